Background: an optimization exercise with open tools, aiming at small area and a short achievable clock period. Do not read the settings as production practice. At most, simulation tests tie the RTL to the original design; equivalence was not proved. The runs stand in the order in which they began. Some may have run side by side, so a run need not build on the results above it, and the first need not be the original design. Some runs may be left out. An edit can pass the tests and still lose a function that they never use. Only the layout flow was run in run 3; the RTL was not checked for function there. No activity file was given, so power comes from the tool's default toggle rates.

$ cat flow/design.v
module ExtensorSinal(input [15:0] A, output [31:0]Y);
		assign Y = (A[15]==1'b1) ? {16'hFFFF,A} : {16'h0000,A}; 
endmodule
module Mux2x1_32bits(input [31:0] A, input [31:0] B, input S, output [31:0] Y);
   assign Y = (S==0) ? A:B;
endmodule
module Mux2x1_5bits(input [4:0]A,input [4:0] B,input S, output [4:0]Y);
   assign Y = (S==0) ? A:B;
endmodule
module PC_Soma4(
    input wire [31:0] A,  
    output wire [31:0] Y  
);
	assign Y = A+1;
endmodule
module PC_SomaDesvio (
  input [31:0] pcAtual,      
  input [31:0] valorDesvio,  
  output wire [31:0] novoPC   
);
   assign novoPC = pcAtual + valorDesvio;
endmodule
module RegistradorPC(
    input wire [31:0] A,  
    input wire Clk,       
    input wire Rst,       
    output wire [31:0] Y  
);
    reg [31:0] pc_reg;
    always @(posedge Clk or posedge Rst) begin
        if (Rst)
            pc_reg <= 32'd0;
        else
            pc_reg <= A;
    end
    assign Y = pc_reg;
endmodule
module ULA (
  input [3:0] codigo_controle,  
  input [31:0] operando_A,      
  input [31:0] operando_B,      
  output reg [31:0] resultado,  
  output reg zero_flag          
);
  always @(*) begin
	zero_flag = 0;
	resultado = 32'd0;
    case (codigo_controle)
      4'b0000:begin
		 resultado = operando_A + operando_B;    
	      	end
      4'b0001:begin
		 resultado = operando_A - operando_B;    
		end
      4'b0010:begin
		 resultado = operando_A & operando_B;    
		end
      4'b0011:begin
		 resultado = operando_A | operando_B;    
		end
      4'b0100:begin
		resultado = (operando_A[31] == 1 && operando_B[31] == 0) ? 1 :		 
           	(operando_A[31] == 0 && operando_B[31] == 1) ? 0 :
           	(operando_A < operando_B) ? 1 : 0;
		end
      4'b0101:begin
		 resultado = operando_A ^ operando_B;    
		end
      4'b0110:begin
		 resultado = ~(operando_A | operando_B);  
		end
      4'b0111:begin
		 resultado = operando_A << operando_B;   
		end
      4'b1000:begin
		 resultado = operando_A >> operando_B;   
		end
      4'b1001:begin
		 resultado = $signed(operando_A) >>> operando_B;  
		end
      4'b1010:begin
		 resultado = (operando_A < operando_B) ? 1'b1 : 1'b0;  
		end
      4'b1011:begin
		 zero_flag = 1'b1;                
		end
      4'b1100:begin
		 resultado = 0;
		zero_flag = (operando_A == operando_B) ? 1'b1: 1'b0;  
		end
      4'b1101:begin
		 zero_flag = 1'b1;                
    		end
       4'b1110:begin
		 zero_flag = (operando_A != operando_B) ? 1'b1 : 1'b0;	 
		end
      4'b1111:begin
		 resultado = {operando_B[15:0], 16'b0}; 
		end
      default:begin
		 resultado = 32'd0;
		end
    endcase
  end
endmodule
module alu_decoder(i_opcode, i_funct, o_alu_control);
input [5:0] i_opcode;		
input [5:0] i_funct;		
output reg [3:0] o_alu_control;	
always @(*) begin 
	o_alu_control = 4'b1011;	
	casez(i_opcode)
		6'b000000:	 
			begin
				casez(i_funct)
					6'b100000:	
						begin	
							o_alu_control = 4'b0000;  
						end 
					6'b100010:	
						begin	
							o_alu_control = 4'b0001;  
						end
					6'b100100:	
						begin
							o_alu_control = 4'b0010;  
						end
					6'b100101:	
						begin	
							o_alu_control = 4'b0011;  
						end
					6'b101010:	
						begin	
							o_alu_control = 4'b0100;  
						end
					6'b100110:	
						begin	
							o_alu_control = 4'b0101;  
						end
					6'b100111:	
						begin	
							o_alu_control = 4'b0110;  
						end
					6'b000000:						
						begin
							o_alu_control = 4'b0111;  
						end
					6'b000010:
						begin
							o_alu_control = 4'b1000;  
						end
					6'b000011:	
						begin
							o_alu_control = 4'b1001;  
						end
					6'b000100:	
						begin
							o_alu_control = 4'b0111;  
						end
					6'b000110:	
						begin
							o_alu_control = 4'b1000;  
						end
					6'b000111:	
						begin
							o_alu_control = 4'b1001;  
						end
					6'b101011:	
						begin
							o_alu_control = 4'b1010;  
						end
					6'b001000:	
						begin
							o_alu_control = 4'b1011;  
						end			
					default: 	
						begin
							o_alu_control = 4'b1011;  
						end
				endcase	
			end
		6'b100011:	 
			begin
				o_alu_control = 4'b0000;	 
			end
		6'b101011:	 
			begin
				o_alu_control = 4'b0000;	 
			end
		6'b000100:	 
			begin
				o_alu_control = 4'b1100;	
			end
		6'b000101:	 
			begin
				o_alu_control = 4'b1110;	
			end
		6'b001000:	 
			begin
				o_alu_control = 4'b0000;	 
			end
		6'b001010:	 
			begin
				o_alu_control = 4'b0100;	 
			end
		6'b001100:	 
			begin
				o_alu_control = 4'b0010;	 
			end
		6'b001101:	 
			begin
				o_alu_control = 4'b0011;	 
			end
		6'b001110:	 
			begin
				o_alu_control = 4'b0101;	 
			end
		6'b001011:	 
			begin
				o_alu_control = 4'b1010;	 
			end
		6'b001111:	 
			begin
				o_alu_control = 4'b1111;	
			end
		6'b000010:	 
			begin
				o_alu_control = 4'b1011;	
			end
		6'b000011:	 
			begin
				o_alu_control = 4'b1101;	
			end
		default:	 
			begin
				o_alu_control = 4'b1011;	
			end
	endcase
end
endmodule
module control(i_opcode, i_funct, o_memto_reg, o_mem_write, o_mem_read, o_branch_beq, o_branch_bne, o_jump, o_jal, o_jr, o_alu_src, o_reg_dst, o_reg_write);  
input [5:0] i_opcode;
input [5:0] i_funct;
output reg o_memto_reg;
output reg o_mem_write;
output reg o_mem_read;
output reg o_branch_beq;
output reg o_branch_bne;
output reg o_jump;
output reg o_jal;
output reg o_jr;
output reg o_alu_src;
output reg o_reg_dst;
output reg o_reg_write;
reg r_valid;
always @(*) begin
	case (i_funct)
		6'b100000, 6'b100010, 6'b100100, 6'b100101, 6'b101010, 6'b100110, 6'b100111,
		6'b000000, 6'b000010, 6'b000011, 6'b000100, 6'b000110, 6'b000111, 6'b101011:
			r_valid = 1'b1;
		default:
			r_valid = 1'b0;
	endcase
end
always @(*) begin
	o_reg_write = 1'b0;
	o_reg_dst = 1'b0;
	o_alu_src = 1'b0;
	o_branch_beq = 1'b0;
	o_branch_bne = 1'b0;
	o_mem_write = 1'b0;
	o_mem_read = 1'b0;
	o_memto_reg = 1'b0;
	o_jump = 1'b0;
	o_jal = 1'b0;
	o_jr = 1'b0;
	case(i_opcode)
		6'b000000:	 
			begin
				o_reg_write = r_valid;
				o_reg_dst = 1'b1;
				o_jump = (i_funct == 6'b001000);
				o_jr = (i_funct == 6'b001000);
			end
		6'b100011:				 
			begin
				o_reg_write = 1'b1;
				o_alu_src = 1'b1;
				o_mem_read = 1'b1;
				o_memto_reg = 1'b1;
			end
		6'b101011:				 
			begin
				o_alu_src = 1'b1;
				o_mem_write = 1'b1;
			end
		6'b000100:				 
			begin
				o_branch_beq = 1'b1;
			end
		6'b000101:				 
			begin
				o_branch_bne = 1'b1;
			end
		6'b001000,				 
		6'b001010,				 
		6'b001100,				 
		6'b001101,				 
		6'b001110,				 
		6'b001011,				 
		6'b001111:				 
			begin
				o_reg_write = 1'b1;
				o_alu_src = 1'b1;
			end
		6'b000010:				 
			begin
				o_jump = 1'b1;
			end
		6'b000011:				 
			begin
				o_reg_write = 1'b1;
				o_jump = 1'b1;
				o_jal = 1'b1;
			end
		default:
			begin
			end
	endcase
end
endmodule
module data_mem #(
parameter mem_size = 32
)
(
  input wire clk,
  input wire [31:0] address,
  input wire [31:0] data_in,
  input wire write_enable,
  input wire read_enable,
  output reg [31:0] data_out
);
  reg [31:0] memory [0:mem_size - 1];
  always @(posedge clk) begin
    if (write_enable) begin
      memory[address[4:0]] <= data_in;
    end
  end
  always @(*) begin
    if (read_enable)
      data_out = memory[address[4:0]];
    else
      data_out = 32'd0;
  end
endmodule
module regfile(
input wire [4:0] ReadAddr1,
input wire [4:0] ReadAddr2,
output reg [31:0] ReadData1,
output reg [31:0] ReadData2,
input wire clk,
input wire [4:0] WriteAddr,
input wire [31:0] WriteData,
input wire RegWrite,
input wire Reset
);
reg [1023:0] regMem;
integer i;
always @(posedge clk or posedge Reset)
	begin
	if(Reset == 1)
		begin
			regMem <= 1024'd0;
		end
	else if(RegWrite == 1 && WriteAddr != 0) begin
		regMem[32*WriteAddr +: 32] <= WriteData;
		end
	end
always @(*) begin
	ReadData1 = regMem[32*ReadAddr1 +: 32];
	ReadData2 = regMem[32*ReadAddr2 +: 32];
	end
endmodule
module Top_Level(
    input wire Clk,               
    input wire Rst,               
    input wire [31:0] instr,      
    output wire [31:0] Y,         
    output wire [31:0] resultado,  
    output wire [31:0] data_out   
);
	wire [31:0] Soma4_Y;
	wire [31:0] i_out;
	wire o_memto_reg;
	wire o_mem_read;
	wire o_mem_write;
	wire o_branch_beq;
	wire o_branch_bne;
	wire o_jump;
	wire o_jal;
	wire o_jr;
	wire o_alu_src;
	wire o_reg_dst;
	wire o_reg_write;
	wire [4:0] Mux_5bits_Y;
	wire [4:0] WriteAddr;
	wire [31:0] ReadData1;
	wire [31:0] ReadData2;
	wire [3:0] o_alu_control;
	wire [31:0] Y_Ext;
	wire zero_flag;
	wire [31:0] Mux_32bits_Y_ULA;
	wire [31:0] pc_desvio;
	wire [31:0] Mux2x1_32bits_Y_memOrUla;
	wire [31:0] WriteData;
	wire [31:0] MuxPC32_Y;
	wire [31:0] MuxPC32_J;
	wire [31:0] pc_jump;
	assign i_out = instr;
	PC_Soma4 pc_soma4(
    .A(Y),
    .Y(Soma4_Y)
   );
	RegistradorPC pc_register(
    .A(MuxPC32_J),
    .Clk(Clk),
    .Rst(Rst),
    .Y(Y)
   );
	control ctrl(
	.i_opcode(i_out[31:26]),
	.i_funct(i_out[5:0]),
	.o_memto_reg(o_memto_reg),
	.o_mem_write(o_mem_write),
	.o_mem_read(o_mem_read),
	.o_branch_beq(o_branch_beq),
	.o_branch_bne(o_branch_bne),
	.o_jump(o_jump),
	.o_jal(o_jal),
	.o_jr(o_jr),
	.o_alu_src(o_alu_src),
	.o_reg_dst(o_reg_dst),
	.o_reg_write(o_reg_write)
	);
	Mux2x1_5bits Mux5Bits_para_regfile(
	.A(i_out[20:16]),
	.B(i_out[15:11]),
	.S(o_reg_dst),
	.Y(Mux_5bits_Y)
	);
	assign WriteAddr = o_jal ? 5'd31 : Mux_5bits_Y;
	assign WriteData = o_jal ? Soma4_Y : Mux2x1_32bits_Y_memOrUla;
	regfile rf(
	.ReadAddr1(i_out[25:21]),
	.ReadAddr2(i_out[20:16]),
	.ReadData1(ReadData1),
	.ReadData2(ReadData2),
	.clk(Clk),
	.WriteAddr(WriteAddr),
	.WriteData(WriteData),
	.RegWrite(o_reg_write),
	.Reset(Rst)
	);
	alu_decoder alu_dec(
	.i_opcode(i_out[31:26]),
	.i_funct(i_out[5:0]),
	.o_alu_control(o_alu_control)
	);
	ExtensorSinal sext(
	.A(i_out[15:0]),
	.Y(Y_Ext)
	);
	Mux2x1_32bits Mux32Bits_para_ULA(
	.A(ReadData2),
	.B(Y_Ext),
	.S(o_alu_src),
	.Y(Mux_32bits_Y_ULA)
	);
	ULA ula(
	.codigo_controle(o_alu_control),
	.operando_A(ReadData1),
	.operando_B(Mux_32bits_Y_ULA),
	.resultado(resultado),
	.zero_flag(zero_flag)
	);
	data_mem dmem(
	.clk(Clk),
	.address(resultado),
	.data_in(ReadData2),
	.write_enable(o_mem_write & ~Rst),  
	.read_enable(o_mem_read),
	.data_out(data_out)
	);
	PC_SomaDesvio pc_soma_desvio(
	.pcAtual(Soma4_Y),
	.valorDesvio(Y_Ext),
	.novoPC(pc_desvio)
	);
	Mux2x1_32bits MuxPC(
	.A(Soma4_Y),
	.B(pc_desvio),
	.S((o_branch_beq | o_branch_bne) & zero_flag),
	.Y(MuxPC32_Y)
	);
	assign pc_jump = o_jr ? ReadData1 : {Soma4_Y[31:26], i_out[25:0]};
	Mux2x1_32bits MuxJump(
	.A(MuxPC32_Y),
	.B(pc_jump),
	.S(o_jump),
	.Y(MuxPC32_J)
	);
	Mux2x1_32bits mem_or_ula(
	.A(resultado),
	.B(data_out),
	.S(o_memto_reg),
	.Y(Mux2x1_32bits_Y_memOrUla)
	);
endmodule
$ cat flow/run.sh
#!/bin/bash
# synth_recipe.tcl (not shown) runs the flow's synth.tcl, then flattens the netlist and writes it again
# the make line also repeats each setting of config.mk as NAME=value (left out here)
make -C /OpenROAD-flow-scripts/flow DESIGN_CONFIG=/design/flow/config.mk WORK_HOME=/design/flow/orfs CLKGATE_MAP_FILE= SYNTH_SCRIPT=/design/flow/synth_recipe.tcl finish
$ cat flow/config.mk
export PLATFORM = sky130hd
export DESIGN_NAME = Top_Level
export DESIGN_NICKNAME = Top_Level
export VERILOG_FILES = /design/flow/design.v
export SDC_FILE = /design/flow/constraint.sdc
export NUM_CORES = 4
export LEC_CHECK = 0
export CAP_MARGIN = 20
export CORE_MARGIN = 2
export CORE_UTILIZATION = 30
export SLEW_MARGIN = 20
$ cat flow/constraint.sdc
create_clock -name core_clock -period 17.0 [get_ports {Clk}]
set_input_delay 3.4000 -clock core_clock [delete_from_list [all_inputs] [get_ports {Clk}]]
set_output_delay 3.4000 -clock core_clock [all_outputs]
set_load 0.01 [all_outputs]
==> results.txt, run 1 <==
status=complete, no violations; DR WL/cell=30.7 um; core area=roughly 0.37 sq mm; Sw Pwr=5100 uW; min cycle time layout=16.23 ns; reg2reg setup slack=7.74 ns; top-count cell post-synth=nor2_1; Die Y-Extent=612 um; Final Hold Vio Count=0; total of max-cap violations=0; initial antenna violation count=28; WP data required=~14 ns; global-route wire length before repair=633,000 um; Seq/Total Area, Yosys=51.6%; Worst Clk Skew=0.112 ns; Pint=10,100 uW; drt initial violations=13.0k; clock latency on the worst-skew pair=0.94 ns; largest cells by area after synthesis=edfxtp_1 28%, dfrtp_1 24%, mux2i_1 7.6%, mux4_2 6.9%, a21oi_1 4.1%; routed wire length=452,000 um; Max Freq=0.0616 GHz; vias in the first global route=82.1k; Post-synth ARST share=between 50 and 60%; Worst Setup End Kind=primary output; GRT Residual Overflow=0; Reg clk slew, reported paths=0.06 ns; Fillers=36.4k; Clk pwr share=31.5%; synth warn=6; gp weighted congestion=roughly 1.0; worst stage delay on the critical path=0.88 ns; Seq pwr share=42.2%; Buf/Inv on CP=7; top cell type's share of synthesized area=27.7%; number of nets with antenna violations after routing=0; Mapped Avg Cell Area=11.2 sq um; Mapped Area=0.111 sq mm; # clock sinks=roughly 2.1k; most frequent cells after synthesis=1,073 x nor2_1, 1,056 x dfrtp_1, 1,024 x edfxtp_1; DRC violation count after routing=0; crit path cell chain=clkdlybuf4s50_1 > and2_4 > buf_4 > a22oi_1 > nand3_1 > nand4_1 > ha_1 > inv_1 > o21bai_1 > a21oi_1 > o21bai_1 > o311ai_0 > nor3b_1 > o31ai_1 > a21oi_1 > a211oi_4 > a21o_4 > clkinv_8 > buf_12 > mux2i_1 > o221ai_1 > nor4b_4 > buf_4 > clkdlybuf4s50_1; ys flop type=dfrtp_1; Initial Util=30.1%; Syn-to-layout area delta=13.2%; Clock Path Buffers=4; Root Driver=clkbuf_16; switching fraction of total power=33.5%; biggest area consumer among synthesized cells=edfxtp_1; hold buffer count at CTS=0; final slew viol count=0; Setup violations, final=0; Max FO, Critical Path=79; worst-margin pin slew=1.20 ns; DR vias/cell=5.94; number of synthesized flops with an enable pin=1,024; Logic pwr share=a little over a quarter; Leak=0.0479 uW; post-synthesis cell count=9,889; htree depth=4; clock buffer count from CTS=217; die width=612 um; Post-CTS Setup Repair Bufs=0; CTS tree=done; WP data arrival=12.83 ns; Detail Placement HPWL=approximately 290,000 um; routed via count=87.6k; Max VDD drop=96.0 uV; Post-DP Area=0.119 sq mm; FP Rows=223; buffers added on ports=between 100 and 150; share of layout cells above drive strength 1=between 10% and 20%; Max-Slew Margin vs Limit=19.0%; Cell variety after synth=109; #FFs+latches synth=roughly 2.1k; first-pass detailed-route iteration total=7; pwr/cell area=121 mW/mm^2; nets=9,898; RSZ-0062 raised after global routing=false; Top delay family on crit path=buffers and inverters; pre-CTS WS=0.964 ns; largest net degree at the start of global routing=~180; Setup crit start kind=input port; IO Count=130; die footprint=0.374 sq mm; worst hold path type=reg -> reg; final period utilization=a little over nine tenths; Setup CP Type=in -> out; post-cts sizing count=0; critical path's slowest cell=clkdlybuf4s50_1; post-route cell area=between 0.1 and 0.15 sq mm; GRT Overall Usage=23.3%; Final WS setup=0.775 ns
worst register-to-register path, delay by kind of cell (launching register included):
family | cells | cell delay (ns)
AOI/OAI and AO/OA | 12 | 4.94
and+or+nand+nor | 4 | 1.43
muxes | 3 | 1.12
buffers and inverters | 3 | 0.96
DFF | 1 | 0.39
adders and majority gates | 1 | 0.31
layer usage:
layer  vias up  global-route usage (%)  share of wire (%)
li1      36800                       -                  -
met1     44100                    31.0                 39
met5         -                       0              0.022
met3      1225                    6.20                 11
met4        14                    12.4                6.2
met2      5423                    34.6                 43
area by class of cell:
type | instances | area [sq um] | share of cell area, %
repair buffers | 526 | 4710 | 3.75
inverters | 332 | 1280 | 1.02
multi-input cells | 6569 | 49300 | 39.3
flip-flops and latches | 2080 | 57200 | 45.5
clock buffers | 291 | 6080 | 4.85
diodes | 10 | 25.0 | 0.0199
clock inverters | 88 | 888 | 0.708
well taps | 4837 | 6050 | 4.82
per-stage QoR:
| stage | setup TNS (ns) | instances | hold slack [ns] | util, % | total power, uW |
|---|---|---|---|---|---|
| 6_report | 0 | 14700 | 0.399 | 34.1 | 15200 |
| 5_1_grt | 0 | 14700 | 0.413 | 34.1 | 15800 |
| 4_1_cts | 0 | 14700 | 0.403 | 34.1 | 15100 |
| 3_5_place_dp | 0 | 14300 | 0.390 | 32.2 | 10400 |
| 3_3_place_gp | 0 | 14300 | 0.383 | 32.2 | 10300 |
| 2_1_floorplan | -1015.38 | 9889 | 0.445 | - | 8890 |
path summary, 6_finish.rpt:
kind	endpoint	from	depth (start not counted)
max reg2reg	rf.regMem[891]	rf.regMem[963]	23
min	rf.regMem[20]	rf.regMem[20]	0
min in group asynchronous	pc_register.pc_reg[13]	Rst	2
max in group asynchronous	rf.regMem[281]	Rst	5
max	data_out[25]	instr[24]	24
min reg2reg	rf.regMem[20]	rf.regMem[20]	0
layout by cell type, fill, tap and decap left out, types with 46 or more instances in the layout:
cell type / n
nand3_1: 238
o21ai_1: 121
buf_4: 362
ha_1: 135
a211oi_1: 449
clkdlybuf4s50_1: 121
clkbuf_16: 220
nor2_1: 1011
mux4_2: 340
a31oi_1: 56
xnor2_1: 62
o211ai_1: 101
nor3_1: 109
inv_1: 316
o21ai_0: 219
a22oi_1: 315
nand4_1: 56
a311oi_1: 46
nand2_1: 564
edfxtp_1: 1024
a21oi_1: 914
o22ai_1: 60
dfrtp_1: 1056
nor2_4: 58
mux2_2: 132
mux2i_1: 837
power by group through the flow:
stage / logic, uW / clock network, uW / registers, uW
2_1_floorplan: 2540 / 0 / 6350
3_3_place_gp: 3850 / 0 / 6480
3_5_place_dp: 3890 / 0 / 6500
4_1_cts: 3900 / 4830 / 6400
5_1_grt: 4240 / 5030 / 6480
6_report: 4010 / 4800 / 6430
kinds of logic after synthesis:
group	after synthesis	share of synthesized area, %
AO/OA/AOI/OAI	2693	15.9
AND/OR/NAND/NOR	2334	9.32
flip-flops	2080	51.6
multiplexers	1315	15.9
buffers and inverters	1240	5.02
adder cells (fa/ha/maj)	138	1.58
XOR/XNOR	89	0.703
==> inputs of run 2 (changes only) <==
==> flow/design.v (replaced) <==
module Top_Level(
    input wire Clk,               
    input wire Rst,               
    input wire [31:0] instr,      
    output wire [31:0] Y,         
    output wire [31:0] resultado,  
    output wire [31:0] data_out   
);
	genvar i, b;
	wire [5:0] op = instr[31:26];
	wire [5:0] fn = instr[5:0];
	wire [4:0] rs = instr[25:21];
	wire [4:0] rt = instr[20:16];
	wire [4:0] rd = instr[15:11];
	wire [15:0] imm = instr[15:0];
	wire [31:0] simm = {{16{imm[15]}}, imm};
	wire rtype = (op == 6'b000000);
	wire f_add  = rtype & (fn == 6'b100000);
	wire f_sub  = rtype & (fn == 6'b100010);
	wire f_and  = rtype & (fn == 6'b100100);
	wire f_or   = rtype & (fn == 6'b100101);
	wire f_xor  = rtype & (fn == 6'b100110);
	wire f_nor  = rtype & (fn == 6'b100111);
	wire f_slt  = rtype & (fn == 6'b101010);
	wire f_sltu = rtype & (fn == 6'b101011);
	wire f_sll  = rtype & (fn == 6'b000000 | fn == 6'b000100);
	wire f_srl  = rtype & (fn == 6'b000010 | fn == 6'b000110);
	wire f_sra  = rtype & (fn == 6'b000011 | fn == 6'b000111);
	wire f_jr   = rtype & (fn == 6'b001000);
	wire o_lw    = (op == 6'b100011);
	wire o_sw    = (op == 6'b101011);
	wire o_beq   = (op == 6'b000100);
	wire o_bne   = (op == 6'b000101);
	wire o_addi  = (op == 6'b001000);
	wire o_slti  = (op == 6'b001010);
	wire o_sltiu = (op == 6'b001011);
	wire o_andi  = (op == 6'b001100);
	wire o_ori   = (op == 6'b001101);
	wire o_xori  = (op == 6'b001110);
	wire o_lui   = (op == 6'b001111);
	wire o_j     = (op == 6'b000010);
	wire o_jal   = (op == 6'b000011);
	wire use_imm = o_lw | o_sw | o_addi | o_slti | o_sltiu | o_andi | o_ori | o_xori;
	wire do_add  = f_add | o_lw | o_sw | o_addi;
	wire do_sub  = f_sub;
	wire do_slt  = f_slt | o_slti;
	wire do_sltu = f_sltu | o_sltiu;
	wire do_and  = f_and | o_andi;
	wire do_or   = f_or | o_ori;
	wire do_xor  = f_xor | o_xori;
	wire do_nor  = f_nor;
	wire inv_b   = do_sub | do_slt | do_sltu;
	wire r_write = f_add | f_sub | f_and | f_or | f_xor | f_nor | f_slt | f_sltu |
	               f_sll | f_srl | f_sra;
	wire reg_write = r_write | o_lw | o_addi | o_slti | o_sltiu | o_andi | o_ori |
	                 o_xori | o_lui | o_jal;
	wire [4:0] waddr = o_jal ? 5'd31 : (rtype ? rd : rt);
	wire [1023:0] rf;
	wire [31:0] rv;
	wire [31:0] wdata;
	assign rf[31:0] = 32'd0;
	assign rv[0] = 1'b0;
	generate
		for (i = 1; i < 32; i = i + 1) begin : g_rf
			reg [31:0] r;
			reg v;
			wire we = reg_write & (waddr == i);
			always @(posedge Clk)
				if (we) r <= wdata;
			always @(posedge Clk or posedge Rst)
				if (Rst) v <= 1'b0;
				else if (we) v <= 1'b1;
			assign rf[32*i +: 32] = r;
			assign rv[i] = v;
		end
	endgenerate
	wire [31:0] selA = (32'd1 << rs) & rv;
	wire [31:0] selB = (32'd1 << rt) & rv;
	wire [31:0] A, B;
	rdmux rdA(.sel(selA), .d(rf), .y(A));
	rdmux rdB(.sel(selB), .d(rf), .y(B));
	wire [31:0] Bop = use_imm ? simm : B;
	wire [31:0] Bx = Bop ^ {32{inv_b}};
	wire [32:0] sum = {1'b0, A} + {1'b0, Bx} + {32'd0, inv_b};
	wire lt_u = ~sum[32];
	wire lt_s = (A[31] ^ Bop[31]) ? A[31] : sum[31];
	wire [31:0] A_rev;
	generate
		for (b = 0; b < 32; b = b + 1) begin : g_rev
			assign A_rev[b] = A[31-b];
		end
	endgenerate
	wire [31:0] sh_in = f_sll ? A_rev : A;
	wire fill = f_sra & A[31];
	wire big = |B[31:5];
	wire [63:0] sh_full = {{32{fill}}, sh_in} >> B[4:0];
	wire [31:0] sh_r = big ? {32{fill}} : sh_full[31:0];
	wire [31:0] sh_rev;
	generate
		for (b = 0; b < 32; b = b + 1) begin : g_rev2
			assign sh_rev[b] = sh_r[31-b];
		end
	endgenerate
	assign resultado =
		({32{do_add | do_sub}} & sum[31:0]) |
		({32{do_and}} & (A & Bop)) |
		({32{do_or}}  & (A | Bop)) |
		({32{do_xor}} & (A ^ Bop)) |
		({32{do_nor}} & ~(A | Bop)) |
		{31'd0, (do_slt & lt_s) | (do_sltu & lt_u)} |
		({32{f_srl | f_sra}} & sh_r) |
		({32{f_sll}} & sh_rev) |
		({32{o_lui}} & {imm, 16'd0});
	wire [4:0] maddr = A[4:0] + imm[4:0];
	wire [31:0] mdec = 32'd1 << maddr;
	wire [31:0] msel = mdec & {32{o_lw}};
	wire [31:0] mwe = mdec & {32{o_sw & ~Rst}};
	wire [1023:0] mem;
	generate
		for (i = 0; i < 32; i = i + 1) begin : g_mem
			reg [31:0] m;
			always @(posedge Clk)
				if (mwe[i]) m <= B;
			assign mem[32*i +: 32] = m;
		end
	endgenerate
	rdmux rdM(.sel(msel), .d(mem), .y(data_out));
	reg [31:0] pc;
	wire [31:0] pc1 = pc + 32'd1;
	assign wdata = o_jal ? pc1 : (o_lw ? data_out : resultado);
	wire eq = (A == B);
	wire taken = (o_beq & eq) | (o_bne & ~eq);
	wire [31:0] pc_br = pc1 + simm;
	wire [31:0] pc_next =
		f_jr ? A :
		(o_j | o_jal) ? {pc1[31:26], instr[25:0]} :
		taken ? pc_br : pc1;
	always @(posedge Clk or posedge Rst)
		if (Rst) pc <= 32'd0;
		else pc <= pc_next;
	assign Y = pc;
endmodule
module rdmux(
    input wire [31:0] sel,
    input wire [1023:0] d,
    output wire [31:0] y
);
	genvar b, i;
	generate
		for (b = 0; b < 32; b = b + 1) begin : g_bit
			wire [31:0] col;
			for (i = 0; i < 32; i = i + 1) begin : g_col
				assign col[i] = d[32*i + b];
			end
			assign y[b] = |(col & sel);
		end
	endgenerate
endmodule
--- a/flow/config.mk
+++ b/flow/config.mk
@@ -8,4 +8,6 @@
 export CAP_MARGIN = 20
 export CORE_MARGIN = 2
 export CORE_UTILIZATION = 30
+export SETUP_SLACK_MARGIN = 5
 export SLEW_MARGIN = 20
+export SYNTH_HIERARCHICAL = 1
==> results.txt, run 2 <==
total of max-cap violations=0; reg2reg setup slack=10.07 ns; most frequent cells in the layout=2,016 x edfxtp_1, 1,493 x a22oi_1, 441 x buf_4, 402 x nand4_1, 210 x clkbuf_16; post-synthesis cell count=6,457; worst hold path type=reg -> reg; Worst Setup End Kind=primary output; IO Count=130; number of synthesized flops with an enable pin=2,016; most frequent cells after synthesis=2,016 x edfxtp_1, 1,550 x a22oi_1, 402 x nand4_1; Setup crit start kind=input port; share of layout cells above drive strength 1=21.5%; largest net degree at the start of global routing=68; max reg flops=1,024; buffers added on ports=129; Final WS setup=4.82 ns; top-count cell post-synth=edfxtp_1; routed via count=69.8k; Mapped Area=0.0919 sq mm; # clock sinks=2,079; WP data arrival=slightly below 9 ns; first-pass detailed-route iteration total=9; CP dominant cell by count=buf_4; pwr/cell area=107 mW/mm^2; Post-synth ARST share=3.03%; final period utilization=71.7%; Detail Placement HPWL=251,000 um; Top delay family on crit path=simple AND/OR/NAND/NOR gates; number of nets with antenna violations after routing=0; Die Y-Extent=~560 um; vias in the first global route=65.7k; worst stage delay on the critical path=0.67 ns; gp weighted congestion=1.04; Leak=approximately 0.037 uW; clock buffer count from CTS=203; final slew viol count=0; die footprint=approximately 0.31 sq mm; initial antenna violation count=45; critical path's slowest cell=or4_4; Cell variety after synth=88; Root Driver=clkbuf_16; nets=7,233; register area=0.0621 sq mm; synth warn=7; Post-Layout Cell Count=11.3k; Fillers=28.8k; DR vias/cell=6.16; Buf/Inv on CP=9; #FFs+latches synth=2,079; biggest area consumer among synthesized cells=edfxtp_1; Setup violations, final=0; placed cells=about 11k; GRT Residual Overflow=0; WP data required=between 10 and 15 ns; Post-DP Area=about 0.1 sq mm; FP Rows=slightly above 200; Final Power=~12,000 uW; Critical Path Start=instr[19]; Largest Register=g_mem.m; Mapped Avg Cell Area=14.2 sq um; hold buffer count at CTS=0; routed wire length=393,000 um; Reg clk slew, reported paths=0.06 ns; Sum Neg Setup Slack=0 ns; Max FO, Critical Path=7; min cycle time layout=12.18 ns; status=complete, no violations; Setup CP Type=in -> out; Worst Clk Skew=0.0936 ns; Max VDD drop=84.7 uV; commonest non-fill, non-tap cell in the layout=edfxtp_1; Final Hold Vio Count=0; Max-Slew Margin vs Limit=16.0%; clock latency on the worst-skew pair=0.89 ns; pre-CTS WS=2.15 ns; global-route wire length before repair=532,000 um; ys flop type=edfxtp_1; largest cells by area after synthesis=edfxtp_1 66%, a22oi_1 13%, nand4_1 2.7%, ha_1 1.9%, dfrtp_1 1.7%; CTS tree=done; worst-margin pin slew=about 1.2 ns; Seq/Total Area, Yosys=about 68%; Initial Util=a little under a third; htree depth=4; top cell type's share of synthesized area=65.8%; die width=558 um; DR WL/cell=34.7 um; Max Freq=0.0821 GHz; drt initial violations=11.2k; multi-input logic area=0.0310 sq mm; Clock Path Buffers=4; Hold Startpoint=g_rf[8].v; post-route cell area=0.112 sq mm; Syn-to-layout area delta=22.1%; DRC violation count after routing=0; core area=0.305 sq mm; worst r2r src=g_rf[5].v; RSZ-0062 raised after global routing=true; GRT Overall Usage=24.2%
-- run 2: changes by cell type after synthesis, sizes merged, moves of 225 or more --
cell,previous run,this run
a211oi,454,26
a21oi,936,140
a22oi,315,1550
buf,395,159
clkbuf,513,251
dfrtp,1056,63
edfxtp,1024,2016
inv,329,104
mux2i,843,62
mux4,340,42
nand2,572,210
nand4,57,402
nor2,1074,283
o21ai,344,115
-- run 2: worst paths after layout --
path,to,cells past startpoint
worst max-delay path,resultado[30],25
worst min-delay path,g_rf[8].v,1
worst min register to register,g_rf[8].v,1
worst max register to register,g_rf[11].r[30],20
min in group asynchronous,pc[11],2
max in group asynchronous,g_rf[28].v,3
-- run 2: logic make-up after synthesis --
family,count (synthesis),synth area share [%]
buf+inv,514,2.57
flops,2079,67.6
fa+ha+maj,142,1.96
mux,112,1.81
compound gates,2108,16.7
other cells,1,0.00408
xor+xnor,153,1.46
simple gates,1348,7.98
-- run 2: metal layers --
metal | global-route usage (%) | vias to the layer above | wire [um] | share of wire [%]
met5 | 0 | - | 148 | 0.038
met4 | 12.7 | 24 | 26100 | 6.6
met3 | 6.05 | 1083 | 47500 | 12
met2 | 38.4 | 5262 | 179000 | 45
met1 | 30.5 | 35400 | 141000 | 36
li1 | - | 28000 | - | -
-- run 2: worst register-to-register path, stage by stage, from the launching register on --
cell	delay [ns]
dfrtp_1	0.39
and3_4	0.25
buf_4	0.21
a22oi_1	0.21
nand4_1	0.34
or4_4	0.70
fa_2	0.48
a21o_1	0.20
a21oi_4	0.23
xor2_2	0.15
nand2_4	0.16
buf_12	0.14
buf_4	0.14
nor2_4	0.04
buf_6	0.20
a22oi_1	0.24
nand4_1	0.29
or4_4	0.62
buf_4	0.16
nor2_1	0.83
o21ai_4	0.48
-- run 2: final cells by class --
class	instances	area share, %
timing repair buffer	727	6.48
tap	4100	4.57
inverter	104	0.371
clock buffer	263	4.83
antenna	18	0.0401
sequential	2079	55.3
clock inverter	92	0.711
multi-input combinational	3942	27.7
-- run 2: Yosys stat by module, one instance, submodules excluded --
module / area [sq um] / cells / flip-flops and latches
rdmux: 5380 / 768 / 0
Top_Level: 75800 / 4153 / 2079
-- run 2: timing repair --
item / in CTS / in global routing
pin swaps: 214 / 110
cloned: 19 / 4
gates resized for setup: 770 / 194
buffers inserted: 185 / 61
endpoints found under the setup margin: 64 / 63
-- run 2: power breakdown --
part	internal [uW]	switching [uW]	leakage, uW
clock network	2420	1940	0.00306
registers	5770	90.2	0.0196
logic	642	1190	0.0143
-- run 2: through the flow --
| step | util, % | hold WS [ns] |
|---|---|---|
| floorplan | - | 0.446 |
| global placement | 32.8 | 0.459 |
| detailed placement | 32.8 | 0.468 |
| CTS | 36.3 | 0.491 |
| global route | 36.7 | 0.512 |
| finish | 36.8 | 0.496 |
==> inputs of run 3 (changes only) <==
--- a/flow/design.v
+++ b/flow/design.v
@@ -81,40 +81,27 @@
 	rdmux rdB(.sel(selB), .d(rf), .y(B));
 	wire [31:0] Bop = use_imm ? simm : B;
 	wire [31:0] Bx = Bop ^ {32{inv_b}};
-	wire [32:0] sum = {1'b0, A} + {1'b0, Bx} + {32'd0, inv_b};
-	wire lt_u = ~sum[32];
-	wire lt_s = (A[31] ^ Bop[31]) ? A[31] : sum[31];
-	wire [31:0] A_rev;
-	generate
-		for (b = 0; b < 32; b = b + 1) begin : g_rev
-			assign A_rev[b] = A[31-b];
-		end
-	endgenerate
-	wire [31:0] sh_in = f_sll ? A_rev : A;
-	wire fill = f_sra & A[31];
-	wire big = |B[31:5];
-	wire [63:0] sh_full = {{32{fill}}, sh_in} >> B[4:0];
-	wire [31:0] sh_r = big ? {32{fill}} : sh_full[31:0];
-	wire [31:0] sh_rev;
-	generate
-		for (b = 0; b < 32; b = b + 1) begin : g_rev2
-			assign sh_rev[b] = sh_r[31-b];
-		end
-	endgenerate
-	assign resultado =
-		({32{do_add | do_sub}} & sum[31:0]) |
+	wire [31:0] sum;
+	wire lt_s, lt_u;
+	ks_add add(.a(A), .b(Bx), .cin(inv_b), .s(sum), .lt_s(lt_s), .lt_u(lt_u));
+	wire [31:0] sh_r, sh_rev;
+	shifter ush(.A(A), .B(B), .f_sll(f_sll), .f_sra(f_sra), .sh_r(sh_r), .sh_rev(sh_rev));
+	wire [31:0] rest_n = ~(
 		({32{do_and}} & (A & Bop)) |
 		({32{do_or}}  & (A | Bop)) |
 		({32{do_xor}} & (A ^ Bop)) |
 		({32{do_nor}} & ~(A | Bop)) |
-		{31'd0, (do_slt & lt_s) | (do_sltu & lt_u)} |
 		({32{f_srl | f_sra}} & sh_r) |
 		({32{f_sll}} & sh_rev) |
-		({32{o_lui}} & {imm, 16'd0});
-	wire [4:0] maddr = A[4:0] + imm[4:0];
-	wire [31:0] mdec = 32'd1 << maddr;
-	wire [31:0] msel = mdec & {32{o_lw}};
-	wire [31:0] mwe = mdec & {32{o_sw & ~Rst}};
+		({32{o_lui}} & {imm, 16'd0}));
+	wire [31:0] sum_n;
+	nand2v #(32) u_sum_n(.a(sum), .b({32{do_add | do_sub}}), .y(sum_n));
+	wire lt_n;
+	ltsel u_lt(.lt_s(lt_s), .lt_u(lt_u), .do_slt(do_slt), .do_sltu(do_sltu), .y_n(lt_n));
+	wire [31:0] res_n0 = {rest_n[31:1], rest_n[0] & lt_n};
+	nand2v #(32) u_res(.a(sum_n), .b(res_n0), .y(resultado));
+	wire [31:0] msel, mwe;
+	mdecode u_md(.a(A[4:0]), .imm(imm[4:0]), .rd_en(o_lw), .wr_en(o_sw & ~Rst), .rsel(msel), .wsel(mwe));
 	wire [1023:0] mem;
 	generate
 		for (i = 0; i < 32; i = i + 1) begin : g_mem
@@ -145,14 +132,151 @@
     input wire [1023:0] d,
     output wire [31:0] y
 );
+	wire [31:0] q0, q1, q2, q3, n01, n23;
+	rd8 u0(.sel(sel[7:0]),   .d(d[255:0]),    .y(q0));
+	rd8 u1(.sel(sel[15:8]),  .d(d[511:256]),  .y(q1));
+	rd8 u2(.sel(sel[23:16]), .d(d[767:512]),  .y(q2));
+	rd8 u3(.sel(sel[31:24]), .d(d[1023:768]), .y(q3));
+	nor2v #(32) u4(.a(q0), .b(q1), .y(n01));
+	nor2v #(32) u5(.a(q2), .b(q3), .y(n23));
+	nand2v #(32) u6(.a(n01), .b(n23), .y(y));
+endmodule
+module rd8(
+    input wire [7:0] sel,
+    input wire [255:0] d,
+    output wire [31:0] y
+);
 	genvar b, i;
 	generate
 		for (b = 0; b < 32; b = b + 1) begin : g_bit
-			wire [31:0] col;
-			for (i = 0; i < 32; i = i + 1) begin : g_col
+			wire [7:0] col;
+			for (i = 0; i < 8; i = i + 1) begin : g_col
 				assign col[i] = d[32*i + b];
 			end
 			assign y[b] = |(col & sel);
 		end
 	endgenerate
 endmodule
+module nor2v #(parameter W = 32) (input wire [W-1:0] a, input wire [W-1:0] b, output wire [W-1:0] y);
+	assign y = ~(a | b);
+endmodule
+module nand2v #(parameter W = 32) (input wire [W-1:0] a, input wire [W-1:0] b, output wire [W-1:0] y);
+	assign y = ~(a & b);
+endmodule
+module ltsel(input wire lt_s, input wire lt_u, input wire do_slt, input wire do_sltu, output wire y_n);
+	assign y_n = ~((lt_s & do_slt) | (lt_u & do_sltu));
+endmodule
+module mdecode(
+    input wire [4:0] a,
+    input wire [4:0] imm,
+    input wire rd_en,
+    input wire wr_en,
+    output wire [31:0] rsel,
+    output wire [31:0] wsel
+);
+	wire [3:0] la = 4'd1 << a[1:0];
+	wire [3:0] li = 4'd1 << imm[1:0];
+	wire [7:0] ha = 8'd1 << a[4:2];
+	wire [7:0] hi = 8'd1 << imm[4:2];
+	wire [3:0] lo;
+	wire [7:0] h0, h1;
+	genvar j, k;
+	generate
+		for (j = 0; j < 4; j = j + 1) begin : g_lo
+			wire [3:0] t;
+			for (k = 0; k < 4; k = k + 1) begin : g_t
+				assign t[k] = la[k] & li[(j - k + 4) % 4];
+			end
+			assign lo[j] = |t;
+		end
+		for (j = 0; j < 8; j = j + 1) begin : g_hi
+			wire [7:0] t;
+			for (k = 0; k < 8; k = k + 1) begin : g_t
+				assign t[k] = ha[k] & hi[(j - k + 8) % 8];
+			end
+			assign h0[j] = |t;
+		end
+	endgenerate
+	wire c2 = (a[1] & imm[1]) | ((a[1] | imm[1]) & a[0] & imm[0]);
+	assign h1 = {h0[6:0], h0[7]};
+	wire [7:0] hd = c2 ? h1 : h0;
+	wire [7:0] hr = hd & {8{rd_en}};
+	wire [7:0] hw = hd & {8{wr_en}};
+	generate
+		for (k = 0; k < 32; k = k + 1) begin : g_k
+			assign rsel[k] = lo[k % 4] & hr[k / 4];
+			assign wsel[k] = lo[k % 4] & hw[k / 4];
+		end
+	endgenerate
+endmodule
+module xor2v #(parameter W = 32) (input wire [W-1:0] a, input wire [W-1:0] b, output wire [W-1:0] y);
+	assign y = a ^ b;
+endmodule
+module and2v #(parameter W = 32) (input wire [W-1:0] a, input wire [W-1:0] b, output wire [W-1:0] y);
+	assign y = a & b;
+endmodule
+module ks_add(
+    input wire [31:0] a,
+    input wire [31:0] b,
+    input wire cin,
+    output wire [31:0] s,
+    output wire lt_s,
+    output wire lt_u
+);
+	wire [31:0] p, g;
+	wire [32:0] c;
+	xor2v #(32) u_p(.a(a), .b(b), .y(p));
+	and2v #(32) u_g(.a(a), .b(b), .y(g));
+	ks_tree u_t(.g(g), .p(p), .cin(cin), .c(c));
+	xor2v #(32) u_s(.a(p), .b(c[31:0]), .y(s));
+	ltcalc u_lt(.p31(p[31]), .c31(c[31]), .a31(a[31]), .c32(c[32]), .lt_s(lt_s), .lt_u(lt_u));
+endmodule
+module ltcalc(input wire p31, input wire c31, input wire a31, input wire c32, output wire lt_s, output wire lt_u);
+	assign lt_u = ~c32;
+	assign lt_s = p31 ? ~c31 : a31;
+endmodule
+module ks_tree(
+    input wire [31:0] g,
+    input wire [31:0] p,
+    input wire cin,
+    output wire [32:0] c
+);
+	wire [31:0] G [0:5];
+	wire [31:0] P [0:5];
+	assign G[0] = {g[31:1], g[0] | (p[0] & cin)};
+	assign P[0] = p;
+	genvar l, i;
+	generate
+		for (l = 0; l < 5; l = l + 1) begin : g_lvl
+			for (i = 0; i < 32; i = i + 1) begin : g_bit
+				if (i >= (1 << l)) begin : g_op
+					assign G[l+1][i] = G[l][i] | (P[l][i] & G[l][i - (1 << l)]);
+					assign P[l+1][i] = P[l][i] & P[l][i - (1 << l)];
+				end else begin : g_pass
+					assign G[l+1][i] = G[l][i];
+					assign P[l+1][i] = P[l][i];
+				end
+			end
+		end
+	endgenerate
+	assign c = {G[5], cin};
+endmodule
+module shifter(input [31:0] A, input [31:0] B, input f_sll, input f_sra, output [31:0] sh_r, output [31:0] sh_rev);
+	genvar b;
+	wire [31:0] A_rev;
+	generate
+		for (b = 0; b < 32; b = b + 1) begin : g_rev
+			assign A_rev[b] = A[31-b];
+		end
+	endgenerate
+	wire [31:0] sh_in = f_sll ? A_rev : A;
+	wire fill = f_sra & A[31];
+	wire big = |B[31:5];
+	wire [63:0] sh_full = {{32{fill}}, sh_in} >> B[4:0];
+	assign sh_r = big ? {32{fill}} : sh_full[31:0];
+	generate
+		for (b = 0; b < 32; b = b + 1) begin : g_rev2
+			assign sh_rev[b] = sh_r[31-b];
+		end
+	endgenerate
+endmodule
==> flow/flow/run.sh (new file) <==
#!/bin/bash
# The standard layout, with a tighter target for the setup repair and a
# clock tree built from larger sink clusters without dummy balancing loads.
export SETUP_SLACK_MARGIN=6
export CTS_ARGS="-sink_clustering_enable -repair_clock_nets -dont_use_dummy_load -sink_clustering_size 30 -sink_clustering_max_diameter 80"
bash standard.sh > standard.log 2>&1
==> flow/standard.sh (new file) <==
#!/bin/bash
# synth_recipe.tcl (not shown) runs the flow's synth.tcl, then flattens the netlist and writes it again
# the make line also repeats each setting of config.mk as NAME=value (left out here)
make -C /OpenROAD-flow-scripts/flow DESIGN_CONFIG=/design/flow/config.mk WORK_HOME=/design/flow/orfs CLKGATE_MAP_FILE= SYNTH_SCRIPT=/design/flow/synth_recipe.tcl "${@:-finish}"
--- a/flow/config.mk
+++ b/flow/config.mk
@@ -7,7 +7,6 @@
 export LEC_CHECK = 0
 export CAP_MARGIN = 20
 export CORE_MARGIN = 2
-export CORE_UTILIZATION = 30
-export SETUP_SLACK_MARGIN = 5
+export CORE_UTILIZATION = 40
 export SLEW_MARGIN = 20
 export SYNTH_HIERARCHICAL = 1
removed: flow/run.sh
==> results.txt, run 3 <==
CP dominant cell by count=nor2_1; Worst Clk Skew=about 0.17 ns; DR vias/cell=6.89; Cell variety after synth=94; largest cells by area after synthesis=edfxtp_1 65%, a22oi_1 13%, nand4_1 2.7%, dfrtp_1 1.7%, nand2_1 1.5%; ys flop type=edfxtp_1; WP data arrival=8.35 ns; critical path's slowest cell=nand4_1; Sum Neg Setup Slack=0 ns; GRT Overall Usage=between 30% and 40%; most frequent cells after synthesis=2,016 x edfxtp_1, 1,574 x a22oi_1, 403 x nand4_1; final slew viol count=0; nets=between 7k and 8k; routed wire length=404,000 um; Max Freq=0.0851 GHz; Setup violations, final=0; Setup crit start kind=input port; multi-input logic area=between 0.03 and 0.04 sq mm; Clock Path Buffers=3; die width=486 um; placed cells=between 9k and 10k; XOR/XNOR Fraction of Synth Area=1.85%; Mapped Avg Cell Area=13.9 sq um; Initial Util=40.1%; pwr/cell area=92.4 mW/mm^2; post-synthesis compound-gate area fraction=about 16%; Post-DP Area=between 0.09 and 0.1 sq mm; commonest non-fill, non-tap cell in the layout=edfxtp_1; gp weighted congestion=0.987; clock latency on the worst-skew pair=0.84 ns; clock buffer count from CTS=98; Top delay family on crit path=simple AND/OR/NAND/NOR gates; Max FO, Critical Path=16; largest family of logic cells by synthesized area=compound AO/OA/AOI/OAI gates; Leak=0.0378 uW; WP data required=13.60 ns; post-synthesis cell count=6,689; worst-margin pin slew=1.18 ns; Post-synth ARST share=approximately 3%; worst hold path type=reg -> reg; CTS tree=done; core area=0.232 sq mm; biggest area consumer among synthesized cells=edfxtp_1; IO Count=130; Hold WS=0.481 ns; Root Driver=clkbuf_16; min cycle time layout=~12 ns; first-pass detailed-route iteration total=8; GRT Residual Overflow=0; final period utilization=69.1%; htree depth=3; top cell type's share of synthesized area=about two thirds; FP Rows=177; worst stage delay on the critical path=0.51 ns; post-route cell area=0.115 sq mm; largest net degree at the start of global routing=between 60 and 70; Synth Area in Adders=1.31%; number of nets with antenna violations after routing=0; Max VDD drop=87.9 uV; Buf/Inv on CP=5; initial antenna violation count=25; DR WL/cell=38.5 um; Setup CP Type=in -> out; Seq/Total Area, Yosys=66.7%; share of layout cells above drive strength 1=27.5%; mux share of post-synthesis cell area=2.15%; synth warn=8; buffers added on ports=129; total of max-cap violations=0; Fillers=19.3k; drt initial violations=about 12k; register area=just over 0.06 sq mm; Final Hold Vio Count=0; Detail Placement HPWL=~230,000 um; vias in the first global route=66.5k; area share of and/or/nand/nor cells after synthesis=under 10%; most frequent cells in the layout=2,016 x edfxtp_1, 1,422 x a22oi_1, 559 x buf_4, 403 x nand4_1, 244 x nand2_1; # clock sinks=2,079; DRC violation count after routing=0; #FFs+latches synth=approximately 2.1k; Largest Register=g_mem.m; Die Y-Extent=~490 um; Syn-to-layout area delta=23.3%; hold buffer count at CTS=0; Reg clk slew, reported paths=around 0.070 ns; status=complete, no violations; max reg flops=1,024; Post-Layout Cell Count=between 10k and 15k; final core occ=49.4%; Max-Slew Margin vs Limit=19.1%; Worst Setup End Kind=primary output; number of synthesized flops with an enable pin=2,016; Mapped Area=0.0931 sq mm; top-count cell post-synth=edfxtp_1; global-route wire length before repair=about 540,000 um; routed via count=72.3k; die footprint=~0.24 sq mm; RSZ-0062 raised after global routing=true
-- run 3: final timing paths --
check | start | to | slack [ns] | cells past startpoint
min in group asynchronous | Rst | pc[1] | 2.95 | 2
setup reg to reg | g_rf[22].v | g_rf[26].r[31] | 9.90 | 27
max in group asynchronous | Rst | g_rf[3].v | 12.83 | 3
hold / removal | g_rf[13].v | g_rf[13].v | 0.48 | 1
hold reg to reg | g_rf[13].v | g_rf[13].v | 0.48 | 1
setup / recovery | instr[16] | resultado[0] | 5.25 | 25
-- run 3: layout make-up --
class                      instances  share of cell area, %
inverter                         101                  0.346
sequential                      2079                   54.1
antenna                           12                 0.0262
timing repair inverter             1                0.00654
tap                             3043                   3.32
clock buffer                      98                   2.14
multi-input combinational       4156                   30.2
timing repair buffer             993                   9.89
-- run 3: cells by family (layout without fill, tap and decap cells) --
family | count (synthesis) | in the layout
buffers and inverters | 536 | 1193
AOI/OAI and AO/OA | 2107 | 2109
other | 1 | 86
DFF | 2079 | 2079
xor gates and xnor gates | 195 | 195
and+or+nand+nor | 1527 | 1534
muxes | 147 | 147
adders and majority gates | 97 | 97
-- run 3: routing by layer --
metal | GRT usage [%] | routed length [um]
met1 | 41.5 | 139000
met5 | 0 | 189
met3 | 12.1 | 62600
met4 | 20.3 | 32500
met2 | 47.0 | 169000
-- run 3: repair_timing --
action / CTS / global route
endpoints found under the hold margin: 0 / 0
setup buffers: 377 / 152
gates resized for setup: 1719 / 298
pin swaps: 506 / 289
endpoints found under the setup margin: 399 / 64
cloned: 56 / 8
-- run 3: metrics by stage --
stage          total power [uW]  setup WS [ns]
2_1_floorplan              6800           6.00
3_3_place_gp               7600           2.28
3_5_place_dp               7600           2.34
4_1_cts                   10400           5.64
5_1_grt                   10800           5.31
6_report                  10600           5.25
-- run 3: Yosys stat by module, one instance, submodules excluded, excerpt --
| module | area [sq um] | copies in the design | flip-flops and latches | cells inside |
|---|---|---|---|---|
| ltcalc | 12.5 | 1 | 0 | 3 |
| ks_tree | 825 | 1 | 0 | 139 |
| Top_Level | 70200 | 1 | 2079 | 3347 |
| shifter | 3290 | 1 | 0 | 409 |
| mdecode | 823 | 1 | 0 | 134 |
| ltsel | 12.5 | 1 | 0 | 1 |
| rd8 | 1320 | 12 | 0 | 184 |
-- run 3: power by group --
group	switching, uW	internal, uW	leakage (uW)
clock	1550	1030	0.00121
sequential	120	5790	0.0192
combinational	1390	730	0.0174
total	3050	7550	0.0378
==> inputs of run 4 (changes only) <==
--- a/flow/design.v
+++ b/flow/design.v
@@ -49,7 +49,6 @@
 	wire do_or   = f_or | o_ori;
 	wire do_xor  = f_xor | o_xori;
 	wire do_nor  = f_nor;
-	wire inv_b   = do_sub | do_slt | do_sltu;
 	wire r_write = f_add | f_sub | f_and | f_or | f_xor | f_nor | f_slt | f_sltu |
 	               f_sll | f_srl | f_sra;
 	wire reg_write = r_write | o_lw | o_addi | o_slti | o_sltiu | o_andi | o_ori |
@@ -80,10 +79,13 @@
 	rdmux rdA(.sel(selA), .d(rf), .y(A));
 	rdmux rdB(.sel(selB), .d(rf), .y(B));
 	wire [31:0] Bop = use_imm ? simm : B;
-	wire [31:0] Bx = Bop ^ {32{inv_b}};
+	wire inv_i = o_slti | o_sltiu;
+	wire inv_r = (fn == 6'b100010) | (fn == 6'b101010) | (fn == 6'b101011);
+	wire sa = use_imm ? inv_i : inv_r;
 	wire [31:0] sum;
 	wire lt_s, lt_u;
-	ks_add add(.a(A), .b(Bx), .cin(inv_b), .s(sum), .lt_s(lt_s), .lt_u(lt_u));
+	ks_add add(.a(A), .inv_a(sa), .b(B), .imm(simm), .use_imm(use_imm),
+	           .s(sum), .lt_s(lt_s), .lt_u(lt_u));
 	wire [31:0] sh_r, sh_rev;
 	shifter ush(.A(A), .B(B), .f_sll(f_sll), .f_sra(f_sra), .sh_r(sh_r), .sh_rev(sh_rev));
 	wire [31:0] rest_n = ~(
@@ -98,8 +100,8 @@
 	nand2v #(32) u_sum_n(.a(sum), .b({32{do_add | do_sub}}), .y(sum_n));
 	wire lt_n;
 	ltsel u_lt(.lt_s(lt_s), .lt_u(lt_u), .do_slt(do_slt), .do_sltu(do_sltu), .y_n(lt_n));
-	wire [31:0] res_n0 = {rest_n[31:1], rest_n[0] & lt_n};
-	nand2v #(32) u_res(.a(sum_n), .b(res_n0), .y(resultado));
+	nand2v #(31) u_res(.a(sum_n[31:1]), .b(rest_n[31:1]), .y(resultado[31:1]));
+	nand3v #(1) u_res0(.a(sum_n[0]), .b(rest_n[0]), .c(lt_n), .y(resultado[0]));
 	wire [31:0] msel, mwe;
 	mdecode u_md(.a(A[4:0]), .imm(imm[4:0]), .rd_en(o_lw), .wr_en(o_sw & ~Rst), .rsel(msel), .wsel(mwe));
 	wire [1023:0] mem;
@@ -209,6 +211,12 @@
 		end
 	endgenerate
 endmodule
+module nand3v #(parameter W = 32) (input wire [W-1:0] a, input wire [W-1:0] b, input wire [W-1:0] c, output wire [W-1:0] y);
+	assign y = ~(a & b & c);
+endmodule
+module mux2v #(parameter W = 32) (input wire [W-1:0] s, input wire [W-1:0] a, input wire [W-1:0] b, output wire [W-1:0] y);
+	assign y = (s & b) | (~s & a);
+endmodule
 module xor2v #(parameter W = 32) (input wire [W-1:0] a, input wire [W-1:0] b, output wire [W-1:0] y);
 	assign y = a ^ b;
 endmodule
@@ -217,33 +225,37 @@
 endmodule
 module ks_add(
     input wire [31:0] a,
+    input wire inv_a,
     input wire [31:0] b,
-    input wire cin,
+    input wire [31:0] imm,
+    input wire use_imm,
     output wire [31:0] s,
     output wire lt_s,
     output wire lt_u
 );
-	wire [31:0] p, g;
+	wire [31:0] ax, bx, p, g, pq;
 	wire [32:0] c;
-	xor2v #(32) u_p(.a(a), .b(b), .y(p));
-	and2v #(32) u_g(.a(a), .b(b), .y(g));
-	ks_tree u_t(.g(g), .p(p), .cin(cin), .c(c));
-	xor2v #(32) u_s(.a(p), .b(c[31:0]), .y(s));
+	xor2v #(32) u_ax(.a(a), .b({32{inv_a}}), .y(ax));
+	mux2v #(32) u_bx(.s({32{use_imm}}), .a(b), .b(imm), .y(bx));
+	xor2v #(32) u_p(.a(ax), .b(bx), .y(p));
+	and2v #(32) u_g(.a(ax), .b(bx), .y(g));
+	ks_tree u_t(.g(g), .p(p), .c(c));
+	xor2v #(32) u_pq(.a(p), .b({32{inv_a}}), .y(pq));
+	xor2v #(32) u_s(.a(pq), .b(c[31:0]), .y(s));
 	ltcalc u_lt(.p31(p[31]), .c31(c[31]), .a31(a[31]), .c32(c[32]), .lt_s(lt_s), .lt_u(lt_u));
 endmodule
 module ltcalc(input wire p31, input wire c31, input wire a31, input wire c32, output wire lt_s, output wire lt_u);
-	assign lt_u = ~c32;
-	assign lt_s = p31 ? ~c31 : a31;
+	assign lt_u = c32;
+	assign lt_s = p31 ? c31 : a31;
 endmodule
 module ks_tree(
     input wire [31:0] g,
     input wire [31:0] p,
-    input wire cin,
     output wire [32:0] c
 );
 	wire [31:0] G [0:5];
 	wire [31:0] P [0:5];
-	assign G[0] = {g[31:1], g[0] | (p[0] & cin)};
+	assign G[0] = g;
 	assign P[0] = p;
 	genvar l, i;
 	generate
@@ -259,24 +271,13 @@
 			end
 		end
 	endgenerate
-	assign c = {G[5], cin};
+	assign c = {G[5], 1'b0};
 endmodule
 module shifter(input [31:0] A, input [31:0] B, input f_sll, input f_sra, output [31:0] sh_r, output [31:0] sh_rev);
-	genvar b;
-	wire [31:0] A_rev;
-	generate
-		for (b = 0; b < 32; b = b + 1) begin : g_rev
-			assign A_rev[b] = A[31-b];
-		end
-	endgenerate
-	wire [31:0] sh_in = f_sll ? A_rev : A;
 	wire fill = f_sra & A[31];
 	wire big = |B[31:5];
-	wire [63:0] sh_full = {{32{fill}}, sh_in} >> B[4:0];
+	wire [63:0] sh_full = {{32{fill}}, A} >> B[4:0];
 	assign sh_r = big ? {32{fill}} : sh_full[31:0];
-	generate
-		for (b = 0; b < 32; b = b + 1) begin : g_rev2
-			assign sh_rev[b] = sh_r[31-b];
-		end
-	endgenerate
-endmodule
+	wire [31:0] shl = A << B[4:0];
+	assign sh_rev = big ? 32'd0 : shl;
+endmodule
==> flow/flow/run.sh (replaced) <==
#!/bin/bash
# The standard layout with: a setup repair target of 5 ns slack, a clock
# tree built from larger sink clusters without dummy balancing loads, and
# plain buffers on the ports.
export CTS_ARGS="-sink_clustering_enable -repair_clock_nets -dont_use_dummy_load -sink_clustering_size 20 -sink_clustering_max_diameter 60"
export BUFFER_PORTS_ARGS="-buffer_cell sky130_fd_sc_hd__buf_4"
bash standard.sh SETUP_SLACK_MARGIN=5 finish > standard.log 2>&1
==> results.txt, run 4 <==
status=complete, no violations; Setup violations, final=0; Max-Slew Margin vs Limit=15.5%; DR WL/cell=35.5 um; synth warn=8; Detail Placement HPWL=226,000 um; DR vias/cell=6.70; ys flop type=edfxtp_1; WP data arrival=8.68 ns; reg2reg end=g_rf[4].r[27]; Setup crit start kind=input port; switching fraction of total power=approximately 27%; top cell type's share of synthesized area=between 60 and 70%; min cycle time layout=12.08 ns; final period utilization=71.1%; buffers added on ports=between 100 and 150; Syn-to-layout area delta=12.1%; Logic pwr share=16.8%; GRT Overall Usage=approximately 29%; max reg flops=1,024; Root Driver=clkbuf_16; die width=~490 um; number of nets with antenna violations after routing=0; post-synthesis cell count=6,718; Max VDD drop=95.0 uV; most frequent cells in the layout=2,016 x edfxtp_1, 1,539 x a22oi_1, 396 x nand4_1, 365 x buf_4, 289 x nor2_1; Mapped Avg Cell Area=14.0 sq um; Mapped Area=0.0943 sq mm; number of synthesized flops with an enable pin=2,016; Final Hold Vio Count=0; #FFs+latches synth=2,079; Critical Path Sink=resultado[14]; Leak=around 0.035 uW; Worst R2R Path Depth=18; reg2reg setup slack=10.07 ns; CP dominant cell by count=buf_4; share of layout cells above drive strength 1=15.6%; Initial Util=40.2%; clock latency on the worst-skew pair=0.85 ns; # clock sinks=2,079; IO Count=130; Worst Clk Skew=about 0.11 ns; WP data required=13.60 ns; Clk pwr share=29.2%; Critical Path Stages=19; GRT Residual Overflow=0; drt initial violations=roughly 10k; Cell variety after synth=98; FP Rows=178; critical path's slowest cell=mux4_2; Buf/Inv on CP=4; hold buffer count at CTS=0; Critical Path Start=instr[23]; final core occ=45.0%; worst hold path type=reg -> reg; routed wire length=around 360,000 um; gp weighted congestion=0.977; clock buffer count from CTS=~150; commonest non-fill, non-tap cell in the layout=edfxtp_1; Top delay family on crit path=simple AND/OR/NAND/NOR gates; Worst Setup End Kind=primary output; Post-Layout Cell Count=approximately 10k; initial antenna violation count=35; final slew viol count=0; first-pass detailed-route iteration total=8; Largest Register=g_mem.m; RSZ-0062 raised after global routing=true; Sum Neg Setup Slack=0 ns; placed cells=9,935; routed via count=68.0k; Setup CP Type=in -> out; total of max-cap violations=0; crit path cell chain=buf_4 > and2_1 > and3_1 > buf_4 > a22oi_1 > nand4_1 > nor2_1 > nand2_1 > buf_4 > mux4_2 > nor2_1 > nor2_1 > o21ai_0 > o221ai_1 > a222oi_1 > o211ai_1 > a21oi_1 > nand2_1 > buf_4; Fillers=20.9k; core area=0.235 sq mm; largest net degree at the start of global routing=between 50 and 60; worst stage delay on the critical path=about 0.51 ns; Seq/Total Area, Yosys=65.9%; Pint=around 7800 uW; pwr/cell area=102 mW/mm^2; most frequent cells after synthesis=2,016 x edfxtp_1, 1,539 x a22oi_1, 400 x nor2_1; nets=7,114; htree depth=4; CTS tree=done; top-count cell post-synth=edfxtp_1; Seq pwr share=54.0%; DRC violation count after routing=0; vias in the first global route=63.6k; worst-margin pin slew=1.26 ns; die footprint=0.240 sq mm; Hold WS=a little under 0.5 ns; Max FO, Critical Path=32; Sw Pwr=roughly 3000 uW; global-route wire length before repair=496,000 um; Reg clk slew, reported paths=0.05 ns; Max Freq=about 0.083 GHz; largest cells by area after synthesis=edfxtp_1 64%, a22oi_1 12%, nand4_1 2.6%, dfrtp_1 1.7%, xor2_1 1.7%; Post-synth ARST share=3.03%; Clock Path Buffers=3; worst r2r src=g_rf[8].v; biggest area consumer among synthesized cells=edfxtp_1; Die Y-Extent=489 um
## run 4: cell families (layout without fill, tap and decap cells)
family	Yosys count	after routing	synth area share, %
compound gates	2126	2128	16.5
xor+xnor	219	219	2.05
fa+ha+maj	97	97	1.30
buf+inv	531	713	3.14
flops	2079	2079	65.9
mux	223	223	3.39
other cells	2	100	0.00797
simple gates	1441	1447	7.71
## run 4: power groups by stage
stage	registers, uW	logic [uW]	clock network (uW)
detailed placement	5920	1660	0
finish	5810	1810	3140
global route	5810	1890	3340
floorplan	5900	976	0
CTS	5800	1720	3180
global placement	5920	1640	0
## run 4: how the worst min path moves through the flow
stage                     startpoint         end  slack [ns]  cells past startpoint
after floorplan           g_rf[10].v  g_rf[10].v        0.44                      1
after global placement    g_rf[17].v  g_rf[17].v        0.47                      1
after detailed placement  g_rf[16].v  g_rf[16].v        0.47                      1
after CTS                 g_rf[18].v  g_rf[18].v        0.48                      1
after global routing      g_rf[18].v  g_rf[18].v        0.50                      1
final                     g_rf[22].v  g_rf[22].v        0.48                      1
## run 4: modules after synthesis (local to each module, per instance), excerpt
module | copies in the design | cells inside
ltcalc | 1 | 2
ks_tree | 1 | 150
shifter | 1 | 430
ltsel | 1 | 1
mdecode | 1 | 134
Top_Level | 1 | 3249
rd8 | 12 | 184
## run 4: final cells by class
cell class	count	area, sq um	area share [%]
inverter	115	432	0.409
multi-input combinational	4189	31500	29.8
tap	3150	3940	3.73
clock buffer	146	3650	3.46
antenna	25	62.6	0.0592
sequential	2079	62100	58.8
timing repair buffer	452	3920	3.71
## run 4: repair_timing
action / 4_1_cts / 5_1_grt
cloned: 5 / 3
gates resized for setup: 209 / 138
pin swaps: 20 / 16
endpoints found under the setup margin: 64 / 57
buffers inserted: 31 / 10
## run 4: per-layer routing
metal	track usage, %	up-vias	share of wire (%)
met5	0	-	0.022
met3	6.61	935	11
met4	16.6	14	6.7
met2	45.4	4535	45
li1	-	27800	-
met1	37.6	34800	37
## run 4: stage by stage
step	power [uW]	setup slack [ns]	instance area, sq um
final	10800	4.92	106000
after global routing	11000	4.93	106000
after CTS	10700	4.92	105000
after detailed placement	7580	3.66	100000
after global placement	7560	3.76	100000
after floorplan	6880	5.35	94500
==> inputs of run 5 (changes only) <==
==> flow/flow/run.sh (replaced) <==
#!/bin/bash
# The standard layout with: gate sizing not held to the cell footprint, a
# setup repair target of 5 ns slack, a clock tree built from larger sink
# clusters without dummy balancing loads, and plain buffers on the ports.
export CTS_ARGS="-sink_clustering_enable -repair_clock_nets -dont_use_dummy_load -sink_clustering_size 20 -sink_clustering_max_diameter 60"
export BUFFER_PORTS_ARGS="-buffer_cell sky130_fd_sc_hd__buf_4"
bash standard.sh MATCH_CELL_FOOTPRINT=0 SETUP_SLACK_MARGIN=5 finish > standard.log 2>&1
==> results.txt, run 5 <==
DR WL/cell=35.6 um; final period utilization=71.3%; Final Hold Vio Count=0; worst hold path type=reg -> reg; Post-Layout Cell Count=10.1k; Max VDD drop=95.1 uV; Seq/Total Area, Yosys=65.9%; nets=7,111; die footprint=0.240 sq mm; crit path cell chain=buf_4 > and2_1 > and3_1 > buf_4 > a22oi_1 > nand4_1 > nor2_1 > nand2_1 > buf_4 > mux4_2 > nor2_1 > nor2_1 > o21ai_0 > o221ai_1 > a222oi_1 > o211ai_1 > a21oi_1 > nand2_1 > buf_4; final slew viol count=0; Cell variety after synth=98; routed wire length=around 360,000 um; Root Driver=clkbuf_16; Die Y-Extent=489 um; GRT Residual Overflow=0; worst-margin pin slew=1.27 ns; most frequent cells in the layout=2,016 x edfxtp_1, 1,539 x a22oi_1, 396 x nand4_1, 362 x buf_4, 282 x nor2_1; IO Count=130; Leak=~0.035 uW; top cell type's share of synthesized area=64.2%; gp weighted congestion=0.977; number of synthesized flops with an enable pin=a little over 2k; CP dominant cell by count=buf_4; global-route wire length before repair=497,000 um; largest net degree at the start of global routing=58; status=complete, no violations; DR vias/cell=~6.7; Initial Util=between 40% and 50%; drt initial violations=10.2k; WP data required=13.60 ns; largest cells by area after synthesis=edfxtp_1 64%, a22oi_1 12%, nand4_1 2.6%, dfrtp_1 1.7%, xor2_1 1.7%; Hold WS=0.481 ns; buffers added on ports=129; Worst Setup End Kind=primary output; clock buffer count from CTS=146; WP data arrival=8.73 ns; final core occ=between 40 and 50%; GRT Overall Usage=29.2%; #FFs+latches synth=2,079; Mapped Avg Cell Area=14.0 sq um; critical path's slowest cell=mux4_2; share of layout cells above drive strength 1=between 10% and 20%; vias in the first global route=~64k; worst stage delay on the critical path=0.52 ns; biggest area consumer among synthesized cells=edfxtp_1; Reg clk slew, reported paths=0.05 ns; Max Freq=0.0825 GHz; number of nets with antenna violations after routing=0; Max FO, Critical Path=32; max reg flops=1,024; pwr/cell area=approximately 100 mW/mm^2; Worst Clk Skew=0.101 ns; die width=489 um; Syn-to-layout area delta=12.0%; CTS tree=done; Setup CP Type=in -> out; Final WS setup=4.87 ns; RSZ-0062 raised after global routing=false; post-synthesis cell count=6,718; commonest non-fill, non-tap cell in the layout=edfxtp_1; htree depth=4; Post-synth ARST share=3.03%; most frequent cells after synthesis=2,016 x edfxtp_1, 1,539 x a22oi_1, 400 x nor2_1; Largest Register=g_mem.m; Sum Neg Setup Slack=0 ns; min cycle time layout=12.13 ns; synth warn=8; Clock Path Buffers=3; initial antenna violation count=31; pre-CTS WS=3.66 ns; Mapped Area=approximately 0.094 sq mm; routed via count=68.0k; total of max-cap violations=0; Setup crit start kind=input port; Detail Placement HPWL=226,000 um; Max-Slew Margin vs Limit=14.8%; first-pass detailed-route iteration total=9; placed cells=between 9k and 10k; core area=~0.23 sq mm; ys flop type=edfxtp_1; # clock sinks=2,079; DRC violation count after routing=0; clock latency on the worst-skew pair=0.85 ns; Setup violations, final=0; FP Rows=roughly 180; top-count cell post-synth=edfxtp_1
## run 5: changes by cell type in the layout (fill, tap and decap cells not counted), moves of 3 or more
cell	delta
nor2_2	+9
diode_2	-10
nand2_4	+3
buf_4	-3
buf_12	-3
nor2_1	-7
## run 5: layout make-up
class                   count  area [sq um]
well taps                3150          3940
inverters                 115           432
fillers                 20900        129000
flip-flops and latches   2079         62100
repair buffers            449          3890
clock buffers             146          3650
diodes                     15          37.5
multi-input cells        4189         31500
## run 5: worst max-delay path, delay by kind of cell
family / cells / cell delay [ns]
simple gates: 8 / 1.85
compound gates: 6 / 1.83
buf+inv: 4 / 1.01
mux: 1 / 0.52
## run 5: cells by family (layout without fill, tap and decap cells)
logic type / after synthesis / after routing / synth area share (%)
AO/OA/AOI/OAI: 2126 / 2128 / 16.5
flip-flops: 2079 / 2079 / 65.9
AND/OR/NAND/NOR: 1441 / 1447 / 7.71
buffers and inverters: 531 / 710 / 3.14
multiplexers: 223 / 223 / 3.39
XOR/XNOR: 219 / 219 / 2.05
adder cells (fa/ha/maj): 97 / 97 / 1.30
other: 2 / 90 / 0.00797
## run 5: final timing paths
check	endpoint	cells after the start	start	slack, ns
max	resultado[14]	19	instr[22]	4.87
min	g_rf[22].v	1	g_rf[22].v	0.48
max reg2reg	g_rf[12].r[27]	18	g_rf[8].v	10.24
min reg2reg	g_rf[22].v	1	g_rf[22].v	0.48
max in group asynchronous	g_rf[24].v	3	Rst	13.35
min in group asynchronous	pc[1]	2	Rst	2.50
## run 5: modules after synthesis (local to each module, per instance), a selection
module,cells,flip-flops and latches,area (sq um)
mdecode,134,0,823
Top_Level,3249,2079,69800
ltsel,1,0,12.5
rd8,184,0,1320
ks_tree,150,0,947
shifter,430,0,3660
ltcalc,2,0,22.5
## run 5: what timing repair did
action / CTS / global route
gates resized for setup: 213 / 152
buffers inserted: 31 / 7
setup endpoints to repair: 64 / 56
hold buffers: 0 / 0
cloned: 5 / 3
pin swaps: 21 / 16
## run 5: power by group
part	total [uW]	switching (uW)	internal, uW
logic	1810	1220	582
clock network	3150	1630	1510
registers	5810	76.2	5730
## run 5: stage by stage
step	total power (uW)	instance area [sq um]
floorplan	6880	94500
global placement	7560	100000
detailed placement	7580	100000
CTS	10700	105000
global route	11000	106000
finish	10800	106000
## run 5: per-layer routing
| metal | track usage, % | share of wire (%) |
|---|---|---|
| met3 | 6.60 | 11 |
| met4 | 16.8 | 6.7 |
| met1 | 37.6 | 37 |
| met2 | 45.4 | 46 |
| met5 | 0 | 0.018 |
==> inputs of run 6 (changes only) <==
--- a/flow/config.mk
+++ b/flow/config.mk
@@ -5,8 +5,8 @@
 export SDC_FILE = /design/flow/constraint.sdc
 export NUM_CORES = 4
 export LEC_CHECK = 0
-export CAP_MARGIN = 20
+export CAP_MARGIN = 10
 export CORE_MARGIN = 2
 export CORE_UTILIZATION = 40
-export SLEW_MARGIN = 20
+export SLEW_MARGIN = 10
 export SYNTH_HIERARCHICAL = 1
==> results.txt, run 6 <==
Max VDD drop=slightly above 90 uV; most frequent cells after synthesis=2,016 x edfxtp_1, 1,539 x a22oi_1, 400 x nor2_1; initial antenna violation count=30; Leak=0.0349 uW; FP Rows=178; #FFs+latches synth=2,079; GRT Overall Usage=29.3%; largest net degree at the start of global routing=58; die footprint=~0.24 sq mm; Detail Placement HPWL=225,000 um; # clock sinks=just over 2k; IO Count=130; Worst Clk Skew=around 0.09 ns; Clock Path Buffers=3; share of layout cells above drive strength 1=15.3%; WP data arrival=8.72 ns; biggest area consumer among synthesized cells=edfxtp_1; final slew viol count=0; gp weighted congestion=0.977; Top delay family on crit path=compound AO/OA/AOI/OAI gates; Worst R2R Path Depth=18; commonest non-fill, non-tap cell in the layout=edfxtp_1; critical path's slowest cell=nor2_1; clock buffer count from CTS=146; die width=a little under 500 um; worst stage delay on the critical path=0.53 ns; worst hold path type=reg -> reg; crit path cell chain=buf_4 > and2_1 > and3_1 > buf_6 > a22oi_1 > nand4_1 > nor2_1 > nand2_1 > buf_4 > mux4_2 > mux2i_1 > o22ai_1 > a22o_1 > a222oi_1 > o21ai_0 > a221o_1 > a21oi_1 > nand2_2 > buf_4; max reg flops=1,024; DR WL/cell=35.5 um; Max-Slew Margin vs Limit=9.19%; Setup violations, final=0; total of max-cap violations=0; CP dominant cell by count=buf_4; Mapped Avg Cell Area=14.0 sq um; min cycle time layout=12.12 ns; DRC violation count after routing=0; Initial Util=40.2%; Setup CP Type=in -> out; Setup crit start kind=input port; Max Freq=0.0825 GHz; Critical Path Start=instr[22]; Reg clk slew, reported paths=0.06 ns; GRT Residual Overflow=0; Largest Register=g_mem.m; global route hottest layer=met2; first-pass detailed-route iteration total=9; status=complete, no violations; top-count cell post-synth=edfxtp_1; Post-synth ARST share=3.03%; number of synthesized flops with an enable pin=roughly 2k; Sum Neg Setup Slack=0 ns; Fillers=20.9k; Critical Path Sink=resultado[26]; routed wire length=360,000 um; Max FO, Critical Path=32; WP data required=13.60 ns; Buf/Inv on CP=4; worst-margin pin slew=about 1.4 ns; Mapped Area=0.0943 sq mm; global-route wire length before repair=497,000 um; RSZ-0062 raised after global routing=true; Die Y-Extent=489 um; Worst Setup End Kind=primary output; worst r2r src=g_rf[4].v; ys flop type=edfxtp_1; synth warn=8; core area=0.235 sq mm; vias in the first global route=63.7k; hold buffer count at CTS=0; reg2reg setup slack=10.04 ns; buffers added on ports=about 130; clock latency on the worst-skew pair=0.86 ns; Global Route met2 Usage=45.7%; drt initial violations=10.3k; Final Power=10,800 uW; DR vias/cell=roughly 6.7; Seq/Total Area, Yosys=65.9%; top cell type's share of synthesized area=approximately 64%; M1 GR Usage=38.0%; routed via count=68.0k; Final Hold Vio Count=0; Critical Path Stages=19; htree depth=4; pwr/cell area=between 100 and 150 mW/mm^2; number of nets with antenna violations after routing=0; nets=7,107; largest cells by area after synthesis=edfxtp_1 64%, a22oi_1 12%, nand4_1 2.6%, dfrtp_1 1.7%, xor2_1 1.7%; CTS tree=done; final period utilization=a little under three quarters; reg2reg end=g_rf[4].r[27]; most frequent cells in the layout=2,016 x edfxtp_1, 1,539 x a22oi_1, 396 x nand4_1, 349 x buf_4, 303 x nor2_1; post-synthesis cell count=6,718; Syn-to-layout area delta=11.9%; Root Driver=clkbuf_16; GR Layer Usage met3=6.05%; Cell variety after synth=98
[run 6: cell counts after synthesis]
No cell type changed its count.
[run 6: modules after synthesis (local to each module, per instance), a selection]
module     flip-flops and latches  area, sq um  copies in the design  cells inside
Top_Level                    2079        69800                     1          3249
ks_tree                         0          947                     1           150
ltcalc                          0         22.5                     1             2
ltsel                           0         12.5                     1             1
mdecode                         0          823                     1           134
rd8                             0         1320                    12           184
shifter                         0         3660                     1           430
[run 6: area by class of cell]
class                           instances  area [sq um]  area share [%]
Antenna cell                           14          35.0          0.0332
Clock buffer                          146          3650            3.47
Inverter                              115           432           0.409
Multi-Input combinational cell       4191         31400            29.8
Sequential cell                      2079         62100            58.9
Tap cell                             3150          3940            3.74
Timing Repair Buffer                  443          3830            3.63
[run 6: worst min-delay path by stage]
stage / end / slack, ns / start / cells after the start
final: g_rf[18].v / 0.48 / g_rf[18].v / 1
after global routing: g_rf[18].v / 0.50 / g_rf[18].v / 1
after CTS: g_rf[18].v / 0.48 / g_rf[18].v / 1
after detailed placement: g_rf[18].v / 0.46 / g_rf[18].v / 1
after global placement: g_rf[17].v / 0.47 / g_rf[17].v / 1
after floorplan: g_rf[10].v / 0.44 / g_rf[10].v / 1
[run 6: cell families (layout without fill, tap and decap cells)]
kind of cell | Yosys count | after routing | synth area share, %
AOI/OAI and AO/OA | 2126 | 2130 | 16.5
DFF | 2079 | 2079 | 65.9
and+or+nand+nor | 1441 | 1447 | 7.71
buffers and inverters | 531 | 704 | 3.14
muxes | 223 | 223 | 3.39
xor gates and xnor gates | 219 | 219 | 2.05
adders and majority gates | 97 | 97 | 1.30
other | 2 | 89 | 0.00797
[run 6: report_power, final]
part	switching, uW	leakage, uW	internal (uW)
sequential	76.9	0.0194	5730
clock	1640	0.00180	1520
combinational	1220	0.0137	579
[run 6: routing by layer]
metal | vias up | share of wire [%]
met5 | - | 0.026
met2 | 4774 | 46
met3 | 945 | 11
met1 | 34500 | 37
met4 | 14 | 6.5
li1 | 27700 | -
[run 6: repair_timing]
item | CTS | global route
endpoints found under the setup margin | 64 | 51
pin swaps | 20 | 17
buffers inserted | 28 | 7
gates resized for setup | 231 | 103
gates cloned | 8 | 2
[run 6: metrics by stage]
step / setup slack [ns] / util (%) / cells / instance area [sq um] / hold WS, ns
after global routing: 4.93 / 44.9 / 10100 / 105000 / 0.496
final: 4.88 / 44.9 / 10100 / 105000 / 0.480
after CTS: 4.94 / 44.7 / 10100 / 105000 / 0.479
after global placement: 3.76 / 42.6 / 9932 / 100000 / 0.468
after floorplan: 5.35 / - / 6791 / 94500 / 0.439
after detailed placement: 3.69 / 42.6 / 9932 / 100000 / 0.463
==> inputs of run 7 (changes only) <==
--- a/flow/design.v
+++ b/flow/design.v
@@ -86,22 +86,27 @@
 	wire lt_s, lt_u;
 	ks_add add(.a(A), .inv_a(sa), .b(B), .imm(simm), .use_imm(use_imm),
 	           .s(sum), .lt_s(lt_s), .lt_u(lt_u));
-	wire [31:0] sh_r, sh_rev;
-	shifter ush(.A(A), .B(B), .f_sll(f_sll), .f_sra(f_sra), .sh_r(sh_r), .sh_rev(sh_rev));
-	wire [31:0] rest_n = ~(
+	wire [31:0] sh_r, sh_l;
+	shifter ush(.A(A), .sh(B[4:0]), .f_sra(f_sra), .sh_r(sh_r), .sh_l(sh_l));
+	wire big = |B[31:5];
+	wire en_r = (f_srl | f_sra) & ~big;
+	wire en_l = f_sll & ~big;
+	wire fill_big = f_sra & big & A[31];
+	wire [31:0] shift_n;
+	aoi221v #(32) u_shn(.a1({32{en_r}}), .a2(sh_r), .b1({32{en_l}}), .b2(sh_l),
+	                    .c({32{fill_big}}), .y(shift_n));
+	wire [31:0] logic_n = ~(
 		({32{do_and}} & (A & Bop)) |
 		({32{do_or}}  & (A | Bop)) |
 		({32{do_xor}} & (A ^ Bop)) |
 		({32{do_nor}} & ~(A | Bop)) |
-		({32{f_srl | f_sra}} & sh_r) |
-		({32{f_sll}} & sh_rev) |
 		({32{o_lui}} & {imm, 16'd0}));
 	wire [31:0] sum_n;
 	nand2v #(32) u_sum_n(.a(sum), .b({32{do_add | do_sub}}), .y(sum_n));
 	wire lt_n;
 	ltsel u_lt(.lt_s(lt_s), .lt_u(lt_u), .do_slt(do_slt), .do_sltu(do_sltu), .y_n(lt_n));
-	nand2v #(31) u_res(.a(sum_n[31:1]), .b(rest_n[31:1]), .y(resultado[31:1]));
-	nand3v #(1) u_res0(.a(sum_n[0]), .b(rest_n[0]), .c(lt_n), .y(resultado[0]));
+	nand3v #(31) u_res(.a(sum_n[31:1]), .b(logic_n[31:1]), .c(shift_n[31:1]), .y(resultado[31:1]));
+	nand4v #(1) u_res0(.a(sum_n[0]), .b(logic_n[0]), .c(shift_n[0]), .d(lt_n), .y(resultado[0]));
 	wire [31:0] msel, mwe;
 	mdecode u_md(.a(A[4:0]), .imm(imm[4:0]), .rd_en(o_lw), .wr_en(o_sw & ~Rst), .rsel(msel), .wsel(mwe));
 	wire [1023:0] mem;
@@ -217,6 +222,12 @@
 module mux2v #(parameter W = 32) (input wire [W-1:0] s, input wire [W-1:0] a, input wire [W-1:0] b, output wire [W-1:0] y);
 	assign y = (s & b) | (~s & a);
 endmodule
+module nand4v #(parameter W = 32) (input wire [W-1:0] a, input wire [W-1:0] b, input wire [W-1:0] c, input wire [W-1:0] d, output wire [W-1:0] y);
+	assign y = ~(a & b & c & d);
+endmodule
+module aoi221v #(parameter W = 32) (input wire [W-1:0] a1, input wire [W-1:0] a2, input wire [W-1:0] b1, input wire [W-1:0] b2, input wire [W-1:0] c, output wire [W-1:0] y);
+	assign y = ~((a1 & a2) | (b1 & b2) | c);
+endmodule
 module xor2v #(parameter W = 32) (input wire [W-1:0] a, input wire [W-1:0] b, output wire [W-1:0] y);
 	assign y = a ^ b;
 endmodule
@@ -273,11 +284,9 @@
 	endgenerate
 	assign c = {G[5], 1'b0};
 endmodule
-module shifter(input [31:0] A, input [31:0] B, input f_sll, input f_sra, output [31:0] sh_r, output [31:0] sh_rev);
+module shifter(input [31:0] A, input [4:0] sh, input f_sra, output [31:0] sh_r, output [31:0] sh_l);
 	wire fill = f_sra & A[31];
-	wire big = |B[31:5];
-	wire [63:0] sh_full = {{32{fill}}, A} >> B[4:0];
-	assign sh_r = big ? {32{fill}} : sh_full[31:0];
-	wire [31:0] shl = A << B[4:0];
-	assign sh_rev = big ? 32'd0 : shl;
-endmodule
+	wire [63:0] sh_full = {{32{fill}}, A} >> sh;
+	assign sh_r = sh_full[31:0];
+	assign sh_l = A << sh;
+endmodule
==> flow/flow/run.sh (replaced) <==
#!/bin/bash
# The standard layout with: a setup repair target of 5 ns slack, a clock
# tree built from larger sink clusters without dummy balancing loads, and
# plain buffers on the ports.
export CTS_ARGS="-sink_clustering_enable -repair_clock_nets -dont_use_dummy_load -sink_clustering_size 20 -sink_clustering_max_diameter 60"
export BUFFER_PORTS_ARGS="-buffer_cell sky130_fd_sc_hd__buf_4"
bash standard.sh SETUP_SLACK_MARGIN=5 finish > standard.log 2>&1
--- a/flow/config.mk
+++ b/flow/config.mk
@@ -5,8 +5,8 @@
 export SDC_FILE = /design/flow/constraint.sdc
 export NUM_CORES = 4
 export LEC_CHECK = 0
-export CAP_MARGIN = 10
+export CAP_MARGIN = 20
 export CORE_MARGIN = 2
 export CORE_UTILIZATION = 40
-export SLEW_MARGIN = 10
+export SLEW_MARGIN = 20
 export SYNTH_HIERARCHICAL = 1
==> results.txt, run 7 <==
status=complete, no violations; reg2reg end=g_rf[17].r[18]; CTS tree=done; Fillers=21.0k; max reg flops=1,024; DRC violation count after routing=0; Worst R2R Path Depth=20; worst stage delay on the critical path=approximately 0.57 ns; Final WS setup=~4.9 ns; most frequent cells in the layout=2,016 x edfxtp_1, 1,552 x a22oi_1, 401 x nand4_1, 342 x buf_4, 271 x nor2_1; biggest area consumer among synthesized cells=edfxtp_1; Leak=0.0346 uW; Reg clk slew, reported paths=0.05 ns; Mapped Area=0.0946 sq mm; Detail Placement HPWL=225,000 um; global-route wire length before repair=a little over 500,000 um; Clock Path Buffers=3; vias in the first global route=64.3k; GRT Residual Overflow=0; final period utilization=71.5%; post-route cell area=0.106 sq mm; worst r2r src=g_rf[2].v; first-pass detailed-route iteration total=9; #FFs+latches synth=2,079; die footprint=0.240 sq mm; Setup crit start kind=input port; worst hold path type=reg -> reg; Logic pwr share=~17%; CP dominant cell by count=buf_4; Buf/Inv on CP=6; number of nets with antenna violations after routing=0; DR vias/cell=6.78; buffers added on ports=129; top-count cell post-synth=edfxtp_1; largest cells by area after synthesis=edfxtp_1 64%, a22oi_1 12%, nand4_1 2.7%, xor2_1 1.7%, dfrtp_1 1.7%; clock buffer count from CTS=146; Final Hold Vio Count=0; min cycle time layout=between 10 and 15 ns; post-synthesis cell count=around 6.8k; IO Count=130; Hold WS=0.478 ns; Setup CP Type=in -> out; DR WL/cell=35.8 um; largest net degree at the start of global routing=67; crit path cell chain=buf_4 > nor2b_1 > buf_4 > and2_1 > and3_1 > buf_6 > a22oi_1 > nand4_1 > nor2_4 > nand2_8 > buf_4 > nor2b_1 > buf_4 > nand2_1 > o22ai_1 > a221o_1 > a221oi_2 > nand3_2 > buf_4; Largest Register=g_mem.m; Critical Path Sink=resultado[11]; synth warn=8; ys flop type=edfxtp_1; GRT Overall Usage=approximately 29%; Worst Setup End Kind=primary output; nets=7,183; total of max-cap violations=0; Max VDD drop=around 89 uV; Setup violations, final=0; Post-DP Area=between 0.1 and 0.15 sq mm; Mapped Avg Cell Area=13.9 sq um; Clk pwr share=29.3%; worst-margin pin slew=between 1 and 1.5 ns; switching fraction of total power=27.7%; commonest non-fill, non-tap cell in the layout=edfxtp_1; Critical Path Stages=19; drt initial violations=10.8k; routed via count=69.3k; Cell variety after synth=around 110; hold buffer count at CTS=0; Sum Neg Setup Slack=0 ns; die width=490 um; Seq/Total Area, Yosys=65.7%; Max FO, Critical Path=40; Max-Slew Margin vs Limit=approximately an eighth; WP data arrival=8.75 ns; pwr/cell area=102 mW/mm^2; clock latency on the worst-skew pair=just under 0.9 ns; Sw Pwr=2990 uW; final slew viol count=0; Pint=7790 uW; Syn-to-layout area delta=11.8%; Critical Path Start=instr[17]; Post-synth ARST share=under 10%; routed wire length=366,000 um; gp weighted congestion=1.03; Worst Clk Skew=0.104 ns; most frequent cells after synthesis=2,016 x edfxtp_1, 1,554 x a22oi_1, 401 x nand4_1; Root Driver=clkbuf_16; RSZ-0062 raised after global routing=true; Top delay family on crit path=simple AND/OR/NAND/NOR gates; reg2reg setup slack=9.61 ns; critical path's slowest cell=a221oi_2; Max Freq=0.0823 GHz; number of synthesized flops with an enable pin=2,016; WP data required=between 10 and 15 ns; share of layout cells above drive strength 1=15.7%; FP Rows=178; initial antenna violation count=37; pre-CTS WS=3.76 ns; Seq pwr share=between 50% and 60%; htree depth=4; core area=approximately 0.24 sq mm; # clock sinks=between 2k and 2.5k; Die Y-Extent=~490 um; Initial Util=40.2%; top cell type's share of synthesized area=between 60% and 70%
## run 7: changes by cell type after synthesis, sizes merged, moves of 15 or more
| cell | change |
|---|---|
| nand3 | +30 |
| inv | -25 |
| nand2 | +17 |
| o22ai | +21 |
| a22oi | +15 |
| a222oi | -16 |
| a221oi | +51 |
| nor2 | -17 |
| mux2 | +31 |
| mux4 | -54 |
| nor2b | +21 |
| clkbuf | -28 |
## run 7: layer usage
metal,vias up,GRT usage (%),wire (um)
li1,28200,-,-
met1,35300,37.8,134000
met2,4832,44.3,162000
met3,928,7.64,43300
met4,18,17.4,26500
met5,-,0,113
## run 7: area by class of cell
cell class	count	area (sq um)	area share [%]
sequential	2079	62100	58.7
multi-input combinational	4309	32000	30.3
tap	3150	3940	3.73
timing repair buffer	425	3690	3.49
clock buffer	146	3650	3.45
inverter	91	347	0.328
antenna	19	47.5	0.0449
## run 7: modules after synthesis (local to each module, per instance), excerpt
| module | flip-flops and latches | cells | area, sq um |
|---|---|---|---|
| Top_Level | 2079 | 3219 | 69700 |
| ks_tree | 0 | 150 | 947 |
| ltcalc | 0 | 2 | 22.5 |
| ltsel | 0 | 1 | 12.5 |
| mdecode | 0 | 134 | 823 |
| rd8 | 0 | 184 | 1320 |
| shifter | 0 | 513 | 3630 |
## run 7: cells by family after synthesis
family | synth area share (%)
XOR/XNOR | 2.06
adder cells (fa/ha/maj) | 1.29
multiplexers | 2.46
AO/OA/AOI/OAI | 17.4
AND/OR/NAND/NOR | 8.12
buffers and inverters | 3.00
flip-flops | 65.7
other | 0.00794
## run 7: power groups by stage
stage | combinational, uW | sequential [uW] | clock [uW]
after global routing | 1830 | 5840 | 3350
after floorplan | 933 | 5930 | 0
after global placement | 1630 | 5950 | 0
final | 1770 | 5850 | 3160
after detailed placement | 1640 | 5950 | 0
after CTS | 1680 | 5830 | 3180
## run 7: through the flow
stage	total power, uW	cells	utilization, %
finish	10800	10200	45.0
CTS	10700	10200	44.6
floorplan	6860	6876	-
global route	11000	10200	45.0
global placement	7580	10000	42.7
detailed placement	7590	10000	42.8
## run 7: worst min path at each step
stage / start / to / slack [ns] / cells past startpoint
finish: g_rf[15].v / g_rf[15].v / 0.48 / 1
global route: g_rf[22].v / g_rf[22].v / 0.51 / 1
CTS: g_rf[15].v / g_rf[15].v / 0.48 / 1
detailed placement: g_rf[15].v / g_rf[15].v / 0.46 / 1
global placement: g_rf[15].v / g_rf[15].v / 0.46 / 1
floorplan: g_rf[10].v / g_rf[10].v / 0.44 / 1
## run 7: what timing repair did
item	CTS	global route
pin swaps	14	27
buffers inserted	5	15
gates resized for setup	153	130
endpoints found under the setup margin	64	58
gates cloned	3	1
==> inputs of run 8 (changes only) <==
==> flow/flow/run.sh (replaced) <==
#!/bin/bash
# The standard layout with: a setup repair target of 5.5 ns slack, a clock
# tree built from larger sink clusters without dummy balancing loads, and
# plain buffers on the ports.
export CTS_ARGS="-sink_clustering_enable -repair_clock_nets -dont_use_dummy_load -sink_clustering_size 20 -sink_clustering_max_diameter 60"
export BUFFER_PORTS_ARGS="-buffer_cell sky130_fd_sc_hd__buf_4"
bash standard.sh SETUP_SLACK_MARGIN=5.5 finish > standard.log 2>&1
==> results.txt, run 8 <==
status=complete, no violations; Root Driver=clkbuf_16; Max-Slew Margin vs Limit=7.64%; Leak=0.0358 uW; worst hold path type=reg -> reg; post-synthesis cell count=6,803; GRT Overall Usage=29.9%; global-route wire length before repair=512,000 um; Mapped Area=0.0946 sq mm; final slew viol count=0; largest cells by area after synthesis=edfxtp_1 64%, a22oi_1 12%, nand4_1 2.7%, xor2_1 1.7%, dfrtp_1 1.7%; DRC violation count after routing=0; WP data arrival=8.28 ns; Clk pwr share=29.0%; pwr/cell area=100 mW/mm^2; Worst Clk Skew=0.107 ns; number of synthesized flops with an enable pin=2,016; worst-margin pin slew=1.37 ns; Max Freq=0.0856 GHz; final period utilization=68.7%; Final Hold Vio Count=0; Post-synth ARST share=3.03%; vias in the first global route=65.3k; share of layout cells above drive strength 1=19.0%; Largest Register=g_mem.m; first-pass detailed-route iteration total=10; WP data required=13.60 ns; Worst Setup End Kind=primary output; Setup violations, final=0; top-count cell post-synth=edfxtp_1; number of nets with antenna violations after routing=0; Cell variety after synth=113; Pint=7860 uW; Die Y-Extent=490 um; Seq/Total Area, Yosys=65.7%; #FFs+latches synth=between 2k and 2.5k; hold buffer count at CTS=0; IO Count=130; Max FO, Critical Path=36; Syn-to-layout area delta=15.1%; Mapped Avg Cell Area=13.9 sq um; Reg clk slew, reported paths=0.06 ns; Setup crit start kind=input port; CTS tree=done; DR WL/cell=36.5 um; core area=roughly 0.24 sq mm; Seq pwr share=53.6%; most frequent cells in the layout=2,016 x edfxtp_1, 1,533 x a22oi_1, 401 x nand4_1, 376 x buf_4, 238 x nand2_1; routed wire length=378,000 um; Detail Placement HPWL=225,000 um; most frequent cells after synthesis=2,016 x edfxtp_1, 1,554 x a22oi_1, 401 x nand4_1; buffers added on ports=around 130; GRT Residual Overflow=0; clock buffer count from CTS=146; Sw Pwr=between 3000 and 4000 uW; RSZ-0062 raised after global routing=true; initial antenna violation count=37; drt initial violations=11.3k; die width=~490 um; Post-Layout Cell Count=10.3k; Initial Util=~40%; ys flop type=edfxtp_1; Sum Neg Setup Slack=0 ns; max reg flops=1,024; Final Power=10,900 uW; Max VDD drop=roughly 90 uV; # clock sinks=2,079; Logic pwr share=17.4%; top cell type's share of synthesized area=between 60% and 70%; synth warn=8; routed via count=just over 70k; largest net degree at the start of global routing=between 60 and 70; switching fraction of total power=between 20 and 30%; htree depth=4; min cycle time layout=11.68 ns; nets=7,295; clock latency on the worst-skew pair=0.87 ns; FP Rows=178; biggest area consumer among synthesized cells=edfxtp_1; DR vias/cell=6.81; commonest non-fill, non-tap cell in the layout=edfxtp_1; Clock Path Buffers=3; total of max-cap violations=0; Setup CP Type=in -> out; placed cells=10.0k; gp weighted congestion=1.03; die footprint=0.240 sq mm
[run 8: cell counts after synthesis]
No cell type changed its count.
[run 8: area by class of cell]
| cell class | count | area, sq um |
|---|---|---|
| clock buffer | 146 | 3650 |
| inverter | 91 | 354 |
| fill | 20700 | 126000 |
| multi-input combinational | 4317 | 33200 |
| timing repair buffer | 529 | 5590 |
| antenna | 26 | 65.1 |
| sequential | 2079 | 62100 |
| tap | 3150 | 3940 |
[run 8: path summary, 6_finish.rpt]
path	from	to	slack (ns)	cells after the start
setup / recovery	instr[20]	resultado[0]	5.32	22
hold / removal	g_rf[15].v	g_rf[15].v	0.48	1
setup reg to reg	g_rf[2].v	g_rf[19].r[18]	10.01	21
hold reg to reg	g_rf[15].v	g_rf[15].v	0.48	1
max in group asynchronous	Rst	g_rf[8].v	13.37	3
min in group asynchronous	Rst	pc[15]	2.95	3
[run 8: metal layers]
| layer | track usage [%] | up-vias | share of wire [%] |
|---|---|---|---|
| met4 | 19.5 | 18 | 8.0 |
| met2 | 44.8 | 5158 | 44 |
| met5 | 0.0794 | - | 0.034 |
| met1 | 38.1 | 35700 | 36 |
| li1 | - | 28400 | - |
| met3 | 7.96 | 1089 | 12 |
[run 8: cells by family (layout without fill, tap and decap cells)]
kind of cell / after synthesis / after routing / synth area share, %
AO/OA/AOI/OAI: 2210 / 2211 / 17.4
flip-flops: 2079 / 2079 / 65.7
AND/OR/NAND/NOR: 1506 / 1517 / 8.12
buffers and inverters: 492 / 766 / 3.00
XOR/XNOR: 220 / 220 / 2.06
multiplexers: 197 / 197 / 2.46
adder cells (fa/ha/maj): 97 / 97 / 1.29
other: 2 / 101 / 0.00794
[run 8: critical path, cell delays in order]
cell      delay, ns
buf_4          0.19
nor2b_2        0.22
nor2b_1        0.17
and3_1         0.22
buf_12         0.19
a22oi_1        0.21
nand4_1        0.33
nor2_2         0.27
nand2_2        0.09
buf_8          0.18
mux2_4         0.38
xor2_4         0.22
nand4_1        0.19
o221ai_4       0.33
nor3b_4        0.10
o31ai_4        0.32
nand2_2        0.13
o31ai_4        0.27
mux2_4         0.22
a22oi_2        0.07
nand4_1        0.27
buf_4          0.18
[run 8: what timing repair did]
item                                    4_1_cts  5_1_grt
gates resized for setup                     467      257
buffers inserted                             56       51
pin swaps                                    81      102
gates cloned                                 17       11
endpoints found under the setup margin       64       64
[run 8: modules after synthesis, one instance, submodules excluded, a selection]
module | cell area, sq um | cells | times used
ks_tree | 947 | 150 | 1
ltsel | 12.5 | 1 | 1
shifter | 3630 | 513 | 1
ltcalc | 22.5 | 2 | 1
mdecode | 823 | 134 | 1
rd8 | 1320 | 184 | 12
Top_Level | 69700 | 3219 | 1
[run 8: stage by stage]
step | hold WS (ns) | area, sq um | worst slack, ns | util (%)
after floorplan | 0.439 | 94900 | 5.59 | -
after global placement | 0.463 | 100000 | 3.82 | 42.7
after detailed placement | 0.463 | 101000 | 3.76 | 42.8
after CTS | 0.478 | 107000 | 5.48 | 45.5
after global routing | 0.509 | 109000 | 5.28 | 46.3
final | 0.479 | 109000 | 5.32 | 46.3
[run 8: power by group through the flow]
stage | Clock (uW) | Sequential [uW] | Combinational (uW)
after CTS | 3180 | 5830 | 1760
after global routing | 3350 | 5840 | 1960
after floorplan | 0 | 5930 | 933
final | 3160 | 5840 | 1900
after detailed placement | 0 | 5950 | 1640
after global placement | 0 | 5950 | 1630
==> inputs of run 9 (changes only) <==
==> flow/flow/run.sh (replaced) <==
#!/bin/bash
# The standard layout with: a setup repair target of 6 ns slack, a clock
# tree built from larger sink clusters without dummy balancing loads, and
# plain buffers on the ports.
export CTS_ARGS="-sink_clustering_enable -repair_clock_nets -dont_use_dummy_load -sink_clustering_size 25 -sink_clustering_max_diameter 70"
export BUFFER_PORTS_ARGS="-buffer_cell sky130_fd_sc_hd__buf_4"
bash standard.sh SETUP_SLACK_MARGIN=6 finish > standard.log 2>&1
==> results.txt, run 9 <==
status=complete, no violations; most frequent cells in the layout=2,016 x edfxtp_1, 1,407 x a22oi_1, 515 x buf_4, 401 x nand4_1, 224 x nand2_1; Reg clk slew, reported paths=0.07 ns; Mapped Area=0.0946 sq mm; Setup crit start kind=input port; global-route wire length before repair=about 540,000 um; Setup violations, final=0; Setup CP Type=in -> out; Max Freq=0.0869 GHz; clock buffer count from CTS=about 110; Largest Register=g_mem.m; Fillers=20.0k; GRT Residual Overflow=0; first-pass detailed-route iteration total=10; WP data required=13.60 ns; Hold WS=0.482 ns; vias in the first global route=66.7k; DRC violation count after routing=0; Max FO, Critical Path=7; Leak=0.0380 uW; top cell type's share of synthesized area=64.0%; DR WL/cell=37.7 um; number of synthesized flops with an enable pin=2,016; IO Count=130; largest cells by area after synthesis=edfxtp_1 64%, a22oi_1 12%, nand4_1 2.7%, xor2_1 1.7%, dfrtp_1 1.7%; Seq/Total Area, Yosys=65.7%; reg2reg end=g_rf[24].r[9]; FP Rows=between 150 and 200; drt initial violations=11.6k; most frequent cells after synthesis=2,016 x edfxtp_1, 1,554 x a22oi_1, 401 x nand4_1; DR vias/cell=6.84; WP data arrival=roughly 8 ns; clock latency on the worst-skew pair=roughly 0.84 ns; die footprint=0.240 sq mm; Detail Placement HPWL=about 230,000 um; Clock Path Buffers=3; Syn-to-layout area delta=21.4%; #FFs+latches synth=2,079; pwr/cell area=93.3 mW/mm^2; # clock sinks=2,079; Initial Util=between 40% and 50%; die width=490 um; Critical Path Sink=resultado[31]; Synth Area in Adders=under 10%; nets=about 7.6k; Worst Setup End Kind=primary output; post-synthesis cell count=6,803; routed wire length=400,000 um; Mapped Avg Cell Area=13.9 sq um; Hold Path Cell Cnt=1; Root Driver=clkbuf_16; Worst Clk Skew=0.128 ns; gp weighted congestion=1.03; RSZ-0062 raised after global routing=true; final core occ=48.8%; ys flop type=edfxtp_1; total of max-cap violations=0; Cell variety after synth=approximately 110; multi-input logic area=between 0.03 and 0.04 sq mm; worst-margin pin slew=1.25 ns; max reg flops=1,024; biggest area consumer among synthesized cells=edfxtp_1; Die Y-Extent=490 um; worst r2r src=g_rf[28].v; min cycle time layout=between 10 and 15 ns; mux share of post-synthesis cell area=2.46%; Max VDD drop=87.6 uV; Worst R2R Path Depth=25; number of nets with antenna violations after routing=0; reg2reg setup slack=10.18 ns; initial antenna violation count=23; htree depth=3; synth warn=8; final period utilization=67.7%; Critical Path Start=instr[16]; buffers added on ports=129; largest family of logic cells by synthesized area=compound AO/OA/AOI/OAI gates; share of layout cells above drive strength 1=26.0%; routed via count=slightly above 70k; area share of and/or/nand/nor cells after synthesis=8.12%; Max-Slew Margin vs Limit=16.4%; Post-synth ARST share=3.03%; register area=0.0621 sq mm; worst hold path type=reg -> reg; post-synthesis compound-gate area fraction=about 17%; commonest non-fill, non-tap cell in the layout=edfxtp_1; largest net degree at the start of global routing=61; CTS tree=done; Sum Neg Setup Slack=0 ns; top-count cell post-synth=edfxtp_1; final slew viol count=0; GRT Overall Usage=31.5%; core area=0.235 sq mm; XOR/XNOR Fraction of Synth Area=2.06%; Final Hold Vio Count=0
## run 9: changes by cell type in the layout (fill, tap and decap cells not counted), sizes merged, moves of 2 or more
cell,before,now
bufbuf,8,32
clkinv,2,0
diode,26,17
clkbuf,160,132
buf,507,778
nand2,319,322
## run 9: logic make-up (layout without fill, tap and decap cells)
kind of cell	after synthesis	in the layout
flops	2079	2079
simple gates	1506	1520
buf+inv	492	1033
fa+ha+maj	97	97
compound gates	2210	2210
xor+xnor	220	220
mux	197	197
other cells	2	92
## run 9: metal layers
| layer | wire [um] | GRT usage, % | up-vias |
|---|---|---|---|
| met3 | 54300 | 8.87 | 1218 |
| met4 | 33600 | 21.0 | 6 |
| met2 | 174000 | 46.9 | 5702 |
| met1 | 138000 | 40.0 | 36600 |
| met5 | 43 | 0 | - |
| li1 | - | - | 28900 |
## run 9: cell type report
class | count | share of cell area [%]
diodes | 17 | 0.0371
repair buffers | 828 | 8.51
flip-flops and latches | 2079 | 54.1
multi-input cells | 4319 | 31.1
well taps | 3150 | 3.43
inverters | 91 | 0.313
clock buffers | 114 | 2.48
## run 9: Yosys stat by module, one instance, submodules excluded, a selection
| module | times used | cells |
|---|---|---|
| ltcalc | 1 | 2 |
| rd8 | 12 | 184 |
| mdecode | 1 | 134 |
| shifter | 1 | 513 |
| ks_tree | 1 | 150 |
| Top_Level | 1 | 3219 |
| ltsel | 1 | 1 |
## run 9: report_power, final
group          total (uW)  leakage (uW)  switching (uW)  internal, uW
combinational        2090        0.0173            1400           693
sequential           5850        0.0193            98.3          5750
clock                2770       0.00140            1580          1180
## run 9: how the worst min path moves through the flow
stage	slack (ns)	to	start
CTS	0.48	g_rf[9].v	g_rf[9].v
detailed placement	0.47	g_rf[9].v	g_rf[9].v
global placement	0.46	g_rf[25].v	g_rf[25].v
floorplan	0.44	g_rf[10].v	g_rf[10].v
finish	0.48	g_rf[9].v	g_rf[9].v
global route	0.49	g_rf[22].v	g_rf[22].v
## run 9: metrics by stage
step	instances	power (uW)	cell area [sq um]	worst slack [ns]
5_1_grt	10600	10900	115000	5.54
4_1_cts	10400	10500	111000	5.75
6_report	10600	10700	115000	5.50
2_1_floorplan	6876	6860	95000	5.99
3_5_place_dp	10000	7610	101000	3.89
3_3_place_gp	10000	7600	101000	3.67
## run 9: timing repair
item                                    4_1_cts  5_1_grt
resized for setup                          1005      353
hold buffers                                  0        0
pin swaps                                   290      238
endpoints found under the setup margin       64       64
buffers inserted                            216      141
gates cloned                                 59       20
## run 9: worst max-delay path: stages
cell	delay, ns
buf_12	0.11
nor2_1	0.05
buf_4	0.16
and2_4	0.19
and3_4	0.21
buf_12	0.16
buf_12	0.14
a22oi_1	0.23
nand4_1	0.40
nor2_4	0.26
buf_12	0.15
nand2_8	0.10
mux2_4	0.32
xor2_2	0.23
nand4_1	0.19
o221ai_4	0.34
nor3b_4	0.09
o31ai_4	0.32
nand2_2	0.13
o31ai_4	0.20
buf_4	0.16
xor2_2	0.16
nand2_1	0.09
nand3_2	0.16
buf_6	0.12
==> inputs of run 10 (changes only) <==
==> flow/design.v: back to that of run 4 <==
==> flow/flow/run.sh (replaced) <==
#!/bin/bash
# The standard layout with: a setup repair target of 5.5 ns slack, a clock
# tree built from larger sink clusters without dummy balancing loads, and
# plain buffers on the ports.
export CTS_ARGS="-sink_clustering_enable -repair_clock_nets -dont_use_dummy_load -sink_clustering_size 25 -sink_clustering_max_diameter 70"
export BUFFER_PORTS_ARGS="-buffer_cell sky130_fd_sc_hd__buf_4"
bash standard.sh SETUP_SLACK_MARGIN=5.5 finish > standard.log 2>&1
==> results.txt, run 10 <==
status=complete, no violations; share of layout cells above drive strength 1=20.0%; worst hold path type=reg -> reg; reg2reg end=g_rf[10].r[23]; drt initial violations=12.4k; die width=489 um; hold buffer count at CTS=0; nets=7,237; ys flop type=edfxtp_1; Syn-to-layout area delta=15.8%; GRT Residual Overflow=0; DR vias/cell=around 6.9; buffers added on ports=approximately 130; largest cells by area after synthesis=edfxtp_1 64%, a22oi_1 12%, nand4_1 2.6%, dfrtp_1 1.7%, xor2_1 1.7%; Setup crit start kind=input port; Initial Util=around two fifths; Sum Neg Setup Slack=0 ns; synth warn=8; Fillers=approximately 20k; Hold WS=0.503 ns; Clock Path Buffers=3; DR WL/cell=37.2 um; #FFs+latches synth=2,079; Setup violations, final=0; FP Rows=178; critical path's slowest cell=a211oi_4; pwr/cell area=~96 mW/mm^2; Mapped Avg Cell Area=about 14 sq um; Pint=7570 uW; Logic pwr share=19.0%; Post-synth ARST share=3.03%; clock latency on the worst-skew pair=approximately 0.83 ns; Mapped Area=0.0943 sq mm; most frequent cells after synthesis=2,016 x edfxtp_1, 1,539 x a22oi_1, 400 x nor2_1; reg2reg setup slack=10.81 ns; Reg clk slew, reported paths=0.07 ns; Detail Placement HPWL=223,000 um; most frequent cells in the layout=2,016 x edfxtp_1, 1,472 x a22oi_1, 410 x buf_4, 396 x nand4_1, 257 x nor2_1; final slew viol count=0; Worst Setup End Kind=primary output; post-route cell area=0.109 sq mm; Sw Pwr=2920 uW; routed via count=70.5k; commonest non-fill, non-tap cell in the layout=edfxtp_1; WP data arrival=roughly 8.3 ns; Max VDD drop=103 uV; routed wire length=382,000 um; CTS tree=done; CP dominant cell by count=nand2_1; Max Freq=0.0856 GHz; # clock sinks=2,079; RSZ-0062 raised after global routing=true; WP data required=13.60 ns; Critical Path Start=instr[24]; Post-DP Area=0.100 sq mm; die footprint=0.240 sq mm; worst stage delay on the critical path=around 0.56 ns; Setup CP Type=in -> out; gp weighted congestion=~1.0; Seq/Total Area, Yosys=65.9%; Worst Clk Skew=0.114 ns; number of nets with antenna violations after routing=0; Final Hold Vio Count=0; total of max-cap violations=0; IO Count=130; clock buffer count from CTS=110; vias in the first global route=65.4k; Max FO, Critical Path=32; final period utilization=68.7%; biggest area consumer among synthesized cells=edfxtp_1; Largest Register=g_mem.m; global-route wire length before repair=505,000 um; htree depth=3; Clk pwr share=25.7%; min cycle time layout=11.68 ns; Final Power=10,500 uW; core area=0.235 sq mm; Leak=0.0361 uW; post-synthesis cell count=6,718; Seq pwr share=55.2%; Root Driver=clkbuf_16; Critical Path Sink=data_out[12]; top cell type's share of synthesized area=about 64%; GRT Overall Usage=29.6%; number of synthesized flops with an enable pin=2,016; switching fraction of total power=27.8%; DRC violation count after routing=0; Cell variety after synth=98; top-count cell post-synth=edfxtp_1; Max-Slew Margin vs Limit=17.9%; worst r2r src=g_rf[5].v; Worst R2R Path Depth=22; Die Y-Extent=around 490 um; max reg flops=~1k; initial antenna violation count=27; largest net degree at the start of global routing=60; crit path cell chain=buf_4 > nand2_1 > nor2_1 > and3_1 > clkbuf_8 > a22oi_1 > nand4_1 > nor2_1 > nand2_1 > buf_6 > or3_1 > mux2i_1 > a211oi_4 > nor3_2 > buf_6 > a22oi_1 > nand4_1 > nor2_4 > nand2_1 > buf_4; first-pass detailed-route iteration total=11; worst-margin pin slew=between 1 and 1.5 ns
run 10: worst max-delay path: cells and delay by family:
kind	cells	cell delay [ns]
multiplexers	1	0.14
buffers and inverters	5	1.29
AO/OA/AOI/OAI	3	0.99
AND/OR/NAND/NOR	11	2.32
run 10: worst min-delay path by stage:
| stage | depth (start not counted) | from | slack [ns] | to |
|---|---|---|---|---|
| floorplan | 1 | g_rf[10].v | 0.44 | g_rf[10].v |
| global placement | 1 | g_rf[3].v | 0.48 | g_rf[3].v |
| detailed placement | 1 | g_rf[20].v | 0.48 | g_rf[20].v |
| CTS | 1 | g_rf[20].v | 0.50 | g_rf[20].v |
| global route | 1 | g_rf[20].v | 0.50 | g_rf[20].v |
| finish | 1 | g_rf[20].v | 0.50 | g_rf[20].v |
run 10: per-layer routing:
layer  routed length, um  up-vias  track usage (%)  part of all wire, %
li1                    -    28000                -                    -
met1              133000    35700             37.7                   35
met2              173000     5470             46.2                   45
met3               45500     1310             6.34                   12
met4               29700       10             18.5                  7.8
met5                 143        -                0                0.037
run 10: through the flow:
step,util (%),setup WS [ns],instances
floorplan,-,5.52,6791
global placement,42.6,4.14,9943
detailed placement,42.6,4.13,9943
CTS,44.9,5.45,10100
global route,46.5,5.39,10300
finish,46.5,5.32,10300
run 10: cell type report:
class | instances | area [sq um] | area share [%]
Sequential cell | 2079 | 62100 | 56.9
Inverter | 115 | 450 | 0.413
Multi-Input combinational cell | 4191 | 33000 | 30.2
Clock buffer | 110 | 2750 | 2.52
Antenna cell | 13 | 32.5 | 0.0298
Tap cell | 3150 | 3940 | 3.61
Timing Repair Buffer | 609 | 6900 | 6.32
run 10: cells by family after synthesis:
group                    synth area share, %
flip-flops                              65.9
buffers and inverters                   3.14
multiplexers                            3.39
AO/OA/AOI/OAI                           16.5
other                                0.00797
XOR/XNOR                                2.05
adder cells (fa/ha/maj)                 1.30
AND/OR/NAND/NOR                         7.71
run 10: power groups by stage:
stage	logic [uW]	clock network [uW]	registers, uW
floorplan	976	0	5900
global placement	1600	0	5910
detailed placement	1610	0	5910
CTS	1720	2720	5800
global route	2070	2880	5800
finish	2000	2700	5800
run 10: Yosys stat by module (local to each module, per instance), a selection:
| module | times used | area [sq um] |
|---|---|---|
| ltcalc | 1 | 22.5 |
| mdecode | 1 | 823 |
| ltsel | 1 | 12.5 |
| shifter | 1 | 3660 |
| ks_tree | 1 | 947 |
| Top_Level | 1 | 69800 |
| rd8 | 12 | 1320 |
run 10: timing repair:
item	CTS	global route
endpoints found under the setup margin	64	55
gates resized for setup	485	441
cloned	12	42
buffers inserted	48	98
pin swaps	58	159
==> inputs of run 11 (changes only) <==
==> flow/design.v: back to that of run 7 <==
==> results.txt, run 11 <==
status=complete, no violations; first-pass detailed-route iteration total=12; Detail Placement HPWL=around 220,000 um; top-count cell post-synth=edfxtp_1; post-synthesis cell count=6,803; routed wire length=between 300,000 and 400,000 um; most frequent cells after synthesis=2,016 x edfxtp_1, 1,554 x a22oi_1, 401 x nand4_1; htree depth=3; WP data required=roughly 14 ns; total of max-cap violations=0; Setup violations, final=0; WP data arrival=roughly 8.3 ns; RSZ-0062 raised after global routing=true; Post-synth ARST share=3.03%; worst-margin pin slew=between 1 and 1.5 ns; switching fraction of total power=28.3%; gp weighted congestion=1.03; initial antenna violation count=31; DRC violation count after routing=0; Pint=7530 uW; worst hold path type=reg -> reg; Sw Pwr=roughly 3000 uW; GRT Residual Overflow=0; drt initial violations=11.5k; share of layout cells above drive strength 1=18.8%; most frequent cells in the layout=2,016 x edfxtp_1, 1,531 x a22oi_1, 401 x nand4_1, 374 x buf_4, 239 x nand2_1; Post-Layout Cell Count=10.3k; Clock Path Buffers=3; Sum Neg Setup Slack=0 ns; number of synthesized flops with an enable pin=2,016; clock latency on the worst-skew pair=0.85 ns; Max Freq=0.0857 GHz; FP Rows=178; global-route wire length before repair=511,000 um; ys flop type=edfxtp_1; GRT Overall Usage=29.8%; Max VDD drop=84.1 uV; # clock sinks=2,079; Setup CP Type=in -> out; buffers added on ports=129; Clk pwr share=26.2%; Seq/Total Area, Yosys=65.7%; Max FO, Critical Path=36; Worst Setup End Kind=primary output; die width=between 400 and 500 um; Hold WS=0.488 ns; IO Count=130; hold buffer count at CTS=0; largest cells by area after synthesis=edfxtp_1 64%, a22oi_1 12%, nand4_1 2.7%, xor2_1 1.7%, dfrtp_1 1.7%; Mapped Area=~0.095 sq mm; Initial Util=40.2%; Syn-to-layout area delta=14.5%; DR vias/cell=about 6.8; Seq pwr share=55.6%; largest net degree at the start of global routing=67; number of nets with antenna violations after routing=0; commonest non-fill, non-tap cell in the layout=edfxtp_1; synth warn=8; vias in the first global route=around 65k; Worst Clk Skew=0.144 ns; CTS tree=done; placed cells=10.0k; Leak=0.0354 uW; biggest area consumer among synthesized cells=edfxtp_1; Mapped Avg Cell Area=13.9 sq um; Root Driver=clkbuf_16; DR WL/cell=36.9 um; Cell variety after synth=113; Fillers=~21k; routed via count=70.4k; final slew viol count=0; die footprint=0.240 sq mm; Reg clk slew, reported paths=0.08 ns; Max-Slew Margin vs Limit=24.0%; Logic pwr share=a little under a fifth; final period utilization=68.7%; clock buffer count from CTS=114; Die Y-Extent=490 um; nets=about 7.3k; min cycle time layout=between 10 and 15 ns; #FFs+latches synth=2,079; top cell type's share of synthesized area=64.0%; pwr/cell area=97.0 mW/mm^2; core area=0.235 sq mm; Largest Register=g_mem.m; Setup crit start kind=input port; max reg flops=1,024; Final Hold Vio Count=0
==> run 11: cell count changes in the layout (fill, tap and decap cells not counted), sizes merged, moves of 26 or more <==
cell / change
nand3: +30
inv: -26
buf: -56
mux2: +31
mux4: -54
a221oi: +51
==> run 11: kinds of logic after synthesis <==
family | count (synthesis) | share of synthesized area [%]
adder cells (fa/ha/maj) | 97 | 1.29
other | 2 | 0.00794
AO/OA/AOI/OAI | 2210 | 17.4
XOR/XNOR | 220 | 2.06
flip-flops | 2079 | 65.7
buffers and inverters | 492 | 3.00
multiplexers | 197 | 2.46
AND/OR/NAND/NOR | 1506 | 8.12
==> run 11: final timing paths <==
kind	slack [ns]	cells past startpoint	from	endpoint
max in group asynchronous	13.32	3	Rst	g_rf[8].v
max reg2reg	9.96	18	g_rf[1].v	g_rf[17].r[18]
min in group asynchronous	2.98	3	Rst	pc[15]
max	5.32	22	instr[16]	resultado[0]
min	0.49	1	g_rf[15].v	g_rf[15].v
min reg2reg	0.49	1	g_rf[15].v	g_rf[15].v
==> run 11: power groups by stage <==
stage / combinational [uW] / sequential [uW] / clock, uW
4_1_cts: 1760 / 5830 / 2770
3_5_place_dp: 1640 / 5950 / 0
6_report: 1910 / 5840 / 2760
2_1_floorplan: 933 / 5930 / 0
3_3_place_gp: 1630 / 5950 / 0
5_1_grt: 1960 / 5840 / 2930
==> run 11: final cells by class <==
class,count,area (sq um),share of cell area [%]
inverter,91,352,0.325
multi-input combinational,4317,33200,30.7
clock buffer,114,2850,2.63
sequential,2079,62100,57.3
tap,3150,3940,3.64
timing repair buffer,537,5790,5.35
antenna,18,45.0,0.0416
==> run 11: modules after synthesis, one instance, submodules excluded, a selection <==
module     flops+latches  times used
Top_Level           2079           1
mdecode                0           1
rd8                    0          12
ltsel                  0           1
ks_tree                0           1
ltcalc                 0           1
shifter                0           1
==> run 11: worst max-delay path: stages <==
cell	delay, ns
buf_6	0.15
nor2_2	0.10
and2_2	0.25
and3_1	0.20
buf_8	0.21
a22oi_1	0.24
nand4_1	0.31
nor2_1	0.33
nand2_2	0.10
buf_8	0.19
mux2_4	0.36
xor2_4	0.22
nand4_1	0.19
o221ai_4	0.31
nor3b_4	0.10
o31ai_4	0.33
nand2_2	0.14
o31ai_4	0.28
mux2_4	0.22
a22oi_2	0.07
nand4_1	0.28
buf_4	0.18
==> run 11: metal layers <==
metal	global-route usage, %	vias up	part of all wire [%]
li1	-	28300	-
met1	38.1	35700	35
met2	45.0	5351	44
met3	7.63	1073	13
met4	19.1	12	8.1
met5	0	-	0.021
==> run 11: timing repair <==
action / in CTS / in global routing
gates resized for setup: 474 / 251
pin swaps: 86 / 101
gates cloned: 19 / 18
endpoints found under the setup margin: 64 / 64
buffers inserted: 49 / 57
==> run 11: through the flow <==
step	setup WS, ns	cell area, sq um	total power, uW	util (%)
after global placement	3.82	100000	7580	42.7
after CTS	5.50	106000	10400	45.2
after global routing	5.35	108000	10700	46.1
after detailed placement	3.76	101000	7590	42.8
final	5.32	108000	10500	46.1
after floorplan	5.59	94900	6860	-

static timing again, ports no longer ideal:
The flow's constraints put no driver on any port. The routed layouts listed below were extracted and timed again, unchanged, in two steps.
Step 1, drivers: a clkbuf_16 drives Clk and a buf_2 each remaining input, both assumed.
Step 2 adds t to the input delays and takes it off the output delays; t is the mean of the earliest and latest rising clock arrival at the registers after step 1. Input paths then give back, and output paths get back, about the clock's delay inside the block.
Slacks: ideal / step 1 / step 2; pairs: ideal / step 1.
run | t (ns) | setup slack, ns | worst hold slack (ns)
run 1 | 0.994 | 0.775 / 0.704 / 0.704 | 0.399 / 0.399 / 0.399
run 2 | 0.925 | 4.817 / 4.767 / 4.767 | 0.496 / 0.496 / 0.496
run 3 | 0.848 | 5.253 / 5.117 / 5.117 | 0.481 / 0.481 / 0.481
run 4 | 0.893 | 4.919 / 4.712 / 4.712 | 0.484 / 0.484 / 0.484
run 5 | 0.893 | 4.875 / 4.695 / 4.695 | 0.481 / 0.481 / 0.481
run 6 | 0.902 | 4.883 / 4.688 / 4.688 | 0.480 / 0.480 / 0.480
run 7 | 0.904 | 4.852 / 4.810 / 4.810 | 0.478 / 0.478 / 0.478
run 8 | 0.906 | 5.316 / 5.200 / 5.200 | 0.479 / 0.479 / 0.479
run 9 | 0.883 | 5.499 / 5.359 / 5.359 | 0.482 / 0.482 / 0.482
run 10 | 0.857 | 5.318 / 5.122 / 5.122 | 0.503 / 0.503 / 0.503
run 11 | 0.874 | 5.325 / 5.205 / 5.205 | 0.488 / 0.488 / 0.488
After both steps setup and hold are still met in every run listed. The setup slack of run 4, which loses most, moves by -0.207 ns with the drivers and by -0.207 ns with both steps.
